Source: an optimization exercise on an open RTL-to-GDS flow (aim: a short achievable clock period and few clock cycles). Production flows keep margins and buffers that such runs may drop. Only simulation tests tie the RTL to the original design; equivalence was not proved. Runs are listed by start time; runs that overlapped did not see each other's results, and the first one shown may already differ from the original design. Not every run is shown, and edits may drop behaviour that the tests do not exercise. No activity file was given, so power comes from the tool's default toggle rates.

### flow/constraint.sdc
create_clock -name core_clock -period 11.0 [get_ports {clk}]
set_input_delay 2.2000 -clock core_clock [delete_from_list [all_inputs] [get_ports {clk}]]
set_output_delay 2.2000 -clock core_clock [all_outputs]
set_load 0.01 [all_outputs]
### flow/design.v
module ALU(
    input [3:0] alu_ctrl,
    input [31:0] alu_in_1,
    input [31:0] alu_in_2,
    output reg [31:0] alu_result
);
always @(*) begin
    case(alu_ctrl)
        4'b0000: alu_result = alu_in_1 + alu_in_2;
        4'b0001: alu_result = alu_in_1 - alu_in_2;
        4'b0010: alu_result = alu_in_1 & alu_in_2;
        4'b0011:  alu_result = alu_in_1 | alu_in_2;
        4'b0100: alu_result = alu_in_1 ^ alu_in_2;
        4'b0101: alu_result = alu_in_1 << alu_in_2;
        4'b0110: alu_result = alu_in_1 >> alu_in_2;
        default:  alu_result = 32'b0;
    endcase
end
endmodule
module ALUControlUnit(
    input [1:0] alu_op,
    input [31:0] inst,
    output reg [3:0] alu_ctrl
);
always @(*) begin
    case(alu_op)
        2'b00: alu_ctrl = 4'b0000;
        2'b01: alu_ctrl = 4'b0001;
        default: begin
            case(inst[6:0])
                7'b0110011: begin
                    case(inst[14:12])
                        3'b000: alu_ctrl = (inst[30]) ? 4'b0001 : 4'b0000;
                        3'b001: alu_ctrl = 4'b0101;
                        3'b101: alu_ctrl = 4'b0110;
                        3'b111: alu_ctrl = 4'b0010;
                        3'b110:  alu_ctrl = 4'b0011;
                        3'b100: alu_ctrl = 4'b0100;
                        default:     alu_ctrl = 4'b0;
                    endcase
                end
                7'b0010011: begin
                    case(inst[14:12])
                        3'b000: alu_ctrl = 4'b0000;
                        3'b001: alu_ctrl = 4'b0101;
                        3'b101: alu_ctrl = 4'b0110;
                        3'b111: alu_ctrl = 4'b0010;
                        3'b110:  alu_ctrl = 4'b0011;
                        3'b100: alu_ctrl = 4'b0100;
                        default:     alu_ctrl = 4'b0;
                    endcase
                end
                7'b1100011: begin
                    case(inst[14:12])
                        3'b000: alu_ctrl = 4'b0111;
                        3'b001: alu_ctrl = 4'b1000;
                        3'b100: alu_ctrl = 4'b1001;
                        3'b101: alu_ctrl = 4'b1010;
                        default:     alu_ctrl = 4'b0;
                    endcase
                end
                7'b0000011:   alu_ctrl = 4'b0000;
                7'b0100011:  alu_ctrl = 4'b0000;
                7'b1101111:    alu_ctrl = 4'b0000;
                7'b1100111:   alu_ctrl = 4'b0000;
                7'b1110011:  alu_ctrl = 4'b0111;
                default: alu_ctrl = 4'b0;
            endcase
        end
    endcase
end
endmodule
module BranchPreFetcher(
    input [2:0] btype,
    input [31:0] rs1_dout,
    input [31:0] rs2_dout,
    output reg bcond
);
always @(*) begin
    case(btype)
        3'b000: bcond = (rs1_dout == rs2_dout);
        3'b001: bcond = (rs1_dout != rs2_dout);
        3'b100: bcond = (rs1_dout  < rs2_dout);
        3'b101: bcond = (rs1_dout >= rs2_dout);
        default: bcond = 0;
    endcase
end
endmodule
module BranchPredict(
  input reset,
  input clk,
  input is_correct,
  input is_control_flow,
  input [31:0] current_pc,
  input [31:0] pc_to_update,
  input [31:0] branch_target,
  output prediction,
  output [31:0] predicted_pc
);
  parameter INDEX_LENGTH = 4;
  parameter ENTRY_NUMBER = 2 ** INDEX_LENGTH;
  parameter TAG_LENGTH = 32 - INDEX_LENGTH - 2;
  reg [31:0] branch_target_buffer[ENTRY_NUMBER - 1: 0];
  reg [1:0] pattern_history_table[ENTRY_NUMBER - 1: 0];
  reg [TAG_LENGTH - 1: 0] tag_table[ENTRY_NUMBER - 1: 0]; 
  wire [INDEX_LENGTH - 1: 0] idx_to_update = pc_to_update[INDEX_LENGTH + 1: 2];
  wire [TAG_LENGTH - 1: 0] new_tag = pc_to_update[31: 32 - TAG_LENGTH];
  wire is_exist = (tag_table[idx_to_update] == new_tag);
  reg [1:0] next_pht;
  always @(*) begin
    case(pattern_history_table[idx_to_update])
    2'b11: next_pht = (is_correct ? 2'b11 : 2'b10);
    2'b10: next_pht = (is_correct ? 2'b11 : 2'b01);
    2'b01: next_pht = (is_correct ? 2'b00 : 2'b10);
    default: next_pht = (is_correct ? 2'b00 : 2'b01);
    endcase
  end
  genvar g;
  generate
    for(g = 0; g < ENTRY_NUMBER; g = g + 1) begin : entry
      always @(posedge clk) begin
        if(reset) begin
          branch_target_buffer[g] <= 0;
          pattern_history_table[g] <= 2'b00;
          tag_table[g] <= 0;
        end else if(is_control_flow && idx_to_update == g) begin
          branch_target_buffer[g] <= branch_target;
          if(is_exist)
            pattern_history_table[g] <= next_pht;
          else begin
            tag_table[g] <= new_tag;
            pattern_history_table[g] <= 2'b00;
          end
        end
      end
    end
  endgenerate
  wire [INDEX_LENGTH - 1: 0] index = current_pc[INDEX_LENGTH + 1: 2];
  wire [TAG_LENGTH - 1: 0] tag = current_pc[31: 32 - TAG_LENGTH];
  wire is_match = (tag_table[index] == tag);
  wire is_taken = pattern_history_table[index][1];
  assign prediction = is_match && is_taken;
  assign predicted_pc = 
    prediction ? branch_target_buffer[index] : (current_pc + 4);
endmodule
module ControlUnit(
    input [31:0] inst,
    input bcond,
    output reg_write,
    output alu_src,
    output mem_read,
    output mem_write,
    output mem_to_reg,
    output pc_to_reg,
    output [1:0] alu_op,
    output is_jalr,
    output is_jal,
    output is_branch,
    output is_ecall
);
    wire [6:0] opcode = inst[6:0];
    wire is_arith = (opcode == 7'b0110011);
    wire is_arith_imm = (opcode == 7'b0010011);
    wire is_load = (opcode == 7'b0000011);
    wire is_store = (opcode == 7'b0100011);
    assign reg_write = !is_store && !is_branch;
    assign alu_src = !is_arith && !is_branch;
    assign mem_read = is_load;
    assign mem_write = is_store;
    assign mem_to_reg = is_load;
    assign pc_to_reg = is_jal || is_jalr;
    assign alu_op[0] = 1'b0;
    assign alu_op[1] = !is_load && !is_store && !is_jalr;
    assign is_jalr = (opcode == 7'b1100111);
    assign is_jal = (opcode == 7'b1101111);
    assign is_branch = (opcode == 7'b1100011);
    assign is_ecall = (opcode == 7'b1110011);
endmodule
module ForwardingUnit(
  input [4:0] ID_rs1,
  input [4:0] ID_rs2,
  input [4:0] EX_rd,
  input [4:0] MEM_rd,
  input [4:0] WB_rd,
  input EX_reg_write,
  input MEM_reg_write,
  input WB_reg_write,
  output reg [1:0] forward_1,
  output reg [1:0] forward_2
);
  always @(*) begin
    if((ID_rs1 != 0) && (ID_rs1 == EX_rd) && EX_reg_write)
      forward_1 = 2'b11;
    else if((ID_rs1 != 0) && (ID_rs1 == MEM_rd) && MEM_reg_write)
      forward_1 = 2'b10;
    else if((ID_rs1 != 0) && (ID_rs1 == WB_rd) && WB_reg_write)
      forward_1 = 2'b01;
    else
      forward_1 = 2'b00;
    if((ID_rs2 != 0) && (ID_rs2 == EX_rd) && EX_reg_write)
      forward_2 = 2'b11;
    else if((ID_rs2 != 0) && (ID_rs2 == MEM_rd) && MEM_reg_write)
      forward_2 = 2'b10;
    else if((ID_rs2 != 0) && (ID_rs2 == WB_rd) && WB_reg_write)
      forward_2 = 2'b01;
    else
      forward_2 = 2'b00;
  end
endmodule
module HazardDetection (
  input bcond,
  input prediction,
  input [6:0] ID_opcode,
  input [4:0] ID_rs1,
  input [4:0] ID_rs2,
  input [4:0] EX_rd,
  input [4:0] MEM_rd,
  input MEM_mem_read,
  input EX_mem_read,
  output is_data_hazard,
  output is_control_hazard
);
  wire is_arith = (ID_opcode == 7'b0110011);
  wire is_store = (ID_opcode == 7'b0100011);
  wire is_branch = (ID_opcode == 7'b1100011);
  wire is_lui = (ID_opcode == 7'b0110111);
  wire is_auipc = (ID_opcode == 7'b0010111);
  wire is_jal = (ID_opcode == 7'b1101111);
  wire is_jalr = (ID_opcode == 7'b1100111);
  wire is_rs1_zero = (ID_rs1 == 5'b0);
  wire is_rs2_zero = (ID_rs2 == 5'b0);
  wire use_rs1 = (!is_lui || !is_auipc || !is_jal) && !is_rs1_zero;
  wire use_rs2 = (is_arith || is_store || is_branch) && !is_rs2_zero;
  wire is_data_hazard_from_EX = 
    ((ID_rs1 == EX_rd) && use_rs1 || (ID_rs2 == EX_rd) && use_rs2) 
      && EX_mem_read;
  wire is_data_hazard_from_MEM = 
    ((ID_rs1 == MEM_rd) && use_rs1 || (ID_rs2 == MEM_rd) && use_rs2)
      && MEM_mem_read;
  assign is_data_hazard = is_data_hazard_from_EX || is_data_hazard_from_MEM;
  assign is_control_hazard = 
    (prediction ^ (is_jalr || is_jal || (is_branch && bcond)));
endmodule
module ImmediateGenerator(
  input [31:0] inst,
  output reg [31:0] immediate
);
  wire [6:0] opcode = inst[6:0];
  always @(*) begin
    case(opcode)
    7'b0010011: immediate = {{20{inst[31]}}, inst[31:20]};
    7'b0000011          : immediate = {{20{inst[31]}}, inst[31:20]};
    7'b0100011: begin
      immediate = {{20{inst[31]}}, inst[31:25], inst[11:7]};
    end
    7'b1100011: begin
      immediate = {
        {19{inst[31]}},
        inst[31],
        inst[7],
        inst[30:25],
        inst[11:8],
        1'b0
      };
    end
    7'b1101111: begin
      immediate = {
        {11{inst[31]}},
        inst[31],
        inst[19:12],
        inst[20],
        inst[30:21],
        1'b0
      };
    end
    7'b1100111  : immediate = {{20{inst[31]}}, inst[31:20]};
    7'b0110111   : immediate = {inst[31:12], 12'b0};
    7'b0010111 : immediate = {inst[31:12], 12'b0};
    default: immediate = {32{1'b0}};
    endcase
  end
endmodule
module PC(
	input reset,
	input clk,
	input pc_write,
	input [31:0] next_pc,
	output reg [31:0] current_pc
);
	always @(posedge clk) begin
		if(reset) 
			current_pc <= 0;
		else if(pc_write)
			current_pc <= next_pc;
	end
endmodule
module RegisterFile(
  input	reset,
  input clk,
  input reg_write,
  input [4:0] rs1,
  input [4:0] rs2,
  input [4:0] rd, 
  input [31:0] din,
  output [31:0] rs1_dout,
  output [31:0] rs2_dout
);
  integer i;
  reg [31:0] rf[0:31];
  assign rs1_dout = rf[rs1];
  assign rs2_dout = rf[rs2];
  always @(posedge clk) begin
    if (reset) begin
      rf[0] <= 32'b0;
      rf[1] <= 32'b0;
      rf[2] <= 32'h2ffc;  
      for (i = 3; i < 32; i = i + 1)
        rf[i] <= 32'b0;
    end
    else if (reg_write & (rd != 0))
      rf[rd] <= din;
  end
endmodule
module cpu(
    input reset,
    input clk,
    output [31:0] imem_addr,
    input [31:0] imem_rdata,
    output [31:0] dmem_addr,
    output [31:0] dmem_wdata,
    output dmem_we,
    input [31:0] dmem_rdata,
    output reg is_halted
);
  wire IF_pc_write;
  wire IF_prediction;
  wire IF_is_stall;
  wire IF_is_flush;
  wire [31:0] IF_next_pc;
  wire [31:0] IF_current_pc;
  wire [31:0] IF_predicted_pc;
  wire [31:0] IF_inst;
  reg IF_ID_prediction;
  reg IF_ID_is_flush;
  reg [31:0] IF_ID_current_pc;
  reg [31:0] IF_ID_predicted_pc;
  reg [31:0] IF_ID_inst;
  PC pc(
    .reset(reset),
    .clk(clk),
    .pc_write(IF_pc_write),
    .next_pc(IF_next_pc),
    .current_pc(IF_current_pc)
  );
  assign imem_addr = IF_current_pc;
  assign IF_inst = imem_rdata;
  BranchPredict branch_predict(
    .reset(reset),
    .clk(clk),
    .is_correct(ID_EX_is_correct),
    .is_control_flow(ID_EX_is_jal || ID_EX_is_branch),
    .current_pc(IF_current_pc),
    .pc_to_update(ID_EX_current_pc),
    .branch_target(ID_EX_branch_target),
    .prediction(IF_prediction),
    .predicted_pc(IF_predicted_pc)
  );
  assign IF_next_pc =
    (ID_is_correct || IF_ID_is_flush) ? IF_predicted_pc : ID_next_pc;
  assign IF_pc_write = !IF_is_stall;
  assign IF_is_stall = ID_is_stall;
  assign IF_is_flush = ID_is_control_hazard && !IF_ID_is_flush;
  always @(posedge clk) begin
    if(reset || !IF_is_stall) begin
      IF_ID_is_flush <= reset ? 0 : IF_is_flush;
      IF_ID_prediction <= reset ? 0 : IF_prediction;
      IF_ID_current_pc <= reset ? 0 : IF_current_pc;
      IF_ID_predicted_pc <= reset ? 0 : IF_predicted_pc;
      IF_ID_inst <= reset ? 0 : IF_inst;
    end
  end
  wire ID_bcond;
  wire ID_is_stall;
  wire ID_is_taken;
  wire ID_reg_write;
  wire ID_alu_src;
  wire ID_mem_read;
  wire ID_mem_write;
  wire ID_mem_to_reg;
  wire ID_pc_to_reg;
  wire [1:0] ID_alu_op;
  wire ID_is_jal;
  wire ID_is_jalr;
  wire ID_is_branch;
  wire ID_is_ecall;
  wire ID_is_data_hazard;
  wire ID_is_control_hazard;
  wire ID_is_correct;
  wire [1:0] ID_forward_1;
  wire [1:0] ID_forward_2;
  wire [4:0] ID_rs1;
  wire [31:0] ID_imm;
  wire [31:0] ID_rs1_dout_rf;
  wire [31:0] ID_rs2_dout_rf;
  wire [31:0] ID_branch_target;
  reg [31:0] ID_next_pc;
  reg [31:0] ID_rs1_dout;
  reg [31:0] ID_rs2_dout;
  reg ID_EX_alu_src;
  reg [1:0] ID_EX_alu_op;
  reg ID_EX_mem_read;
  reg ID_EX_mem_write;
  reg ID_EX_is_jalr;
  reg ID_EX_jalr_wait;
  reg ID_EX_is_jal;
  reg ID_EX_is_branch;
  reg ID_EX_is_correct;
  reg ID_EX_is_halted;
  reg ID_EX_reg_write;
  reg ID_EX_mem_to_reg;
  reg ID_EX_pc_to_reg;
  reg [31:0] ID_EX_inst;
  reg [31:0] ID_EX_current_pc;
  reg [31:0] ID_EX_branch_target;
  reg [31:0] ID_EX_rs1_dout;
  reg [31:0] ID_EX_rs2_dout;
  reg [31:0] ID_EX_imm;
  HazardDetection hazard_detection(
    .bcond(ID_bcond),
    .prediction(IF_ID_prediction),
    .ID_opcode(IF_ID_inst[6:0]),
    .ID_rs1(ID_rs1),
    .ID_rs2(IF_ID_inst[24:20]),
    .EX_rd(ID_EX_inst[11:7]),
    .MEM_rd(EX_MEM_inst[11:7]),
    .MEM_mem_read(EX_MEM_mem_read),
    .EX_mem_read(ID_EX_mem_read),
    .is_data_hazard(ID_is_data_hazard),
    .is_control_hazard(ID_is_control_hazard)
  );
  ControlUnit control_unit(
    .inst(IF_ID_inst),
    .bcond(ID_bcond),
    .reg_write(ID_reg_write),
    .alu_src(ID_alu_src),
    .mem_read(ID_mem_read),
    .mem_write(ID_mem_write),
    .mem_to_reg(ID_mem_to_reg),
    .pc_to_reg(ID_pc_to_reg),
    .alu_op(ID_alu_op),
    .is_jalr(ID_is_jalr),
    .is_jal(ID_is_jal),
    .is_branch(ID_is_branch),
    .is_ecall(ID_is_ecall)
  );
  RegisterFile register_file(
    .reset(reset),
    .clk(clk),
    .reg_write(MEM_WB_reg_write),
    .rs1(ID_rs1),
    .rs2(IF_ID_inst[24:20]),
    .rd(MEM_WB_inst[11:7]),
    .din(WB_din),
    .rs1_dout(ID_rs1_dout_rf),
    .rs2_dout(ID_rs2_dout_rf)
  );
  ImmediateGenerator immediate_generator(
    .inst(IF_ID_inst),
    .immediate(ID_imm)
  );
  ForwardingUnit forwarding_unit(
    .ID_rs1(ID_rs1),
    .ID_rs2(IF_ID_inst[24:20]),
    .EX_rd(ID_EX_inst[11:7]),
    .MEM_rd(EX_MEM_inst[11:7]),
    .WB_rd(MEM_WB_inst[11:7]),
    .EX_reg_write(ID_EX_reg_write),
    .MEM_reg_write(EX_MEM_reg_write),
    .WB_reg_write(MEM_WB_reg_write),
    .forward_1(ID_forward_1),
    .forward_2(ID_forward_2)
  );
  BranchPreFetcher branch_prefetcher(
    .btype(IF_ID_inst[14:12]),
    .rs1_dout(ID_rs1_dout),
    .rs2_dout(ID_rs2_dout),
    .bcond(ID_bcond)
  );
  assign ID_is_stall = ID_is_data_hazard ||
    (ID_is_jalr && !ID_EX_jalr_wait && !IF_ID_is_flush);
  assign ID_is_taken = ID_is_jal || ID_is_jalr || ID_is_branch && ID_bcond; 
  assign ID_rs1 = ID_is_ecall ? 17 : IF_ID_inst[19:15];
  assign ID_branch_target = IF_ID_current_pc + ID_imm; 
  assign ID_is_correct = !(IF_ID_prediction ^ ID_is_taken);
  always @(*) begin
    if(ID_EX_jalr_wait)
      ID_next_pc = EX_alu_result;
    else if(ID_is_jal || ID_is_branch && ID_bcond)
      ID_next_pc = ID_branch_target;
    else
      ID_next_pc = IF_ID_current_pc + 4;
  end
  always @(*) begin
    case(ID_forward_1)
    2'b00: ID_rs1_dout = ID_rs1_dout_rf;
    2'b01: ID_rs1_dout = WB_din;
    2'b10: ID_rs1_dout =
      EX_MEM_pc_to_reg ? EX_MEM_current_pc + 4 : EX_MEM_alu_result;
    2'b11: ID_rs1_dout = 
      ID_EX_pc_to_reg ? ID_EX_current_pc + 4 : EX_alu_result;
    default: ID_rs1_dout = 0;
    endcase
    case(ID_forward_2)
    2'b00: ID_rs2_dout = ID_rs2_dout_rf;
    2'b01: ID_rs2_dout = WB_din;
    2'b10: ID_rs2_dout = 
      EX_MEM_pc_to_reg ? EX_MEM_current_pc + 4 : EX_MEM_alu_result;
    2'b11: ID_rs2_dout = 
      ID_EX_pc_to_reg ? ID_EX_current_pc + 4 : EX_alu_result;
    default: ID_rs2_dout = 0;
    endcase
  end
  always @(posedge clk) begin
    ID_EX_alu_src <= reset ? 0 : ID_alu_src;
    ID_EX_alu_op <= reset ? 0 : ID_alu_op;
    ID_EX_mem_read <=
      (reset || IF_ID_is_flush || ID_is_stall) ? 0 : ID_mem_read;
    ID_EX_mem_write <= 
      (reset || IF_ID_is_flush || ID_is_stall) ? 0 : ID_mem_write;
    ID_EX_is_jalr <= reset ? 0 : ID_is_jalr;
    ID_EX_jalr_wait <= reset ? 0 :
      ID_is_jalr && !IF_ID_is_flush && !ID_is_data_hazard && !ID_EX_jalr_wait;
    ID_EX_is_jal <= reset ? 0 : ID_is_jal;
    ID_EX_is_branch <= reset ? 0 : ID_is_branch;
    ID_EX_is_correct <= reset ? 0 : ID_is_correct;
    ID_EX_is_halted <= (reset || IF_ID_is_flush || ID_is_stall) ? 0 :
      ID_is_ecall && (ID_rs1_dout == 10);
    ID_EX_reg_write <= 
      (reset || IF_ID_is_flush || ID_is_stall) ? 0 : ID_reg_write;
    ID_EX_mem_to_reg <= reset ? 0 : ID_mem_to_reg;
    ID_EX_pc_to_reg <= reset ? 0 : ID_pc_to_reg;
    ID_EX_inst <= reset ? 0 : IF_ID_inst;
    ID_EX_current_pc <= reset ? 0 : IF_ID_current_pc;
    ID_EX_branch_target <= reset ? 0 : ID_branch_target;
    ID_EX_rs1_dout <= reset ? 0 : ID_rs1_dout;
    ID_EX_rs2_dout <= reset ? 0 : ID_rs2_dout;
    ID_EX_imm <= reset ? 0 : ID_imm;
  end
  wire [3:0] EX_alu_ctrl;
  wire [31:0] EX_alu_in_2;
  wire [31:0] EX_alu_result;
  reg EX_MEM_is_jal;
  reg EX_MEM_is_jalr;
  reg EX_MEM_mem_read;
  reg EX_MEM_mem_write;
  reg EX_MEM_reg_write;
  reg EX_MEM_mem_to_reg;
  reg EX_MEM_pc_to_reg;
  reg EX_MEM_is_halted;
  reg [31:0] EX_MEM_inst;
  reg [31:0] EX_MEM_rs2_dout;
  reg [31:0] EX_MEM_current_pc;
  reg [31:0] EX_MEM_alu_result;
  ALU alu(
    .alu_ctrl(EX_alu_ctrl),
    .alu_in_1(ID_EX_rs1_dout),
    .alu_in_2(EX_alu_in_2),
    .alu_result(EX_alu_result)
  );
  ALUControlUnit alu_control_unit(
    .alu_op(ID_EX_alu_op),
    .inst(ID_EX_inst),
    .alu_ctrl(EX_alu_ctrl)
  );
  assign EX_alu_in_2 = ID_EX_alu_src ? ID_EX_imm : ID_EX_rs2_dout; 
  always @(posedge clk) begin
    EX_MEM_is_jal <= reset ? 0 : ID_EX_is_jal;
    EX_MEM_is_jalr <= reset ? 0 : ID_EX_is_jalr;
    EX_MEM_mem_read <= reset ? 0 : ID_EX_mem_read;
    EX_MEM_mem_write <= reset ? 0 : ID_EX_mem_write;
    EX_MEM_reg_write <= reset ? 0 : ID_EX_reg_write;
    EX_MEM_mem_to_reg <= reset ? 0 : ID_EX_mem_to_reg;
    EX_MEM_pc_to_reg <= reset ? 0 : ID_EX_pc_to_reg;
    EX_MEM_is_halted <= reset ? 0 : ID_EX_is_halted;
    EX_MEM_inst <= reset ? 0 : ID_EX_inst;
    EX_MEM_rs2_dout <= reset ? 0 : ID_EX_rs2_dout;
    EX_MEM_current_pc <= reset ? 0 : ID_EX_current_pc;
    EX_MEM_alu_result <= reset ? 0 : EX_alu_result;
  end
  wire [31:0] MEM_dout;
  reg MEM_WB_is_jal;
  reg MEM_WB_is_jalr;
  reg MEM_WB_reg_write;
  reg MEM_WB_mem_to_reg;
  reg MEM_WB_pc_to_reg;
  reg MEM_WB_is_halted;
  reg [31:0] MEM_WB_inst;
  reg [31:0] MEM_WB_dout;
  reg [31:0] MEM_WB_alu_result;
  reg [31:0] MEM_WB_current_pc;
  assign dmem_addr = EX_MEM_alu_result;
  assign dmem_wdata = EX_MEM_rs2_dout;
  assign dmem_we = EX_MEM_mem_write;
  assign MEM_dout = EX_MEM_mem_read ? dmem_rdata : 32'b0;
  always @(posedge clk) begin
    MEM_WB_is_jal <= reset ? 0 : EX_MEM_is_jal;
    MEM_WB_is_jalr <= reset ? 0 : EX_MEM_is_jalr;
    MEM_WB_reg_write <= reset ? 0 : EX_MEM_reg_write;
    MEM_WB_mem_to_reg <= reset ? 0 : EX_MEM_mem_to_reg;
    MEM_WB_pc_to_reg <= reset ? 0 : EX_MEM_pc_to_reg;
    MEM_WB_is_halted <= reset ? 0 : EX_MEM_is_halted;
    MEM_WB_inst <= reset ? 0 : EX_MEM_inst;
    MEM_WB_dout <= reset ? 0 : MEM_dout;
    MEM_WB_alu_result <= reset ? 0 : EX_MEM_alu_result;
    MEM_WB_current_pc <= reset ? 0 : EX_MEM_current_pc;
  end
  reg [31:0] WB_din;
  always @(*) begin
    if(MEM_WB_pc_to_reg)
      WB_din = MEM_WB_current_pc + 4;
    else if(MEM_WB_mem_to_reg)
      WB_din = MEM_WB_dout;
    else
      WB_din = MEM_WB_alu_result;
  end
  always @(posedge clk) begin
    is_halted <= reset ? 0 : MEM_WB_is_halted;
  end
endmodule
### flow/run.sh
#!/bin/bash
# synth_recipe.tcl (not shown) runs the flow's synth.tcl, then flattens the netlist and writes it again
# the make line also repeats each setting of config.mk as NAME=value (left out here)
make -C /OpenROAD-flow-scripts/flow DESIGN_CONFIG=/design/flow/config.mk WORK_HOME=/design/flow/orfs CLKGATE_MAP_FILE= SYNTH_SCRIPT=/design/flow/synth_recipe.tcl finish
### flow/config.mk
export PLATFORM = sky130hd
export DESIGN_NAME = cpu
export DESIGN_NICKNAME = cpu
export VERILOG_FILES = /design/flow/design.v
export SDC_FILE = /design/flow/constraint.sdc
export NUM_CORES = 4
export LEC_CHECK = 0
export CAP_MARGIN = 20
export CORE_MARGIN = 2
export CORE_UTILIZATION = 25
export PLACE_DENSITY = 0.45
export SLEW_MARGIN = 20
==> results.sh, run 1 <==
export IMPL_period_minus_slack_ps=10080
export IMPL_cellLeakagePower_nw=49.3
export IMPL_regToRegSetupSlack_ps=920
export IMPL_post_place_ws_ps=1200
export IMPL_status="no timing/DRC/antenna violations"
export IMPL_crit_start="ID_EX_alu_src"
export IMPL_drtAntennaViolNets=0
export IMPL_cpPeakStageDelay_ps=900
export IMPL_synth_cell_type_count=104
export IMPL_io_buffers=163
export IMPL_synth_edf_count=1090
export IMPL_drt_iter0_markers=16914
export IMPL_fin_util_pct=28.9
export IMPL_cp_max_fo=49
export IMPL_synth_top_area_share_pct=25.5
export IMPL_place_gp_congestion=0.979
export IMPL_yosysTopAreaCell="edfxtp_1"
export IMPL_max_slew_margin_pct=7.14
export IMPL_drv_slew=0
export IMPL_first_pass_iters=9
export IMPL_route_met2_wl_um=291000
export IMPL_critical_path_top_delay_family="compound AO/OA/AOI/OAI gates"
export IMPL_cp_num_cells=31
export IMPL_highest_layer="met5"
export IMPL_grt_total_usage_pct=25.5
export IMPL_worstSetupEndpointType="flop"
export IMPL_initial_core_util_pct=25.0
export IMPL_r2r_end="pc.current_pc[30]"
export IMPL_cts_buffer_depth=4
export IMPL_slowest_stage="nor4b_1"
export IMPL_skew_ps=63.5
export IMPL_largest_reg_flops=1024
export IMPL_fp_row_count=263
export IMPL_cts_tree="built"
export IMPL_cts_resized=0
export IMPL_timing_hold_ws_ps=440
export IMPL_fmax_mhz=99.2
export IMPL_insertion_delay_ps=980
export IMPL_yosysSeqAreaShare_pct=47.3
export IMPL_endpoint="pc.current_pc[30]"
export IMPL_numCtsBuffers=305
export IMPL_synth_top_cells_by_area="edfxtp_1 26%, dfxtp_1 22%, mux4_2 6.7%"
export IMPL_crit_required_ps=11800
export IMPL_hold_buffers=0
export IMPL_wl_per_cell_um=34.6
export IMPL_globalRouteOverflowTotal=0
export IMPL_syn_cell_area_um2=128000
export IMPL_postSynth_asyncResetShare_pct=0
export IMPL_antenna_found_initial=60
export IMPL_fillerInstances=53816
export IMPL_cts_root_buf="clkbuf_16"
export IMPL_clock_sinks=2488
export IMPL_grt_first_pass_wirelength_um=935000
export IMPL_fp_dieW_um=720
export IMPL_timing_max_cap_violations=0
export IMPL_vias_per_cell=5.75
export IMPL_drt_total_wl_um=695000
export IMPL_worstRegToRegCells=31
export IMPL_routed_wl_met3_um=70900
export IMPL_crit_arrival_ps=10880
export IMPL_top_regs="register_file.rf x1024, branch_predict.branch_target_buffer x512, branch_predict.tag_table x416"
export IMPL_startpoint_type="flop"
export IMPL_path_buf_inv=2
export IMPL_drive_above_1_share_pct=12.2
export IMPL_syn_area_per_cell_um2=9.62
export IMPL_cts_max_level=5
export IMPL_worst_pin_slew_ps=1390
export IMPL_ys_warn_count=12
export IMPL_drt_met1_wl_um=296000
export IMPL_tns_ps=0
export IMPL_dpl_instance_area_um2=138000
export IMPL_worst_slack_ps=919
export IMPL_synthFlopType="dfxtp_1"
export IMPL_stdcell_area_um2=148000
export IMPL_regMostFlops="register_file.rf"
export IMPL_worstSetupPathType="reg -> reg"
export IMPL_fin_nets=13266
export IMPL_coreArea_um2=512000
export IMPL_p_per_area_nw_per_um2=167
export IMPL_die_h_um=720
export IMPL_clk_pin_slew_worst_paths_ps=70
export IMPL_grt_pass1_vias=107309
export IMPL_setup_viol=0
export IMPL_hold_viol_final=0
export IMPL_dieArea_um2=519000
export IMPL_crit_top_cell="o21ai_0"
export IMPL_min_from="ID_EX_mem_to_reg"
export IMPL_grt_start_max_net_pins=181
export IMPL_rsz0062_at_grt="false"
export IMPL_peakVddDrop_mv=0.121
export IMPL_hpwl_um=445000
export IMPL_hp_class="reg -> reg"
export IMPL_vias=115320
export IMPL_finalCritPeriodShare_pct=91.6
export IMPL_pin_count=164
export IMPL_post_cts_buffers=0
export IMPL_netlist_instances=13326
export IMPL_drc=0
export IMPL_worstReg2RegStart="ID_EX_alu_src"
export IMPL_area_growth_pct=15.5
export IMPL_synth_seq_cells=2488
## cell usage in the layout, fill, tap and decap left out, drive strengths merged, types with 145 or more instances in the layout
| cell | instances |
|---|---|
| o21ai | 292 |
| inv | 163 |
| clkdlybuf4s50 | 162 |
| ha | 171 |
| dfxtp | 1398 |
| nand4 | 145 |
| nor2 | 1979 |
| mux2i | 772 |
| mux4 | 382 |
| nand2 | 1762 |
| nor2b | 340 |
| clkbuf | 418 |
| a22oi | 404 |
| edfxtp | 1090 |
| nand3 | 249 |
| buf | 433 |
| a21oi | 922 |
| xnor2 | 164 |
## routing by layer
metal	global-route usage (%)	vias to the layer above
li1	-	47546
met1	35.9	58986
met2	37.2	7317
met3	5.35	1447
met4	11.8	24
met5	0	-
## worst register-to-register path: cells and delay by family (launching register included)
kind                       cells  cell delay (ps)
AOI/OAI and AO/OA             14             3340
and+or+nand+nor                8             2730
muxes                          4             1600
buffers and inverters          2              850
adders and majority gates      2              680
DFF                            1              520
xor gates and xnor gates       1              180
## kinds of logic (layout without fill, tap and decap cells)
| kind of cell | count (synthesis) | after routing | synth area share, % |
|---|---|---|---|
| simple gates | 5014 | 5014 | 17.0 |
| compound gates | 2760 | 2760 | 14.4 |
| flops | 2488 | 2488 | 47.3 |
| buf+inv | 1381 | 1294 | 4.24 |
| mux | 1226 | 1226 | 13.4 |
| xor+xnor | 283 | 283 | 1.93 |
| fa+ha+maj | 173 | 173 | 1.70 |
| other cells | 1 | 69 | 0.00292 |
## synthesized netlist by cell type (34+ instances only)
cell type / n
a222oi_1: 59
a211oi_1: 121
edfxtp_1: 1090
a22oi_1: 404
xnor2_1: 164
a22o_1: 102
and2_1: 80
mux4_2: 382
buf_1: 175
mux2i_1: 766
o21ai_0: 286
inv_1: 144
dfxtp_1: 1398
o21a_1: 38
o221ai_1: 59
xor2_1: 119
clkbuf_1: 905
nor3_1: 118
mux2_2: 72
nor2_1: 1977
buf_2: 137
nand4_1: 145
a21oi_1: 917
nor2b_1: 340
nand3_1: 249
and3_1: 109
a31oi_1: 73
a21o_1: 52
nand2_1: 1760
o22ai_1: 113
nand2b_1: 57
ha_1: 171
o211ai_1: 86
nor4_1: 34
a221oi_1: 140
## worst min path at each step
stage / end / slack (ps) / depth (start not counted)
detailed placement: EX_MEM_mem_to_reg / 430 / 1
global placement: EX_MEM_mem_to_reg / 430 / 1
floorplan: EX_MEM_is_halted / 410 / 1
CTS: EX_MEM_mem_to_reg / 440 / 1
global route: EX_MEM_mem_to_reg / 450 / 1
finish: EX_MEM_mem_to_reg / 440 / 1
## metrics by stage
stage | total power [W] | instances
6_report | 0.0247 | 20064
3_5_place_dp | 0.0144 | 19476
2_1_floorplan | 0.0123 | 13357
5_1_grt | 0.0252 | 20036
4_1_cts | 0.0246 | 20026
3_3_place_gp | 0.0144 | 19473
## layout make-up
| cell class | count | area (µm²) | area share, % |
|---|---|---|---|
| Tap cell | 6757 | 8450 | 5.71 |
| Antenna cell | 37 | 92.6 | 0.0625 |
| Inverter | 149 | 564 | 0.381 |
| Clock inverter | 132 | 1250 | 0.844 |
| Multi-Input combinational cell | 9488 | 63300 | 42.7 |
| Timing Repair Buffer | 595 | 5150 | 3.48 |
| Clock buffer | 418 | 8590 | 5.80 |
| Sequential cell | 2488 | 60800 | 41.0 |
## power breakdown
part / internal [W] / switching [W]
registers: 0.00988 / 0.000356
clock network: 0.00581 / 0.00446
logic: 0.00121 / 0.00299
Testbench counts, summed over its fixed seeds: cycles 124,360.
==> run 2: changes to the inputs <==
==> flow/design.v (replaced) <==
module cpu(
    input reset,
    input clk,
    output [31:0] imem_addr,
    input [31:0] imem_rdata,
    output [31:0] dmem_addr,
    output [31:0] dmem_wdata,
    output dmem_we,
    input [31:0] dmem_rdata,
    output reg is_halted
);
  integer i;
  localparam [6:0] OP_R = 7'b0110011, OP_I = 7'b0010011, OP_LD = 7'b0000011,
                   OP_ST = 7'b0100011, OP_BR = 7'b1100011, OP_JAL = 7'b1101111,
                   OP_JALR = 7'b1100111, OP_LUI = 7'b0110111,
                   OP_AUIPC = 7'b0010111, OP_SYS = 7'b1110011;
  reg [9:0] pc_f;
  reg        d_v;
  reg [31:0] d_inst;
  reg [9:0]  d_pc, d_btgt, d_pnext;
  reg        d_pt, d_cv;
  reg [1:0]  d_ctr;
  reg        e_wr, e_ldwr, e_st, e_br, e_jalr, e_ecall, e_kill;
  reg [4:0]  e_rd;
  reg [31:0] e_a, e_b, e_sd;
  reg [4:0]  e_sh;
  reg        e_add, e_sub, e_sll, e_srl, e_and, e_or, e_xor, e_link;
  reg        e_beq, e_bne, e_blt, e_bge;
  reg [10:0] e_pc1;
  reg [9:0]  e_pc, e_btgt;
  reg [11:0] e_expa;
  reg        e_pt, e_cv, e_ind;
  reg [1:0]  e_ctr;
  reg        m_we, m_wr, m_ld;
  reg [4:0]  m_rd;
  reg [31:0] m_res, m_sd;
  reg        w_wr;
  reg [4:0]  w_rd;
  reg [31:0] w_val;
  reg        uc_en, ui_en;
  reg [9:0]  u_pc;
  reg [1:0]  uc_ctr;
  reg [9:0]  ui_tgt;
  reg [9:0]  ras;
  reg [127:0] bc_v;
  reg [255:0] bc;
  reg [1:0]   f_ctr;
  reg         f_cv;
  always @(*) begin
    f_ctr = 2'b0;
    f_cv = 1'b0;
    for (i = 0; i < 128; i = i + 1) begin
      f_ctr = f_ctr | ({2{pc_f[6:0] == i}} & bc[i*2 +: 2]);
      f_cv = f_cv | ((pc_f[6:0] == i) & bc_v[i]);
    end
  end
  reg [4:0]  ct_r;
  reg [11:0] ct_v;
  reg [15:0]     it_v;
  reg [16*16-1:0] it;
  reg [15:0]     f_it;
  reg            f_itv;
  always @(*) begin
    f_it = 16'b0;
    f_itv = 1'b0;
    for (i = 0; i < 16; i = i + 1) begin
      f_it = f_it | ({16{pc_f[3:0] == i}} & it[i*16 +: 16]);
      f_itv = f_itv | ((pc_f[3:0] == i) & it_v[i]);
    end
  end
  wire f_ithit = f_itv && f_it[15:10] == pc_f[9:4];
  wire [31:0] ir = imem_rdata;
  wire f_jal  = ir[6:0] == OP_JAL;
  wire f_br   = ir[6:0] == OP_BR;
  wire f_jalr = ir[6:0] == OP_JALR;
  wire f_rs0  = ir[19:15] == 5'd0;
  wire f_ret  = ir[19:15] == 5'd1 && ir[11:7] == 5'd0;
  wire f_call = ir[11:7] == 5'd1;
  wire [9:0] f_jtgt = pc_f + {ir[20], ir[30:22]};
  wire [9:0] f_btgt = pc_f + {ir[7], ir[30:25], ir[11:9]};
  wire [9:0] f_pc1  = pc_f + 10'd1;
  wire [11:0] f_ctgt = ct_v + ir[31:20];
  wire f_ct = ir[19:15] == ct_r;
  wire f_addi0 = ir[6:0] == OP_I && ir[14:12] == 3'b000 && f_rs0;
  wire f_pt = f_cv ? f_ctr[1] : ir[31];
  reg  [9:0] f_pnext;
  always @(*) begin
    if (f_jal)
      f_pnext = f_jtgt;
    else if (f_br && f_pt)
      f_pnext = f_btgt;
    else if (f_jalr && f_rs0)
      f_pnext = ir[31:22];
    else if (f_jalr && f_ret)
      f_pnext = ras;
    else if (f_jalr && f_ithit)
      f_pnext = f_it[9:0];
    else if (f_jalr && f_ct)
      f_pnext = f_ctgt[11:2];
    else
      f_pnext = f_pc1;
  end
  assign imem_addr = {20'b0, pc_f, 2'b00};
  wire [6:0] op  = d_inst[6:0];
  wire [4:0] rd  = d_inst[11:7];
  wire [2:0] f3  = d_inst[14:12];
  wire is_r     = op == OP_R;
  wire is_i     = op == OP_I;
  wire is_ld    = op == OP_LD;
  wire is_st    = op == OP_ST;
  wire is_br    = op == OP_BR;
  wire is_jal   = op == OP_JAL;
  wire is_jalr  = op == OP_JALR;
  wire is_u     = op == OP_LUI || op == OP_AUIPC;
  wire is_ecall = op == OP_SYS;
  wire is_other = !(is_r || is_i || is_ld || is_st || is_br || is_jal ||
                    is_jalr || is_u || is_ecall);
  wire [4:0] rs1 = is_ecall ? 5'd17 : d_inst[19:15];
  wire [4:0] rs2 = d_inst[24:20];
  wire rd_nz = rd != 5'd0;
  wire d_wr  = (is_r || is_i || is_ld || is_jal || is_jalr || is_u ||
                is_other) && rd_nz;
  wire uses1 = !is_jal;
  wire uses2 = is_r || is_st || is_br;
  wire b_reg = is_r || is_br;
  reg [31:0] imm;
  always @(*) begin
    if (is_i || is_ld || is_jalr) imm = {{20{d_inst[31]}}, d_inst[31:20]};
    else if (is_st) imm = {{20{d_inst[31]}}, d_inst[31:25], d_inst[11:7]};
    else if (is_u) imm = {d_inst[31:12], 12'b0};
    else imm = 32'b0;
  end
  wire [10:0] d_pc1 = {1'b0, d_pc} + 11'd1;
  wire stall_d = d_v && e_ldwr &&
    ((uses1 && rs1 == e_rd) || (uses2 && rs2 == e_rd));
  reg [32*32-1:0] rf;
  reg [31:0] rf1, rf2;
  always @(*) begin
    rf1 = 32'b0;
    rf2 = 32'b0;
    for (i = 1; i < 32; i = i + 1) begin
      rf1 = rf1 | ({32{rs1 == i}} & rf[i*32 +: 32]);
      rf2 = rf2 | ({32{rs2 == i}} & rf[i*32 +: 32]);
    end
  end
  wire [31:0] rv1 = (w_wr && w_rd == rs1) ? w_val : rf1;
  wire [31:0] rv2 = (w_wr && w_rd == rs2) ? w_val : rf2;
  wire [31:0] a = e_a;
  wire [31:0] b = e_b;
  wire [31:0] sum = a + b;
  wire [31:0] dif = a - b;
  wire big = |b[31:5];
  wire [31:0] shl = big ? 32'b0 : a << e_sh;
  wire [31:0] shr = big ? 32'b0 : a >> e_sh;
  wire [31:0] res =
    ({32{e_add}} & sum) |
    ({32{e_sub}} & dif) |
    ({32{e_sll}} & shl) |
    ({32{e_srl}} & shr) |
    ({32{e_and}} & (a & b)) |
    ({32{e_or}} & (a | b)) |
    ({32{e_xor}} & (a ^ b)) |
    ({32{e_link}} & {19'b0, e_pc1, 2'b00});
  wire eq = a == b;
  wire lt = a < b;
  wire taken = (e_beq && eq) || (e_bne && !eq) || (e_blt && lt) || (e_bge && !lt);
  wire [11:0] jt = a[11:0] + e_b[11:0];
  wire mis_br = e_br && !e_kill && (taken != e_pt);
  wire mis_j  = e_jalr && !e_kill && (a[11:0] != e_expa);
  wire redirect_e = mis_br || mis_j;
  wire [9:0] tgt_e = e_jalr ? jt[11:2] : taken ? e_btgt : e_pc1[9:0];
  wire halt_e = e_ecall && !e_kill && a == 32'd10;
  wire mv = d_v && !stall_d;
  wire [31:0] mval = m_ld ? dmem_rdata : m_res;
  wire f1_a = e_wr && e_rd == rs1;
  wire f1_2 = e_wr && e_rd == rs2;
  wire f1_b = b_reg && f1_2;
  wire [31:0] alt_a  = (m_wr && m_rd == rs1) ? mval : rv1;
  wire [31:0] alt_sd = (m_wr && m_rd == rs2) ? mval : rv2;
  wire [31:0] alt_b  = b_reg ? alt_sd : imm;
  wire is_shift = (is_r || is_i) && (f3 == 3'b001 || f3 == 3'b101);
  always @(posedge clk) begin
    if (reset)
      pc_f <= 10'd0;
    else if (redirect_e)
      pc_f <= tgt_e;
    else if (!stall_d)
      pc_f <= f_pnext;
    if (reset || redirect_e)
      d_v <= 1'b0;
    else if (!stall_d)
      d_v <= 1'b1;
    if (!stall_d) begin
      d_inst  <= imem_rdata;
      d_pc    <= pc_f;
      d_btgt  <= f_btgt;
      d_pnext <= f_pnext;
      d_pt    <= f_pt;
      d_cv    <= f_cv;
      d_ctr   <= f_ctr;
    end
    e_kill  <= redirect_e;
    e_wr    <= !reset && mv && d_wr;
    e_ldwr  <= !reset && mv && is_ld && rd_nz;
    e_st    <= !reset && mv && is_st;
    e_br    <= !reset && mv && is_br;
    e_jalr  <= !reset && mv && is_jalr;
    e_ecall <= !reset && mv && is_ecall;
    e_rd    <= rd;
    e_a     <= f1_a ? res : alt_a;
    e_b     <= f1_b ? res : alt_b;
    e_sd    <= f1_2 ? res : alt_sd;
    e_sh    <= !is_shift ? 5'b0 : f1_b ? res[4:0] : alt_b[4:0];
    e_sub   <= is_r && f3 == 3'b000 && d_inst[30];
    e_add   <= (is_r && f3 == 3'b000 && !d_inst[30]) ||
               (is_i && f3 == 3'b000) ||
               ((is_r || is_i) && (f3 == 3'b010 || f3 == 3'b011)) ||
               is_ld || is_st || is_u || is_other;
    e_sll   <= (is_r || is_i) && f3 == 3'b001;
    e_srl   <= (is_r || is_i) && f3 == 3'b101;
    e_and   <= (is_r || is_i) && f3 == 3'b111;
    e_or    <= (is_r || is_i) && f3 == 3'b110;
    e_xor   <= (is_r || is_i) && f3 == 3'b100;
    e_link  <= is_jal || is_jalr;
    e_beq   <= f3 == 3'b000;
    e_bne   <= f3 == 3'b001;
    e_blt   <= f3 == 3'b100;
    e_bge   <= f3 == 3'b101;
    e_pc1   <= d_pc1;
    e_pc    <= d_pc;
    e_btgt  <= d_btgt;
    e_expa  <= {d_pnext, 2'b00} - imm[11:0];
    e_pt    <= d_pt;
    e_cv    <= d_cv;
    e_ctr   <= d_ctr;
    e_ind   <= d_inst[19:15] != 5'd0 &&
               !(d_inst[19:15] == 5'd1 && rd == 5'd0);
    m_we  <= !reset && e_st && !e_kill;
    m_wr  <= !reset && e_wr && !e_kill;
    m_ld  <= e_ldwr;
    m_rd  <= e_rd;
    m_res <= res;
    m_sd  <= e_sd;
    w_wr  <= !reset && m_wr;
    w_rd  <= m_rd;
    w_val <= mval;
    if (reset) begin
      rf <= {32*32{1'b0}};
      rf[2*32 +: 32] <= 32'h00002ffc;
    end else if (w_wr) begin
      for (i = 1; i < 32; i = i + 1)
        if (w_rd == i) rf[i*32 +: 32] <= w_val;
    end
    uc_en  <= !reset && e_br && !e_kill;
    ui_en  <= !reset && e_jalr && !e_kill && e_ind;
    u_pc   <= e_pc;
    uc_ctr <= !e_cv ? {2{taken}} :
              taken ? (e_ctr == 2'b11 ? 2'b11 : e_ctr + 2'b01) :
                      (e_ctr == 2'b00 ? 2'b00 : e_ctr - 2'b01);
    ui_tgt <= jt[11:2];
    if (reset)
      bc_v <= 128'b0;
    else if (uc_en)
      bc_v[u_pc[6:0]] <= 1'b1;
    for (i = 0; i < 128; i = i + 1)
      if (uc_en && u_pc[6:0] == i) bc[i*2 +: 2] <= uc_ctr;
    if (reset)
      ct_r <= 5'd0;
    else if (!stall_d && f_addi0)
      ct_r <= ir[11:7];
    if (!stall_d && f_addi0)
      ct_v <= ir[31:20];
    if (reset)
      it_v <= 16'b0;
    else if (ui_en)
      it_v[u_pc[3:0]] <= 1'b1;
    for (i = 0; i < 16; i = i + 1)
      if (ui_en && u_pc[3:0] == i) it[i*16 +: 16] <= {u_pc[9:4], ui_tgt};
    if (reset)
      ras <= 10'd0;
    else if (!stall_d && (f_jal || f_jalr) && f_call)
      ras <= f_pc1;
    is_halted <= !reset && (is_halted || halt_e);
  end
  assign dmem_addr  = m_res;
  assign dmem_wdata = m_sd;
  assign dmem_we    = m_we;
endmodule
==> flow/flow/run.sh (new file) <==
#!/bin/bash
# The standard layout, with timing repair aiming well below the clock period.
set -uo pipefail
bash standard.sh SETUP_SLACK_MARGIN=7.5 finish > standard_make.log 2>&1
==> flow/standard.sh (new file) <==
#!/bin/bash
# synth_recipe.tcl (not shown) runs the flow's synth.tcl, then flattens the netlist and writes it again
# the make line also repeats each setting of config.mk as NAME=value (left out here)
make -C /OpenROAD-flow-scripts/flow DESIGN_CONFIG=/design/flow/config.mk WORK_HOME=/design/flow/orfs CLKGATE_MAP_FILE= SYNTH_SCRIPT=/design/flow/synth_recipe.tcl "${@:-finish}"
--- a/flow/config.mk
+++ b/flow/config.mk
@@ -5,6 +5,7 @@
 export SDC_FILE = /design/flow/constraint.sdc
 export NUM_CORES = 4
 export LEC_CHECK = 0
+export ABC_CLOCK_PERIOD_IN_PS = 2500
 export CAP_MARGIN = 20
 export CORE_MARGIN = 2
 export CORE_UTILIZATION = 25
removed: flow/run.sh
==> results.sh, run 2 <==
export IMPL_die_h_um=624
export IMPL_fmax_mhz=240
export IMPL_synth_edf_count=590
export IMPL_p_switching_w=0.00482
export IMPL_crit_required_ps=11890
export IMPL_io_buffers=141
export IMPL_synth_compound_area_share_pct=22.2
export IMPL_synth_top_area_share_pct=30.6
export IMPL_ys_warn_count=1
export IMPL_r2r_end="pc_f[6]"
export IMPL_final_cell_mix="2315 x nand2_1, 1350 x dfxtp_1, 1299 x a21oi_1, 676 x a22oi_1, 590 x edfxtp_1"
export IMPL_yosysSeqAreaShare_pct=49.1
export IMPL_synth_top_cells_by_area="dfxtp_1 31%, edfxtp_1 18%, nand2_1 9.3%"
export IMPL_cts_tree="built"
export IMPL_pwr_share_clk_pct=44.6
export IMPL_top_regs="rf x992, bc x256, it x256"
export IMPL_fillerInstances=39428
export IMPL_syn_cell_area_um2=96100
export IMPL_drive_above_1_share_pct=19.6
export IMPL_worstRegToRegCells=13
export IMPL_coreArea_um2=383000
export IMPL_switching_share_pct=27.1
export IMPL_worstSetupPathType="reg -> reg"
export IMPL_globalRouteOverflowTotal=0
export IMPL_synth_cell_type_count=94
export IMPL_grt_first_pass_wirelength_um=785000
export IMPL_cellLeakagePower_nw=41.6
export IMPL_drc=0
export IMPL_setup_viol=0
export IMPL_fin_nets=11367
export IMPL_vias=98800
export IMPL_area_growth_pct=27.8
export IMPL_period_minus_slack_ps=4160
export IMPL_numCtsBuffers=226
export IMPL_hp_class="reg -> reg"
export IMPL_cp_max_fo=23
export IMPL_drt_iter0_markers=18835
export IMPL_cts_max_level=4
export IMPL_p_per_area_nw_per_um2=145
export IMPL_status="no timing/DRC/antenna violations"
export IMPL_skew_ps=135
export IMPL_regToRegSetupSlack_ps=6840
export IMPL_yosysMostFrequentCell="nand2_1"
export IMPL_cts_buffer_depth=4
export IMPL_hpwl_um=331000
export IMPL_clk_pin_slew_worst_paths_ps=60
export IMPL_hold_buffers=0
export IMPL_synth_seq_cells=2060
export IMPL_yosys_area_share_simple_pct=17.6
export IMPL_internal_power_w=0.0129
export IMPL_grt_pass1_vias=89821
export IMPL_max_slew_margin_pct=13.7
export IMPL_antenna_found_initial=41
export IMPL_place_gp_congestion=0.945
export IMPL_yosysTopAreaCell="dfxtp_1"
export IMPL_synth_fa_ha_area_share_pct=1.88
export IMPL_wl_per_cell_um=36.0
export IMPL_fp_row_count=227
export IMPL_startpoint_type="flop"
export IMPL_hold_path_cell_count=0
export IMPL_largest_reg_flops=992
export IMPL_timing_hold_ws_ps=326
export IMPL_power_frac_seq_pct=45.3
export IMPL_pin_count=164
export IMPL_cts_root_buf="clkbuf_16"
export IMPL_regMostFlops="rf"
export IMPL_drt_total_wl_um=590000
export IMPL_crit_arrival_ps=5050
export IMPL_timing_max_cap_violations=0
export IMPL_postSynth_asyncResetShare_pct=0
export IMPL_layout_commonest_cell="nand2_1"
export IMPL_vias_per_cell=6.02
export IMPL_hold_viol_final=0
export IMPL_worstSetupEndpointType="flop"
export IMPL_finalCritPeriodShare_pct=37.9
export IMPL_grt_total_usage_pct=28.8
export IMPL_insertion_delay_ps=1000
export IMPL_drv_slew=0
export IMPL_rsz0062_at_grt="true"
export IMPL_peakVddDrop_mv=0.122
export IMPL_min_from="e_pc[2]"
export IMPL_syn_area_per_cell_um2=8.81
export IMPL_clock_sinks=2060
export IMPL_tns_ps=0
export IMPL_synthMuxAreaShare_pct=3.50
export IMPL_synth_xor_xnor_area_share_pct=1.04
export IMPL_grt_start_max_net_pins=197
export IMPL_synth_common_cells="2370 x nand2_1, 1470 x dfxtp_1, 1351 x a21oi_1"
export IMPL_synthFlopType="dfxtp_1"
export IMPL_worstReg2RegStart="pc_f[2]"
export IMPL_min_to="u_pc[2]"
export IMPL_first_pass_iters=17
export IMPL_worst_pin_slew_ps=1290
export IMPL_fp_dieW_um=624
export IMPL_power_frac_comb_pct=10.1
export IMPL_netlist_instances=10907
export IMPL_dieArea_um2=389000
export IMPL_synth_top_family_by_area="compound AO/OA/AOI/OAI gates"
export IMPL_drtAntennaViolNets=0
export IMPL_initial_core_util_pct=25.1
-- run 2: changes by cell type in the layout (fill, tap and decap cells not counted), moves of 116 or more --
cell             before   now
a21oi_1             886  1299
a22oi_1             404   676
buf_12               21   137
buf_6                 0   166
clkdlybuf4s50_1     162    45
edfxtp_1           1090   590
mux2i_1             765   115
mux4_2              382    50
nand2_1            1712  2315
nor2_1             1958   577
nor2b_1             339    25
o21ai_0             280   124
-- run 2: worst max-delay path by stage --
stage,from,to,slack [ps],cells past startpoint
2_1_floorplan,imem_rdata[21],pc_f[9],6570,12
3_3_place_gp,imem_rdata[4],pc_f[1],5140,11
3_5_place_dp,imem_rdata[6],pc_f[9],5070,10
4_1_cts,pc_f[5],pc_f[1],6920,13
5_1_grt,pc_f[1],pc_f[9],6800,16
6_report,pc_f[2],pc_f[6],6840,13
-- run 2: power groups by stage --
stage	registers, W	logic [W]	clock network (W)
floorplan	0.00819	0.000730	0
global placement	0.00824	0.00133	0
detailed placement	0.00824	0.00133	0
CTS	0.00805	0.00165	0.00793
global route	0.00806	0.00183	0.00823
finish	0.00806	0.00180	0.00792
-- run 2: stage by stage --
| step | instances | instance area [µm²] | util, % | worst slack (ps) | power (W) |
|---|---|---|---|---|---|
| global route | 16387 | 123000 | 32.1 | 6800 | 0.0181 |
| detailed placement | 15425 | 103000 | 27.0 | 5070 | 0.00957 |
| CTS | 16254 | 120000 | 31.3 | 6920 | 0.0176 |
| global placement | 15424 | 103000 | 27.0 | 5140 | 0.00957 |
| floorplan | 10928 | 96300 | - | 6570 | 0.00892 |
| finish | 16412 | 123000 | 32.1 | 6840 | 0.0178 |
-- run 2: cell type report --
type	count	area [µm²]	share of cell area (%)
Clock inverter	97	1010	0.822
Sequential cell	2060	47500	38.6
Antenna cell	29	72.6	0.0591
Multi-Input combinational cell	7703	49000	39.9
Inverter	180	724	0.590
Timing Repair Buffer	988	11800	9.61
Tap cell	5038	6300	5.13
Clock buffer	317	6440	5.24
-- run 2: timing repair --
item,in CTS,in global routing
pin swaps,218,211
setup endpoints to repair,988,919
gates resized for setup,1381,355
cloned,49,9
buffers inserted,366,120
-- run 2: cell families (layout without fill, tap and decap cells) --
logic type	count (synthesis)	count (layout)
fa+ha+maj	142	142
flops	2060	2060
mux	264	264
buf+inv	1167	1582
xor+xnor	114	114
simple gates	3951	3953
other cells	1	51
compound gates	3208	3208
-- run 2: worst max-delay path, cell delays in order, from the launching register on --
cell       delay (ps)
dfxtp_4           410
bufbuf_16         350
and2_2            390
nand2_1           190
o32ai_1            90
or4_1             500
or4_4             590
or2_4             310
o211ai_4          360
buf_4             190
o32a_1            170
o21ai_4            90
a2111o_1          300
a21oi_2           120
-- run 2: layer usage --
layer / part of all wire [%] / wire length [µm] / global-route usage, % / vias to the layer above
li1: - / - / - / 40084
met1: 38 / 222000 / 36.1 / 48215
met2: 41 / 240000 / 41.1 / 8082
met3: 13 / 77800 / 10.2 / 2383
met4: 8.5 / 50100 / 19.9 / 36
met5: 0.096 / 564 / 0.173 / -
Testbench counts for the RTL of run 2, summed over its fixed seeds: cycles 104,744.
==> run 3: changes to the inputs <==
--- a/flow/config.mk
+++ b/flow/config.mk
@@ -9,5 +9,7 @@
 export CAP_MARGIN = 20
 export CORE_MARGIN = 2
 export CORE_UTILIZATION = 25
+export CTS_CLUSTER_DIAMETER = 100
+export CTS_CLUSTER_SIZE = 20
 export PLACE_DENSITY = 0.45
 export SLEW_MARGIN = 20
==> results.sh, run 3 <==
export IMPL_status="no timing/DRC/antenna violations"
export IMPL_yosysSeqAreaShare_pct=49.1
export IMPL_cts_tree="built"
export IMPL_fp_row_count=227
export IMPL_cts_root_buf="clkbuf_16"
export IMPL_setup_viol=0
export IMPL_synth_cell_type_count=94
export IMPL_dpl_instance_area_um2=103000
export IMPL_die_h_um=624
export IMPL_yosysTopAreaCell="dfxtp_1"
export IMPL_syn_cell_area_um2=96100
export IMPL_cellLeakagePower_nw=39.4
export IMPL_cpPeakStageDelay_ps=640
export IMPL_io_buffers=141
export IMPL_fp_dieW_um=624
export IMPL_numCtsBuffers=122
export IMPL_synthFlopType="dfxtp_1"
export IMPL_crit_top_cell="buf_4"
export IMPL_worst_pin_slew_ps=1320
export IMPL_syn_area_per_cell_um2=8.81
export IMPL_cts_max_level=3
export IMPL_antenna_found_initial=42
export IMPL_vias=98158
export IMPL_min_from="e_pc[2]"
export IMPL_crit_arrival_ps=4980
export IMPL_drc=0
export IMPL_coreArea_um2=383000
export IMPL_largest_reg_flops=992
export IMPL_hold_buffers=0
export IMPL_period_minus_slack_ps=4140
export IMPL_fmax_mhz=241
export IMPL_tns_ps=0
export IMPL_synth_edf_count=590
export IMPL_globalRouteOverflowTotal=0
export IMPL_drive_above_1_share_pct=17.6
export IMPL_netlist_instances=10907
export IMPL_cp_max_fo=11
export IMPL_max_slew_margin_pct=11.5
export IMPL_synth_seq_cells=2060
export IMPL_startpoint_type="flop"
export IMPL_grt_total_usage_pct=28.4
export IMPL_regToRegSetupSlack_ps=6860
export IMPL_dieArea_um2=389000
export IMPL_p_per_area_nw_per_um2=126
export IMPL_area_growth_pct=22.9
export IMPL_cts_buffer_depth=4
export IMPL_layout_commonest_cell="nand2_1"
export IMPL_hold_viol_final=0
export IMPL_pin_count=164
export IMPL_grt_pass1_vias=88479
export IMPL_regMostFlops="rf"
export IMPL_worstRegToRegCells=16
export IMPL_slowest_stage="or4_1"
export IMPL_rsz0062_at_grt="true"
export IMPL_worstSetupEndpointType="flop"
export IMPL_synth_common_cells="2370 x nand2_1, 1470 x dfxtp_1, 1351 x a21oi_1"
export IMPL_final_cell_mix="2317 x nand2_1, 1348 x dfxtp_1, 1303 x a21oi_1, 686 x a22oi_1, 590 x edfxtp_1"
export IMPL_wl_per_cell_um=36.2
export IMPL_synth_top_area_share_pct=30.6
export IMPL_postSynth_asyncResetShare_pct=0
export IMPL_hpwl_um=331000
export IMPL_drv_slew=0
export IMPL_first_pass_iters=9
export IMPL_finalCritPeriodShare_pct=37.7
export IMPL_hp_class="reg -> reg"
export IMPL_crit_required_ps=11840
export IMPL_grt_start_max_net_pins=197
export IMPL_drt_iter0_markers=18213
export IMPL_worstReg2RegStart="pc_f[1]"
export IMPL_drt_total_wl_um=585000
export IMPL_clock_sinks=2060
export IMPL_crit_chain="buf_6, ha_4, buf_12, buf_16, buf_4, nand2_1, o22ai_1, or4_1, nor4_4, o211ai_1, buf_4, o211ai_4, o32a_1, o21ai_2, a211o_1, a311oi_1"
export IMPL_synth_top_cells_by_area="dfxtp_1 31%, edfxtp_1 18%, nand2_1 9.3%"
export IMPL_vias_per_cell=6.07
export IMPL_r2r_end="pc_f[1]"
export IMPL_crit_start="pc_f[1]"
export IMPL_timing_max_cap_violations=0
export IMPL_top_regs="rf x992, bc x256, it x256"
export IMPL_drtAntennaViolNets=0
export IMPL_peakVddDrop_mv=0.161
export IMPL_ys_warn_count=1
export IMPL_fin_nets=11243
export IMPL_clk_pin_slew_worst_paths_ps=90
export IMPL_insertion_delay_ps=970
export IMPL_worstSetupPathType="reg -> reg"
export IMPL_grt_first_pass_wirelength_um=776000
export IMPL_place_gp_congestion=0.945
export IMPL_stdcell_area_um2=118000
export IMPL_skew_ps=139
export IMPL_endpoint="pc_f[1]"
export IMPL_yosysMostFrequentCell="nand2_1"
export IMPL_initial_core_util_pct=25.1
run 3: cell counts after synthesis:
No cell type changed its count.
run 3: cells by family after synthesis:
family | synth area share [%]
multiplexers | 3.50
XOR/XNOR | 1.04
flip-flops | 49.1
other | 0.00390
AO/OA/AOI/OAI | 22.2
AND/OR/NAND/NOR | 17.6
adder cells (fa/ha/maj) | 1.88
buffers and inverters | 4.74
run 3: area by class of cell:
cell class	instances	area (µm²)
fill	39726	265000
multi-input combinational	7703	48700
sequential	2060	47500
timing repair buffer	968	11400
tap	5038	6300
clock buffer	164	3250
inverter	180	727
clock inverter	15	218
antenna	34	85.1
run 3: power by group:
| group | internal (W) | leakage (nW) | total (W) | switching [W] |
|---|---|---|---|---|
| sequential | 0.00793 | 17.5 | 0.00805 | 0.000119 |
| combinational | 0.000582 | 20.3 | 0.00179 | 0.00120 |
| clock | 0.00213 | 1.68 | 0.00500 | 0.00287 |
| total | 0.0106 | 39.4 | 0.0148 | 0.00419 |
run 3: stage by stage:
stage	setup WS (ps)	util, %	total power [W]	hold slack [ps]	instances
2_1_floorplan	6570	-	0.00892	310	10928
3_3_place_gp	5140	27.0	0.00957	311	15424
3_5_place_dp	5070	27.0	0.00957	313	15425
4_1_cts	6910	30.2	0.0147	328	16014
5_1_grt	6780	30.8	0.0151	333	16133
6_report	6860	30.9	0.0148	326	16162
run 3: metal layers:
metal / wire length (µm) / up-vias / GRT usage [%]
li1: - / 39714 / -
met1: 220000 / 47826 / 36.0
met2: 238000 / 8217 / 40.7
met3: 76800 / 2367 / 9.39
met4: 50100 / 34 / 19.4
met5: 335 / - / 0.222
run 3: worst min path at each step:
| stage | endpoint | slack (ps) | depth (start not counted) |
|---|---|---|---|
| 6_report | u_pc[2] | 330 | 0 |
| 3_3_place_gp | u_pc[3] | 310 | 0 |
| 5_1_grt | u_pc[0] | 330 | 0 |
| 4_1_cts | u_pc[2] | 330 | 0 |
| 2_1_floorplan | m_sd[0] | 310 | 0 |
| 3_5_place_dp | u_pc[6] | 310 | 0 |
run 3: worst max-delay path: cells and delay by family, from the launching register on:
family,cells,cell delay (ps)
AO/OA/AOI/OAI,7,1300
AND/OR/NAND/NOR,3,1380
flip-flops,1,390
buffers and inverters,5,800
adder cells (fa/ha/maj),1,160
run 3: timing repair:
action | 4_1_cts | 5_1_grt
setup buffers | 365 | 103
setup endpoints to repair | 975 | 911
gates resized for setup | 1340 | 295
gates cloned | 45 | 10
pin swaps | 214 | 183
==> run 4: changes to the inputs <==
--- a/flow/design.v
+++ b/flow/design.v
@@ -42,16 +42,16 @@
   reg [1:0]  uc_ctr;
   reg [9:0]  ui_tgt;
   reg [9:0]  ras;
-  reg [127:0] bc_v;
-  reg [255:0] bc;
+  reg [63:0]  bc_v;
+  reg [127:0] bc;
   reg [1:0]   f_ctr;
   reg         f_cv;
   always @(*) begin
     f_ctr = 2'b0;
     f_cv = 1'b0;
-    for (i = 0; i < 128; i = i + 1) begin
-      f_ctr = f_ctr | ({2{pc_f[6:0] == i}} & bc[i*2 +: 2]);
-      f_cv = f_cv | ((pc_f[6:0] == i) & bc_v[i]);
+    for (i = 0; i < 64; i = i + 1) begin
+      f_ctr = f_ctr | ({2{pc_f[5:0] == i}} & bc[i*2 +: 2]);
+      f_cv = f_cv | ((pc_f[5:0] == i) & bc_v[i]);
     end
   end
   reg [4:0]  ct_r;
@@ -259,11 +259,11 @@
                       (e_ctr == 2'b00 ? 2'b00 : e_ctr - 2'b01);
     ui_tgt <= jt[11:2];
     if (reset)
-      bc_v <= 128'b0;
+      bc_v <= 64'b0;
     else if (uc_en)
-      bc_v[u_pc[6:0]] <= 1'b1;
-    for (i = 0; i < 128; i = i + 1)
-      if (uc_en && u_pc[6:0] == i) bc[i*2 +: 2] <= uc_ctr;
+      bc_v[u_pc[5:0]] <= 1'b1;
+    for (i = 0; i < 64; i = i + 1)
+      if (uc_en && u_pc[5:0] == i) bc[i*2 +: 2] <= uc_ctr;
     if (reset)
       ct_r <= 5'd0;
     else if (!stall_d && f_addi0)
--- a/flow/config.mk
+++ b/flow/config.mk
@@ -9,7 +9,5 @@
 export CAP_MARGIN = 20
 export CORE_MARGIN = 2
 export CORE_UTILIZATION = 25
-export CTS_CLUSTER_DIAMETER = 100
-export CTS_CLUSTER_SIZE = 20
 export PLACE_DENSITY = 0.45
 export SLEW_MARGIN = 20
==> results.sh, run 4 <==
export IMPL_synth_top_family_by_area="compound AO/OA/AOI/OAI gates"
export IMPL_tns_ps=0
export IMPL_synth_edf_count=462
export IMPL_drive_above_1_share_pct=20.0
export IMPL_pin_count=164
export IMPL_crit_required_ps=11750
export IMPL_grt_start_max_net_pins=214
export IMPL_period_minus_slack_ps=4230
export IMPL_layout_commonest_cell="nand2_1"
export IMPL_yosysSeqAreaShare_pct=47.3
export IMPL_largest_reg_flops=992
export IMPL_regMostFlops="rf"
export IMPL_fin_nets=10831
export IMPL_startpoint_type="flop"
export IMPL_syn_area_per_cell_um2=8.57
export IMPL_synthMuxAreaShare_pct=3.91
export IMPL_initial_core_util_pct=25.1
export IMPL_drt_total_wl_um=560000
export IMPL_drc=0
export IMPL_skew_ps=97.9
export IMPL_globalRouteOverflowTotal=0
export IMPL_cts_root_buf="clkbuf_16"
export IMPL_multi_input_area_um2=47200
export IMPL_hold_buffers=0
export IMPL_worst_pin_slew_ps=1300
export IMPL_place_gp_congestion=0.944
export IMPL_yosys_area_share_simple_pct=18.0
export IMPL_fin_util_pct=32.3
export IMPL_slowest_stage="nor4_4"
export IMPL_placedCellCount=14649
export IMPL_hpwl_um=309000
export IMPL_timing_max_cap_violations=0
export IMPL_worstRegToRegCells=14
export IMPL_path_buf_inv=4
export IMPL_cp_max_fo=19
export IMPL_setup_viol=0
export IMPL_fillerInstances=36312
export IMPL_synth_common_cells="2466 x nand2_1, 1406 x dfxtp_1, 1244 x a21oi_1"
export IMPL_max_slew_margin_pct=13.4
export IMPL_dieArea_um2=360000
export IMPL_cpPeakStageDelay_ps=550
export IMPL_peakVddDrop_mv=0.143
export IMPL_coreArea_um2=353000
export IMPL_fp_dieW_um=600
export IMPL_final_cell_mix="2427 x nand2_1, 1283 x dfxtp_1, 1186 x a21oi_1, 829 x a22oi_1, 528 x buf_4"
export IMPL_min_to="e_ctr[0]"
export IMPL_die_h_um=600
export IMPL_hold_viol_final=0
export IMPL_synth_xor_xnor_area_share_pct=1.11
export IMPL_clock_sinks=1868
export IMPL_grt_total_usage_pct=29.6
export IMPL_drtAntennaViolNets=0
export IMPL_antenna_found_initial=49
export IMPL_cts_buffer_depth=4
export IMPL_netlist_instances=10365
export IMPL_top_regs="rf x992, it x256, bc x128"
export IMPL_fmax_mhz=236
export IMPL_post_place_ws_ps=5010
export IMPL_hp_class="reg -> reg"
export IMPL_worstSetupEndpointType="flop"
export IMPL_numCtsBuffers=211
export IMPL_crit_arrival_ps=4980
export IMPL_grt_first_pass_wirelength_um=742000
export IMPL_first_pass_iters=13
export IMPL_worst_slack_ps=6770
export IMPL_critical_path_top_delay_family="simple AND/OR/NAND/NOR gates"
export IMPL_synth_fa_ha_area_share_pct=2.03
export IMPL_hold_path_cell_count=0
export IMPL_worstReg2RegStart="d_inst[2]"
export IMPL_stdcell_area_um2=114000
export IMPL_grt_pass1_vias=86377
export IMPL_wl_per_cell_um=36.0
export IMPL_clk_pin_slew_worst_paths_ps=60
export IMPL_min_from="d_ctr[0]"
export IMPL_syn_cell_area_um2=88800
export IMPL_synth_top_area_share_pct=31.7
export IMPL_regToRegSetupSlack_ps=6770
export IMPL_synth_cell_type_count=98
export IMPL_synth_compound_area_share_pct=22.8
export IMPL_cts_tree="built"
export IMPL_finalCritPeriodShare_pct=38.5
export IMPL_drt_iter0_markers=18777
export IMPL_yosysTopAreaCell="dfxtp_1"
export IMPL_drv_slew=0
export IMPL_r2r_end="e_a[2]"
export IMPL_synthFlopType="dfxtp_1"
export IMPL_yosysMostFrequentCell="nand2_1"
export IMPL_vias_per_cell=6.11
export IMPL_synth_seq_cells=1868
export IMPL_p_per_area_nw_per_um2=145
export IMPL_cellLeakagePower_nw=39.2
export IMPL_vias=95114
export IMPL_worstSetupPathType="reg -> reg"
export IMPL_area_growth_pct=28.4
export IMPL_ys_warn_count=1
export IMPL_status="no timing/DRC/antenna violations"
export IMPL_instances_no_fill=15555
export IMPL_fp_row_count=218
export IMPL_rsz0062_at_grt="true"
export IMPL_crit_top_cell="buf_6"
export IMPL_insertion_delay_ps=930
export IMPL_postSynth_asyncResetShare_pct=0
export IMPL_dpl_instance_area_um2=96100
export IMPL_io_buffers=141
export IMPL_cts_max_level=4
export IMPL_regArea_um2=42300
export IMPL_crit_chain="nand4bb_4, o31ai_4, buf_6, nor2_4, buf_6, buf_8, a22oi_1, nand2_1, or4_1, nor4_4, a211oi_2, buf_4, a21oi_2, a21oi_1"
export IMPL_synth_top_cells_by_area="dfxtp_1 32%, edfxtp_1 16%, nand2_1 10%"
-- run 4: changes by cell type in the layout (fill, tap and decap cells not counted), moves of 72 or more --
cell	before	now
clkbuf_16	135	231
a21oi_1	1303	1186
nand2_1	2317	2427
edfxtp_1	590	462
a22o_1	214	106
nand4_1	162	90
a22oi_1	686	829
nor2_1	577	463
-- run 4: routing by layer --
layer / share of wire [%] / track usage, % / up-vias
li1: - / - / 37913
met1: 38 / 37.5 / 46405
met2: 40 / 41.4 / 8344
met3: 14 / 11.0 / 2407
met4: 8.6 / 20.0 / 45
met5: 0.085 / 0.134 / -
-- run 4: worst max path at each step --
stage                   from       to  slack [ps]  cells past startpoint
6_report           d_inst[2]   e_a[2]        6770                     14
2_1_floorplan  imem_rdata[4]  pc_f[6]        6450                     10
3_5_place_dp   imem_rdata[4]  pc_f[8]        5010                     11
4_1_cts        imem_rdata[4]  pc_f[6]        6880                     11
5_1_grt        imem_rdata[4]  pc_f[6]        6810                     11
3_3_place_gp   imem_rdata[4]  pc_f[6]        5000                     11
-- run 4: repair_timing --
item                                    4_1_cts  5_1_grt
endpoints found under the setup margin      774      479
cloned                                       32       13
resized for setup                          1401      359
setup buffers                               288      157
pin swaps                                   195      178
-- run 4: where the power goes --
part           internal, W  leakage, nW  switching [W]
clock network      0.00442         3.55        0.00314
logic             0.000563         19.8        0.00112
registers          0.00715         15.8       0.000121
total               0.0121         39.2        0.00438
-- run 4: final cells by class --
type | count | area share, %
Tap cell | 4730 | 5.19
Clock buffer | 284 | 5.29
Timing Repair Buffer | 951 | 9.36
Antenna cell | 41 | 0.0899
Multi-Input combinational cell | 7412 | 41.3
Timing Repair inverter | 1 | 0.00987
Inverter | 178 | 0.645
Clock inverter | 90 | 1.01
Sequential cell | 1868 | 37.1
-- run 4: metrics by stage --
| step | power, W | hold WS (ps) |
|---|---|---|
| after floorplan | 0.00807 | 310 |
| after global routing | 0.0168 | 307 |
| after detailed placement | 0.00867 | 312 |
| after CTS | 0.0163 | 296 |
| final | 0.0165 | 300 |
| after global placement | 0.00868 | 314 |
-- run 4: kinds of logic after synthesis --
family	Yosys count
AO/OA/AOI/OAI	3072
other	1
multiplexers	266
buffers and inverters	1107
flip-flops	1868
adder cells (fa/ha/maj)	142
XOR/XNOR	113
AND/OR/NAND/NOR	3796
Testbench counts for the RTL of run 4, summed over its fixed seeds: cycles 104,930.
==> run 5: changes to the inputs <==
--- a/flow/config.mk
+++ b/flow/config.mk
@@ -9,5 +9,7 @@
 export CAP_MARGIN = 20
 export CORE_MARGIN = 2
 export CORE_UTILIZATION = 25
+export CTS_CLUSTER_DIAMETER = 100
+export CTS_CLUSTER_SIZE = 20
 export PLACE_DENSITY = 0.45
 export SLEW_MARGIN = 20
==> results.sh, run 5 <==
export IMPL_largest_reg_flops=992
export IMPL_io_buffers=141
export IMPL_fillerInstances=36597
export IMPL_die_h_um=600
export IMPL_grt_start_max_net_pins=214
export IMPL_path_buf_inv=3
export IMPL_status="no timing/DRC/antenna violations"
export IMPL_insertion_delay_ps=840
export IMPL_yosysTopAreaCell="dfxtp_1"
export IMPL_postSynth_asyncResetShare_pct=0
export IMPL_wl_per_cell_um=36.3
export IMPL_netlist_instances=10365
export IMPL_timing_max_cap_violations=0
export IMPL_regMostFlops="rf"
export IMPL_initial_core_util_pct=25.1
export IMPL_worstSetupEndpointType="flop"
export IMPL_max_slew_margin_pct=11.8
export IMPL_busiest_layer="met2"
export IMPL_cpPeakStageDelay_ps=570
export IMPL_crit_arrival_ps=4980
export IMPL_fin_nets=10712
export IMPL_drtAntennaViolNets=0
export IMPL_yosysMostFrequentCell="nand2_1"
export IMPL_pin_count=164
export IMPL_final_cell_mix="2425 x nand2_1, 1282 x dfxtp_1, 1193 x a21oi_1, 829 x a22oi_1, 516 x buf_4"
export IMPL_slowest_stage="nor4_4"
export IMPL_syn_cell_area_um2=88800
export IMPL_hold_path_cell_count=0
export IMPL_synth_edf_count=462
export IMPL_grt_util_met2_pct=41.6
export IMPL_cts_buffer_depth=3
export IMPL_drt_iter0_markers=18971
export IMPL_drive_above_1_share_pct=18.3
export IMPL_critical_path_top_delay_family="simple AND/OR/NAND/NOR gates"
export IMPL_cts_tree="built"
export IMPL_finalCritPeriodShare_pct=39.1
export IMPL_vias_per_cell=6.13
export IMPL_peakVddDrop_mv=0.151
export IMPL_grt_total_usage_pct=29.4
export IMPL_cts_root_buf="clkbuf_16"
export IMPL_stdcell_area_um2=110000
export IMPL_dpl_instance_area_um2=96100
export IMPL_use_met1_pct=37.7
export IMPL_hpwl_um=309000
export IMPL_vias=93847
export IMPL_globalRouteMet3Util_pct=10.3
export IMPL_synth_common_cells="2466 x nand2_1, 1406 x dfxtp_1, 1244 x a21oi_1"
export IMPL_setup_viol=0
export IMPL_cp_num_cells=13
export IMPL_place_gp_congestion=0.944
export IMPL_antenna_found_initial=38
export IMPL_fp_row_count=218
export IMPL_area_growth_pct=23.8
export IMPL_globalRouteOverflowTotal=0
export IMPL_skew_ps=78.1
export IMPL_synth_cell_type_count=98
export IMPL_synthFlopType="dfxtp_1"
export IMPL_syn_area_per_cell_um2=8.57
export IMPL_numCtsBuffers=110
export IMPL_synth_top_cells_by_area="dfxtp_1 32%, edfxtp_1 16%, nand2_1 10%"
export IMPL_yosysSeqAreaShare_pct=47.3
export IMPL_fp_dieW_um=600
export IMPL_hold_buffers=0
export IMPL_hp_class="reg -> reg"
export IMPL_fmax_mhz=233
export IMPL_synth_top_area_share_pct=31.7
export IMPL_crit_chain="nand4bb_4, o31ai_4, buf_6, nor2_4, buf_4, a22oi_1, nand2_1, or4_1, nor4_4, a211oi_1, buf_4, a21oi_2, a21oi_1"
export IMPL_period_minus_slack_ps=4300
export IMPL_drt_total_wl_um=556000
export IMPL_cellLeakagePower_nw=37.1
export IMPL_p_per_area_nw_per_um2=124
export IMPL_drc=0
export IMPL_crit_top_cell="buf_4"
export IMPL_crit_required_ps=11690
export IMPL_dieArea_um2=360000
export IMPL_top_regs="rf x992, it x256, bc x128"
export IMPL_grt_first_pass_wirelength_um=738000
export IMPL_regToRegSetupSlack_ps=6700
export IMPL_worst_pin_slew_ps=1320
export IMPL_clk_pin_slew_worst_paths_ps=100
export IMPL_tns_ps=0
export IMPL_rsz0062_at_grt="true"
export IMPL_first_pass_iters=17
export IMPL_drv_slew=0
export IMPL_ys_warn_count=1
export IMPL_multi_input_area_um2=47000
export IMPL_worstRegToRegCells=13
export IMPL_clock_sinks=1868
export IMPL_cts_max_level=3
export IMPL_regArea_um2=42300
export IMPL_coreArea_um2=353000
export IMPL_synth_seq_cells=1868
export IMPL_layout_commonest_cell="nand2_1"
export IMPL_cp_max_fo=20
export IMPL_startpoint_type="flop"
export IMPL_hold_viol_final=0
export IMPL_grt_pass1_vias=85269
export IMPL_worstSetupPathType="reg -> reg"
## run 5: changes by cell type in the layout (fill, tap and decap cells not counted), sizes merged, moves of 16 or more
cell and delta:
clkbuf -143, clkinv -40, bufinv -21, diode -17, buf -16
## run 5: area by class of cell
| type | count | area share [%] |
|---|---|---|
| Antenna cell | 24 | 0.0546 |
| Timing Repair inverter | 1 | 0.0102 |
| Clock buffer | 146 | 2.65 |
| Sequential cell | 1868 | 38.5 |
| Timing Repair Buffer | 933 | 9.60 |
| Tap cell | 4730 | 5.38 |
| Multi-Input combinational cell | 7412 | 42.7 |
| Clock inverter | 24 | 0.411 |
| Inverter | 178 | 0.660 |
## run 5: power breakdown
| group | internal, W | total (W) | leakage, nW | switching [W] |
|---|---|---|---|---|
| Clock | 0.00200 | 0.00466 | 1.61 | 0.00266 |
| Combinational | 0.000568 | 0.00169 | 19.7 | 0.00112 |
| Sequential | 0.00714 | 0.00726 | 15.8 | 0.000119 |
| Total | 0.00971 | 0.0136 | 37.1 | 0.00390 |
## run 5: final timing paths
kind	end	from
worst max register to register	e_a[2]	d_inst[2]
worst min-delay path	e_ctr[0]	d_ctr[0]
worst max-delay path	e_a[2]	d_inst[2]
worst min register to register	e_ctr[0]	d_ctr[0]
## run 5: metal layers
metal	up-vias	wire (µm)	share of wire, %
met2	8165	223000	40
met5	-	361	0.065
li1	37510	-	-
met4	44	46900	8.4
met1	45805	209000	38
met3	2323	77200	14
## run 5: cell families (layout without fill, tap and decap cells)
kind of cell | Yosys count | after routing | share of synthesized area, %
XOR/XNOR | 113 | 113 | 1.11
multiplexers | 266 | 266 | 3.91
other | 1 | 46 | 0.00422
AO/OA/AOI/OAI | 3072 | 3072 | 22.8
adder cells (fa/ha/maj) | 142 | 142 | 2.03
buffers and inverters | 1107 | 1282 | 4.88
AND/OR/NAND/NOR | 3796 | 3797 | 18.0
flip-flops | 1868 | 1868 | 47.3
## run 5: through the flow
stage,setup WS [ps],cells,util (%),hold slack (ps),power (W)
final,6700,15316,31.1,327,0.0136
after CTS,6800,15146,30.3,331,0.0134
after floorplan,6450,10386,-,310,0.00807
after global placement,5000,14649,27.2,314,0.00868
after detailed placement,5010,14649,27.2,312,0.00867
after global routing,6710,15295,31.1,336,0.0139
## run 5: repair_timing
item                                    4_1_cts  5_1_grt
gates cloned                                 32       11
pin swaps                                   178      146
buffers inserted                            295      135
resized for setup                          1390      313
endpoints found under the setup margin      776      464
==> run 6: changes to the inputs <==
--- a/flow/config.mk
+++ b/flow/config.mk
@@ -8,8 +8,8 @@
 export ABC_CLOCK_PERIOD_IN_PS = 2500
 export CAP_MARGIN = 20
 export CORE_MARGIN = 2
-export CORE_UTILIZATION = 25
+export CORE_UTILIZATION = 30
 export CTS_CLUSTER_DIAMETER = 100
 export CTS_CLUSTER_SIZE = 20
-export PLACE_DENSITY = 0.45
+export PLACE_DENSITY = 0.5
 export SLEW_MARGIN = 20
==> results.sh, run 6 <==
export IMPL_insertion_delay_ps=820
export IMPL_p_per_area_nw_per_um2=123
export IMPL_grt_pass1_vias=85785
export IMPL_worstSetupPathType="reg -> reg"
export IMPL_min_to="u_pc[0]"
export IMPL_dieArea_um2=300000
export IMPL_p_total_w=0.0134
export IMPL_largest_reg_flops=992
export IMPL_regToRegSetupSlack_ps=6900
export IMPL_worst_pin_slew_ps=1340
export IMPL_netlist_instances=10365
export IMPL_timing_max_cap_violations=0
export IMPL_drv_slew=0
export IMPL_postSynth_asyncResetShare_pct=0
export IMPL_crit_arrival_ps=4820
export IMPL_p_switching_w=0.00382
export IMPL_yosysMostFrequentCell="nand2_1"
export IMPL_regMostFlops="rf"
export IMPL_syn_cell_area_um2=88800
export IMPL_synth_top_area_share_pct=31.7
export IMPL_tns_ps=0
export IMPL_synth_common_cells="2466 x nand2_1, 1406 x dfxtp_1, 1244 x a21oi_1"
export IMPL_fin_nets=10734
export IMPL_hp_class="reg -> reg"
export IMPL_skew_ps=76.1
export IMPL_hold_buffers=0
export IMPL_hold_viol_final=0
export IMPL_antenna_found_initial=56
export IMPL_drt_iter0_markers=19610
export IMPL_cts_max_level=3
export IMPL_switching_share_pct=28.4
export IMPL_drtAntennaViolNets=0
export IMPL_wl_per_cell_um=36.9
export IMPL_io_buffers=141
export IMPL_drc=0
export IMPL_crit_required_ps=11720
export IMPL_syn_area_per_cell_um2=8.57
export IMPL_die_h_um=548
export IMPL_fp_row_count=199
export IMPL_vias_per_cell=6.52
export IMPL_yosysSeqAreaShare_pct=47.3
export IMPL_cts_tree="built"
export IMPL_synth_edf_count=462
export IMPL_ys_warn_count=1
export IMPL_area_growth_pct=22.8
export IMPL_numCtsBuffers=109
export IMPL_yosysTopAreaCell="dfxtp_1"
export IMPL_power_frac_comb_pct=11.9
export IMPL_period_minus_slack_ps=4100
export IMPL_synthFlopType="dfxtp_1"
export IMPL_rsz0062_at_grt="true"
export IMPL_pin_count=164
export IMPL_synth_top_cells_by_area="dfxtp_1 32%, edfxtp_1 16%, nand2_1 10%"
export IMPL_synth_seq_cells=1868
export IMPL_fmax_mhz=244
export IMPL_final_cell_mix="2422 x nand2_1, 1281 x dfxtp_1, 1201 x a21oi_1, 818 x a22oi_1, 515 x buf_4"
export IMPL_pwr_share_clk_pct=33.8
export IMPL_grt_start_max_net_pins=124
export IMPL_initial_core_util_pct=30.2
export IMPL_layout_commonest_cell="nand2_1"
export IMPL_startpoint_type="flop"
export IMPL_min_from="e_pc[0]"
export IMPL_grt_first_pass_wirelength_um=715000
export IMPL_finalCritPeriodShare_pct=37.3
export IMPL_place_gp_congestion=0.993
export IMPL_status="no timing/DRC/antenna violations"
export IMPL_cellLeakagePower_nw=37.2
export IMPL_globalRouteOverflowTotal=0
export IMPL_internal_power_w=0.00962
export IMPL_r2r_end="pc_f[6]"
export IMPL_vias=94875
export IMPL_grt_total_usage_pct=33.8
export IMPL_worstReg2RegStart="pc_f[1]"
export IMPL_cts_buffer_depth=3
export IMPL_worstRegToRegCells=13
export IMPL_clock_sinks=1868
export IMPL_fp_dieW_um=548
export IMPL_drt_total_wl_um=536000
export IMPL_top_regs="rf x992, it x256, bc x128"
export IMPL_hold_path_cell_count=0
export IMPL_worstSetupEndpointType="flop"
export IMPL_cp_max_fo=25
export IMPL_first_pass_iters=13
export IMPL_cts_root_buf="clkbuf_16"
export IMPL_hpwl_um=308000
export IMPL_power_frac_seq_pct=54.3
export IMPL_max_slew_margin_pct=10.6
export IMPL_coreArea_um2=294000
export IMPL_setup_viol=0
export IMPL_clk_pin_slew_worst_paths_ps=100
export IMPL_drive_above_1_share_pct=18.5
export IMPL_synth_cell_type_count=98
export IMPL_peakVddDrop_mv=0.141
==> run 6: layout make-up <==
type                       count  area, µm²
clock inverter                18        312
tap                         3919       4900
antenna                       53        133
clock buffer                 143       2920
timing repair buffer         958      10700
sequential                  1868      42300
multi-input combinational   7411      47100
inverter                     178        709
fill                       29612     185000
==> run 6: worst max path at each step <==
stage                         end  depth (start not counted)     startpoint
final                     pc_f[6]                         13        pc_f[1]
after global routing      pc_f[6]                         13        pc_f[1]
after CTS                 pc_f[6]                         12  imem_rdata[4]
after detailed placement  pc_f[6]                         11  imem_rdata[4]
after global placement    pc_f[6]                         11  imem_rdata[4]
after floorplan           pc_f[6]                         10  imem_rdata[4]
==> run 6: worst max-delay path, stage by stage (launching register included) <==
cell and delay [ps]:
dfxtp_4 420, clkinvlp_4 190, ha_4 220, buf_12 170, and3b_2 260, a221o_1 350
o211ai_1 270, o2111ai_1 160, or4_4 580, a31o_4 270, and2_4 180, a211o_1 280
a311o_1 350, a221oi_2 260
==> run 6: cells by family (layout without fill, tap and decap cells) <==
| family | after synthesis | in the layout | share of synthesized area [%] |
|---|---|---|---|
| compound gates | 3072 | 3072 | 22.8 |
| xor+xnor | 113 | 113 | 1.11 |
| fa+ha+maj | 142 | 142 | 2.03 |
| buf+inv | 1107 | 1297 | 4.88 |
| flops | 1868 | 1868 | 47.3 |
| mux | 266 | 266 | 3.91 |
| other cells | 1 | 75 | 0.00422 |
| simple gates | 3796 | 3796 | 18.0 |
==> run 6: stage by stage <==
step	cells	worst slack [ps]	hold WS, ps	utilization [%]	instance area, µm²
2_1_floorplan	10386	6450	310	-	89100
4_1_cts	14355	6880	326	35.8	105000
5_1_grt	14498	6790	334	37.0	109000
3_3_place_gp	13827	5010	313	32.3	95000
3_5_place_dp	13829	4950	312	32.3	95000
6_report	14548	6900	320	37.1	109000
==> run 6: timing repair <==
item / 4_1_cts / 5_1_grt
cloned: 13 / 13
pin swaps: 149 / 211
endpoints found under the setup margin: 753 / 384
resized for setup: 1284 / 438
setup buffers: 352 / 127
==> run 6: power by group through the flow <==
stage	Sequential, W	Combinational (W)	Clock [W]
floorplan	0.00737	0.000692	0
global placement	0.00748	0.00119	0
detailed placement	0.00748	0.00118	0
CTS	0.00729	0.00144	0.00453
global route	0.00730	0.00162	0.00477
finish	0.00729	0.00160	0.00455
==> run 6: routing by layer <==
layer  track usage (%)  wire length [µm]  vias to the layer above
met5             0.649               922                        -
met4              22.8             45200                       54
met3              13.9             80700                     2505
met2              46.6            212000                     8740
met1              42.6            198000                    46001
li1                  -                 -                    37575

## separate check: timing with driven ports
Ports are ideal in the flow. The routed layouts listed here were re-timed in OpenROAD. Step 1, drivers: a clkbuf_16 drives clk and a buf_2 each remaining input, both assumed. Step 2, shift: input delay + t, output delay - t, t = (earliest + latest rising clock arrival at the registers) / 2. This alone moves slack from input paths to output paths. Three values: no drivers, after step 1, after step 2; two values: the first two.
run | t (ns) | setup WS [ns] | clock arrival spread, ns | cell pins on the clock port's net
run 1 | 1.085 | 0.919 / 0.919 / 0.919 | 0.064 / 0.064 | 1
run 2 | 1.026 | 6.835 / 6.835 / 5.989 | 0.147 / 0.146 | 1
run 3 | 0.998 | 6.857 / 6.857 / 5.962 | 0.150 / 0.149 | 1
run 4 | 0.973 | 6.770 / 6.770 / 5.934 | 0.108 / 0.108 | 1
run 5 | 0.912 | 6.702 / 6.702 / 5.909 | 0.102 / 0.103 | 1
run 6 | 0.897 | 6.896 / 6.896 / 6.094 | 0.102 / 0.101 | 1
After both steps setup and hold are still met in every run listed. The setup slack of run 3, which loses most, moves by 0.000 ns with the drivers and by -0.895 ns with both steps.
